Background: an optimization exercise with open tools, aiming at a short achievable clock period and few clock cycles. Do not read the settings as production practice. The RTL was checked by simulation tests, not by an equivalence proof against the original design. Runs are listed by start time; runs that overlapped did not see each other's results, and the first one shown may already differ from the original design. Some runs may be left out. An edit can pass the tests and still lose a function that they never use.

==> flow/config.mk <==
export PLATFORM = sky130hd
export DESIGN_NAME = mar810
export DESIGN_NICKNAME = mar810
export VERILOG_FILES = /design/flow/design.v
export SDC_FILE = /design/flow/constraint.sdc
export NUM_CORES = 4
export LEC_CHECK = 0
export ABC_CLOCK_PERIOD_IN_PS = 3000
export CAP_MARGIN = 20
export CORE_MARGIN = 2
export CORE_UTILIZATION = 40
export SETUP_SLACK_MARGIN = 5
export SLEW_MARGIN = 20
export TNS_END_PERCENT = 20
==> flow/constraint.sdc <==
create_clock -name core_clock -period 10.5 [get_ports {clk}]
set_input_delay 2.1000 -clock core_clock [delete_from_list [all_inputs] [get_ports {clk}]]
set_output_delay 2.1000 -clock core_clock [all_outputs]
set_load 0.01 [all_outputs]
==> flow/design.v <==
module mar810_pre
(
	input  logic [15:0]       i,
	output logic [61-1:0]  pd
);
	logic is_bal, is_mulgrp, is_40, special, lo0;
	logic bal_t, is_mul, is_bin, is_imm, is_bcc, is_adr, is_alu, is_01;
	logic is_mem, is_ld, is_st, is_inc, is_shi, xwr;
	logic use_a, use_b, wr_d, const_a, const_b;
	logic [3:0] src_a, src_b, dst;
	logic op_add, op_sub, op_and, op_orr, op_xor, op_shl, op_shr;
	logic [1:0] cb_sel;
	logic [12:0] off, off1, off2;
	always_comb begin
		is_bal    = i[7:4] == 4'b0000;
		is_mulgrp = i[7:0] == 8'h80;
		is_40     = i[6:0] == 7'h40;
		lo0       = i[3:0] == 4'b0000;
		special   = is_bal || is_mulgrp || is_40;
		bal_t  = is_bal && {i[15:8], i[3:0]} != 12'd0;
		is_mul = is_mulgrp && i[15:12] != 4'd0 && i[11:8] != 4'd0;
		is_bin = is_40 && i[15:12] == 4'd0 && !i[7];
		is_imm = is_40 && i[15:12] != 4'd0;
		is_bcc = !special && lo0;
		is_adr = !special && !lo0 && i[5:4] == 2'b11;
		is_alu = !special && !lo0 && !i[4];
		is_01  = !special && !lo0 && i[5:4] == 2'b01;
		is_mem = is_01 && i[15:11] == 5'd0;
		is_ld  = is_mem && i[6];
		is_st  = is_mem && !i[6];
		is_inc = is_01 && i[15:11] != 5'd0 && i[10:7] == 4'd0;
		is_shi = is_01 && i[15:11] != 5'd0 && i[10:7] != 4'd0;
		xwr    = is_alu || is_imm || is_adr || is_inc || is_shi;
		use_a   = 1'b0;
		use_b   = 1'b0;
		const_a = 1'b0;
		const_b = 1'b0;
		cb_sel  = 2'd0;
		src_a   = i[15:12];
		src_b   = i[11:8];
		wr_d    = 1'b0;
		dst     = i[3:0];
		if (is_alu) begin
			use_a = 1'b1; use_b = 1'b1; wr_d = 1'b1;
		end
		if (is_mul) begin
			use_a = 1'b1; use_b = 1'b1; wr_d = 1'b1; dst = i[11:8];
		end
		if (is_bin) begin
			use_a = 1'b1; src_a = i[11:8];
		end
		if (is_imm) begin
			wr_d = 1'b1; dst = i[15:12];
			const_a = 1'b1; const_b = 1'b1; cb_sel = 2'd0;
		end
		if (is_bcc) begin
			use_a = 1'b1; use_b = 1'b1;
			src_a = {i[15:13], 1'b0}; src_b = {i[15:13], 1'b1};
		end
		if (is_adr) begin
			wr_d = 1'b1;
			const_a = 1'b1; const_b = 1'b1; cb_sel = 2'd2;
		end
		if (is_ld) begin
			use_a = 1'b1; src_a = i[10:7]; wr_d = 1'b1;
		end
		if (is_st) begin
			use_a = 1'b1; use_b = 1'b1; src_a = i[10:7]; src_b = i[3:0];
		end
		if (is_inc) begin
			use_a = 1'b1; src_a = i[3:0]; wr_d = 1'b1;
			const_b = 1'b1; cb_sel = 2'd1;
		end
		if (is_shi) begin
			use_a = 1'b1; src_a = i[10:7]; wr_d = 1'b1;
			const_b = 1'b1; cb_sel = 2'd1;
		end
		op_sub = (is_alu && i[7:5] == 3'b111) || (is_inc && i[6]);
		op_and = is_alu && i[7:5] == 3'b001;
		op_orr = is_alu && i[7:5] == 3'b010;
		op_xor = is_alu && i[7:5] == 3'b011;
		op_shl = (is_alu && i[7:5] == 3'b100) || (is_shi && !i[6]);
		op_shr = (is_alu && i[7:5] == 3'b101) || (is_shi && i[6]);
		op_add = !op_sub && !op_and && !op_orr && !op_xor && !op_shl && !op_shr;
		if (is_bal)
			off = {i[15], i[15:8], i[3:0]};
		else if (is_adr)
			off = {{3{i[15]}}, i[15:6]};
		else
			off = {{6{i[12]}}, i[12:6]};
		off1 = off + 13'd1;
		off2 = off + 13'd2;
	end
	assign pd = {off2, off1, bal_t, is_mul, is_bin, is_bcc, is_adr, is_mem, is_ld, is_st, xwr,
	             use_a, use_b, wr_d, const_a, const_b, cb_sel, src_a, src_b, dst,
	             op_add, op_sub, op_and, op_orr, op_xor, op_shl, op_shr};
endmodule
module mar810_mul
(
	input  logic        clk,
	input  logic [31:0] a,
	                    b,
	output logic [31:0] p
);
	logic [31:0] pp0;
	assign pp0 = (a & {32{b[0]}}) << 0;
	logic [31:0] pp1;
	assign pp1 = (a & {32{b[1]}}) << 1;
	logic [31:0] pp2;
	assign pp2 = (a & {32{b[2]}}) << 2;
	logic [31:0] pp3;
	assign pp3 = (a & {32{b[3]}}) << 3;
	logic [31:0] pp4;
	assign pp4 = (a & {32{b[4]}}) << 4;
	logic [31:0] pp5;
	assign pp5 = (a & {32{b[5]}}) << 5;
	logic [31:0] pp6;
	assign pp6 = (a & {32{b[6]}}) << 6;
	logic [31:0] pp7;
	assign pp7 = (a & {32{b[7]}}) << 7;
	logic [31:0] pp8;
	assign pp8 = (a & {32{b[8]}}) << 8;
	logic [31:0] pp9;
	assign pp9 = (a & {32{b[9]}}) << 9;
	logic [31:0] pp10;
	assign pp10 = (a & {32{b[10]}}) << 10;
	logic [31:0] pp11;
	assign pp11 = (a & {32{b[11]}}) << 11;
	logic [31:0] pp12;
	assign pp12 = (a & {32{b[12]}}) << 12;
	logic [31:0] pp13;
	assign pp13 = (a & {32{b[13]}}) << 13;
	logic [31:0] pp14;
	assign pp14 = (a & {32{b[14]}}) << 14;
	logic [31:0] pp15;
	assign pp15 = (a & {32{b[15]}}) << 15;
	logic [31:0] pp16;
	assign pp16 = (a & {32{b[16]}}) << 16;
	logic [31:0] pp17;
	assign pp17 = (a & {32{b[17]}}) << 17;
	logic [31:0] pp18;
	assign pp18 = (a & {32{b[18]}}) << 18;
	logic [31:0] pp19;
	assign pp19 = (a & {32{b[19]}}) << 19;
	logic [31:0] pp20;
	assign pp20 = (a & {32{b[20]}}) << 20;
	logic [31:0] pp21;
	assign pp21 = (a & {32{b[21]}}) << 21;
	logic [31:0] pp22;
	assign pp22 = (a & {32{b[22]}}) << 22;
	logic [31:0] pp23;
	assign pp23 = (a & {32{b[23]}}) << 23;
	logic [31:0] pp24;
	assign pp24 = (a & {32{b[24]}}) << 24;
	logic [31:0] pp25;
	assign pp25 = (a & {32{b[25]}}) << 25;
	logic [31:0] pp26;
	assign pp26 = (a & {32{b[26]}}) << 26;
	logic [31:0] pp27;
	assign pp27 = (a & {32{b[27]}}) << 27;
	logic [31:0] pp28;
	assign pp28 = (a & {32{b[28]}}) << 28;
	logic [31:0] pp29;
	assign pp29 = (a & {32{b[29]}}) << 29;
	logic [31:0] pp30;
	assign pp30 = (a & {32{b[30]}}) << 30;
	logic [31:0] pp31;
	assign pp31 = (a & {32{b[31]}}) << 31;
	logic [31:0] l1_s1, l1_c2;
	assign l1_s1 = pp0 ^ pp1 ^ pp2;
	assign l1_c2 = ((pp0 & pp1) | (pp0 & pp2) | (pp1 & pp2)) << 1;
	logic [31:0] l1_s3, l1_c4;
	assign l1_s3 = pp3 ^ pp4 ^ pp5;
	assign l1_c4 = ((pp3 & pp4) | (pp3 & pp5) | (pp4 & pp5)) << 1;
	logic [31:0] l1_s5, l1_c6;
	assign l1_s5 = pp6 ^ pp7 ^ pp8;
	assign l1_c6 = ((pp6 & pp7) | (pp6 & pp8) | (pp7 & pp8)) << 1;
	logic [31:0] l1_s7, l1_c8;
	assign l1_s7 = pp9 ^ pp10 ^ pp11;
	assign l1_c8 = ((pp9 & pp10) | (pp9 & pp11) | (pp10 & pp11)) << 1;
	logic [31:0] l1_s9, l1_c10;
	assign l1_s9 = pp12 ^ pp13 ^ pp14;
	assign l1_c10 = ((pp12 & pp13) | (pp12 & pp14) | (pp13 & pp14)) << 1;
	logic [31:0] l1_s11, l1_c12;
	assign l1_s11 = pp15 ^ pp16 ^ pp17;
	assign l1_c12 = ((pp15 & pp16) | (pp15 & pp17) | (pp16 & pp17)) << 1;
	logic [31:0] l1_s13, l1_c14;
	assign l1_s13 = pp18 ^ pp19 ^ pp20;
	assign l1_c14 = ((pp18 & pp19) | (pp18 & pp20) | (pp19 & pp20)) << 1;
	logic [31:0] l1_s15, l1_c16;
	assign l1_s15 = pp21 ^ pp22 ^ pp23;
	assign l1_c16 = ((pp21 & pp22) | (pp21 & pp23) | (pp22 & pp23)) << 1;
	logic [31:0] l1_s17, l1_c18;
	assign l1_s17 = pp24 ^ pp25 ^ pp26;
	assign l1_c18 = ((pp24 & pp25) | (pp24 & pp26) | (pp25 & pp26)) << 1;
	logic [31:0] l1_s19, l1_c20;
	assign l1_s19 = pp27 ^ pp28 ^ pp29;
	assign l1_c20 = ((pp27 & pp28) | (pp27 & pp29) | (pp28 & pp29)) << 1;
	logic [31:0] l1_s21, l1_c22;
	assign l1_s21 = l1_s1 ^ l1_c2 ^ l1_s3;
	assign l1_c22 = ((l1_s1 & l1_c2) | (l1_s1 & l1_s3) | (l1_c2 & l1_s3)) << 1;
	logic [31:0] l1_s23, l1_c24;
	assign l1_s23 = l1_c4 ^ l1_s5 ^ l1_c6;
	assign l1_c24 = ((l1_c4 & l1_s5) | (l1_c4 & l1_c6) | (l1_s5 & l1_c6)) << 1;
	logic [31:0] l1_s25, l1_c26;
	assign l1_s25 = l1_s7 ^ l1_c8 ^ l1_s9;
	assign l1_c26 = ((l1_s7 & l1_c8) | (l1_s7 & l1_s9) | (l1_c8 & l1_s9)) << 1;
	logic [31:0] l1_s27, l1_c28;
	assign l1_s27 = l1_c10 ^ l1_s11 ^ l1_c12;
	assign l1_c28 = ((l1_c10 & l1_s11) | (l1_c10 & l1_c12) | (l1_s11 & l1_c12)) << 1;
	logic [31:0] l1_s29, l1_c30;
	assign l1_s29 = l1_s13 ^ l1_c14 ^ l1_s15;
	assign l1_c30 = ((l1_s13 & l1_c14) | (l1_s13 & l1_s15) | (l1_c14 & l1_s15)) << 1;
	logic [31:0] l1_s31, l1_c32;
	assign l1_s31 = l1_c16 ^ l1_s17 ^ l1_c18;
	assign l1_c32 = ((l1_c16 & l1_s17) | (l1_c16 & l1_c18) | (l1_s17 & l1_c18)) << 1;
	logic [31:0] l1_s33, l1_c34;
	assign l1_s33 = l1_s19 ^ l1_c20 ^ pp30;
	assign l1_c34 = ((l1_s19 & l1_c20) | (l1_s19 & pp30) | (l1_c20 & pp30)) << 1;
	logic [31:0] l1_s35, l1_c36;
	assign l1_s35 = l1_s21 ^ l1_c22 ^ l1_s23;
	assign l1_c36 = ((l1_s21 & l1_c22) | (l1_s21 & l1_s23) | (l1_c22 & l1_s23)) << 1;
	logic [31:0] l1_s37, l1_c38;
	assign l1_s37 = l1_c24 ^ l1_s25 ^ l1_c26;
	assign l1_c38 = ((l1_c24 & l1_s25) | (l1_c24 & l1_c26) | (l1_s25 & l1_c26)) << 1;
	logic [31:0] l1_s39, l1_c40;
	assign l1_s39 = l1_s27 ^ l1_c28 ^ l1_s29;
	assign l1_c40 = ((l1_s27 & l1_c28) | (l1_s27 & l1_s29) | (l1_c28 & l1_s29)) << 1;
	logic [31:0] l1_s41, l1_c42;
	assign l1_s41 = l1_c30 ^ l1_s31 ^ l1_c32;
	assign l1_c42 = ((l1_c30 & l1_s31) | (l1_c30 & l1_c32) | (l1_s31 & l1_c32)) << 1;
	logic [31:0] l1_s43, l1_c44;
	assign l1_s43 = l1_s33 ^ l1_c34 ^ pp31;
	assign l1_c44 = ((l1_s33 & l1_c34) | (l1_s33 & pp31) | (l1_c34 & pp31)) << 1;
	logic [31:0] l1_s45, l1_c46;
	assign l1_s45 = l1_s35 ^ l1_c36 ^ l1_s37;
	assign l1_c46 = ((l1_s35 & l1_c36) | (l1_s35 & l1_s37) | (l1_c36 & l1_s37)) << 1;
	logic [31:0] l1_s47, l1_c48;
	assign l1_s47 = l1_c38 ^ l1_s39 ^ l1_c40;
	assign l1_c48 = ((l1_c38 & l1_s39) | (l1_c38 & l1_c40) | (l1_s39 & l1_c40)) << 1;
	logic [31:0] l1_s49, l1_c50;
	assign l1_s49 = l1_s41 ^ l1_c42 ^ l1_s43;
	assign l1_c50 = ((l1_s41 & l1_c42) | (l1_s41 & l1_s43) | (l1_c42 & l1_s43)) << 1;
	logic [31:0] l1_s51, l1_c52;
	assign l1_s51 = l1_s45 ^ l1_c46 ^ l1_s47;
	assign l1_c52 = ((l1_s45 & l1_c46) | (l1_s45 & l1_s47) | (l1_c46 & l1_s47)) << 1;
	logic [31:0] l1_s53, l1_c54;
	assign l1_s53 = l1_c48 ^ l1_s49 ^ l1_c50;
	assign l1_c54 = ((l1_c48 & l1_s49) | (l1_c48 & l1_c50) | (l1_s49 & l1_c50)) << 1;
	logic [31:0] r1_0;
	logic [31:0] r1_1;
	logic [31:0] r1_2;
	logic [31:0] r1_3;
	logic [31:0] r1_4;
	always_ff @(posedge clk) begin
		r1_0 <= l1_s51;
		r1_1 <= l1_c52;
		r1_2 <= l1_s53;
		r1_3 <= l1_c54;
		r1_4 <= l1_c44;
	end
	logic [31:0] l2_s55, l2_c56;
	assign l2_s55 = r1_0 ^ r1_1 ^ r1_2;
	assign l2_c56 = ((r1_0 & r1_1) | (r1_0 & r1_2) | (r1_1 & r1_2)) << 1;
	logic [31:0] l2_s57, l2_c58;
	assign l2_s57 = l2_s55 ^ l2_c56 ^ r1_3;
	assign l2_c58 = ((l2_s55 & l2_c56) | (l2_s55 & r1_3) | (l2_c56 & r1_3)) << 1;
	logic [31:0] l2_s59, l2_c60;
	assign l2_s59 = l2_s57 ^ l2_c58 ^ r1_4;
	assign l2_c60 = ((l2_s57 & l2_c58) | (l2_s57 & r1_4) | (l2_c58 & r1_4)) << 1;
	assign p = l2_s59 + l2_c60;
endmodule
module mar810
(
	input  logic        clk,
	                    rst_n,
	input  logic        irq,
	                    halt,
	input  logic        fetch_ready,
	                    data_ready,
	input  logic [31:0] fetch_data_rd,
	                    data_data_rd,
	output logic [31:0] data_data_wr,
	output logic [29:0] fetch_addr,
	                    data_addr,
	output logic        fetch_start,
	                    data_start,
	                    data_write,
	output logic [3:0]  data_data_be,
	output logic        halted
);
	localparam int PD_BALT = 34, PD_MUL = 33, PD_BIN = 32, PD_BCC = 31, PD_ADR = 30,
	               PD_MEM = 29, PD_LD = 28, PD_ST = 27, PD_XWR = 26, PD_USEA = 25,
	               PD_USEB = 24, PD_WRD = 23, PD_CA = 22, PD_CB = 21;
	assign halted = 1'b0;
	assign data_data_be = 4'b1111;
	logic [29:0] fptr;
	logic        f_busy, f_disc, f_odd;
	logic [15:0] hq [6];
	logic [60:0] hp [6];
	logic [2:0]  hcnt;
	logic [30:0] dpc;
	logic        redir;
	logic [30:0] redir_tgt;
	logic        d_go, d_adv;
	logic f_acc, f_resp, push, two;
	logic        sel_x2, sel_x, sel_d, spec, pres_ok;
	logic        psel_f, psel_x2, psel_xt, psel_xa, psel_br;
	logic        br_ok, br_bcc, s1;
	logic [30:0] br_tgt, pres_tgt;
	logic [29:0] pres_next, pres_next2, s1_w1, s1_w2;
	logic        binadr;
	assign sel_x2   = psel_x2;
	assign sel_x    = psel_xt || psel_xa;
	assign sel_d    = psel_br;
	assign spec     = !psel_f;
	assign pres_tgt = psel_xa ? x_a[31:1] : psel_xt ? x_tgt : br_tgt;
	assign pres_next  = pres_tgt[30:1] + 30'd1;
	assign pres_next2 = pres_tgt[30:1] + 30'd2;
	assign fetch_addr  = ({30{psel_f}} & fptr) | ({30{psel_x2}} & s1_w1)
	                   | ({30{psel_xt}} & x_tgt[30:1]) | ({30{psel_xa}} & x_a[31:2])
	                   | ({30{psel_br}} & br_tgt[30:1]);
	logic room;
	assign fetch_start = !psel_f || room;
	assign f_acc  = fetch_start && (!f_busy || fetch_ready);
	assign f_resp = f_busy && fetch_ready;
	assign push   = f_resp && !f_disc;
	assign two    = !f_odd;
	logic s1_taken, s1push;
	assign s1_taken = sel_x2 && (x_bcc ? x_taken : d_redir);
	assign s1push   = s1_taken && f_resp;
	always_ff @(posedge clk or negedge rst_n)
		if (!rst_n) begin
			fptr   <= 30'd0;
			f_busy <= 1'b0;
			f_disc <= 1'b0;
			f_odd  <= 1'b0;
			hcnt   <= 3'd0;
			dpc    <= 31'd0;
		end else if (redir) begin
			if (s1_taken) begin
				if (!f_resp) begin
					fptr   <= s1_w1;
					f_busy <= 1'b1;
				end else if (f_acc) begin
					fptr   <= s1_w2;
					f_busy <= 1'b1;
				end else begin
					fptr   <= s1_w1;
					f_busy <= 1'b0;
				end
				f_disc <= 1'b0;
				f_odd  <= f_resp ? 1'b0 : x_tgt[0];
				hcnt   <= f_resp ? (x_tgt[0] ? 3'd1 : 3'd2) : 3'd0;
			end else begin
				if (pres_ok) begin
					fptr   <= pres_next;
					f_busy <= 1'b1;
					f_disc <= 1'b0;
				end else begin
					fptr   <= redir_tgt[30:1];
					f_busy <= f_acc || (f_busy && !fetch_ready);
					f_disc <= f_acc || (f_busy && !fetch_ready);
				end
				f_odd  <= redir_tgt[0];
				hcnt   <= 3'd0;
			end
			dpc    <= redir_tgt;
		end else begin
			if (f_acc) begin
				if (!spec)
					fptr <= fptr + 30'd1;
				f_busy <= 1'b1;
				f_disc <= spec;
			end else if (f_resp)
				f_busy <= 1'b0;
			if (push)
				f_odd <= 1'b0;
			hcnt <= d_adv ? hcnt_go : hcnt_st;
			if (d_adv)
				dpc <= dpc + 31'd1;
		end
	logic [2:0] hcnt_go, hcnt_st, pushamt;
	assign pushamt = push ? (two ? 3'd2 : 3'd1) : 3'd0;
	assign hcnt_st = hcnt + pushamt;
	assign hcnt_go = hcnt + pushamt - 3'd1;
	logic nx_f_busy, room_go, room_st;
	assign nx_f_busy = f_acc || (f_busy && !fetch_ready);
	assign room_st = ({1'b0, hcnt_st} + {2'b00, nx_f_busy, 1'b0}) <= 4'd4;
	assign room_go = ({1'b0, hcnt_go} + {2'b00, nx_f_busy, 1'b0}) <= 4'd4;
	always_ff @(posedge clk or negedge rst_n)
		if (!rst_n)
			room <= 1'b1;
		else
			room <= redir || (d_adv ? room_go : room_st);
	logic [15:0] n1;
	logic [12:0] n1_off;
	logic        n1_bal, n1_bcc, n1_adrbin;
	assign n1 = hq[1];
	assign n1_bal = hp[1][PD_BALT];
	assign n1_bcc = hp[1][PD_BCC];
	assign n1_adrbin = hp[1][PD_ADR] && hcnt >= 3'd3 && hp[2][PD_BIN] && hq[2][11:8] == n1[3:0];
	assign n1_off = hp[1][60:48];
	logic nx_br_ok, nx_s1, nx_x_bcc, nx_x_bin, nx_binadr;
	always_comb begin
		nx_br_ok = br_ok;
		if (redir)
			nx_br_ok = 1'b0;
		else if (d_adv)
			nx_br_ok = hcnt >= 3'd2 && (n1_bal || n1_bcc || n1_adrbin);
		else if (hcnt == 3'd0)
			nx_br_ok = 1'b0;
		else if (bal_wait)
			nx_br_ok = 1'b1;
		nx_s1     = !redir && sel_d && br_bcc && f_acc && d_adv;
		nx_x_bcc  = d_adv && is_bcc;
		nx_x_bin  = d_adv && is_bin && !bin_early;
		nx_binadr = d_adv && is_adr && hcnt >= 3'd2 && hp[1][PD_BIN]
		            && n1[11:8] == r_lo;
	end
	always_ff @(posedge clk or negedge rst_n)
		if (!rst_n) begin
			br_ok   <= 1'b0;
			br_bcc  <= 1'b0;
			s1      <= 1'b0;
			binadr  <= 1'b0;
			psel_f  <= 1'b1;
			psel_x2 <= 1'b0;
			psel_xt <= 1'b0;
			psel_xa <= 1'b0;
			psel_br <= 1'b0;
		end else begin
			br_ok <= nx_br_ok;
			if (!redir && d_adv)
				br_bcc <= n1_bcc || n1_adrbin;
			else if (bal_wait)
				br_bcc <= 1'b0;
			s1     <= nx_s1;
			binadr <= nx_binadr;
			psel_x2 <= (nx_x_bcc || nx_binadr) && nx_s1;
			psel_xt <= (nx_x_bcc || nx_binadr) && !nx_s1;
			psel_xa <= nx_x_bin;
			psel_br <= nx_br_ok && !nx_x_bcc && !nx_x_bin && !nx_binadr;
			psel_f  <= !nx_x_bcc && !nx_x_bin && !nx_binadr && !nx_br_ok;
		end
	always_ff @(posedge clk) begin
		if (d_go)
			br_tgt <= dpc + {{18{n1_off[12]}}, n1_off};
		else if (bal_wait)
			br_tgt <= d_tgt;
		s1_w1 <= pres_next;
		s1_w2 <= pres_next2;
	end
	logic [15:0] in_lo, in_hi, h_first, s1_first;
	logic [60:0] pd_lo, pd_hi, p_first, ps1_first;
	assign in_lo = fetch_data_rd[15:0];
	assign in_hi = fetch_data_rd[31:16];
	mar810_pre pre_lo (.i(in_lo), .pd(pd_lo));
	mar810_pre pre_hi (.i(in_hi), .pd(pd_hi));
	assign h_first   = f_odd ? in_hi : in_lo;
	assign p_first   = f_odd ? pd_hi : pd_lo;
	assign s1_first  = x_tgt[0] ? in_hi : in_lo;
	assign ps1_first = x_tgt[0] ? pd_hi : pd_lo;
	logic [76:0] qe [6], qe_up [6], qe_go [6], qe_st [6];
	always_comb
		for (int k = 0; k < 6; k++)
			qe[k] = {hp[k], hq[k]};
	always_comb begin
		for (int k = 0; k < 5; k++)
			qe_up[k] = qe[k + 1];
		qe_up[5] = qe[5];
	end
	always_comb
		for (int k = 0; k < 6; k++) begin
			if (push && hcnt == 3'(k + 1))
				qe_go[k] = {p_first, h_first};
			else if (push && two && hcnt == 3'(k))
				qe_go[k] = {pd_hi, in_hi};
			else
				qe_go[k] = qe_up[k];
			if (push && hcnt == 3'(k))
				qe_st[k] = {p_first, h_first};
			else if (push && two && hcnt + 3'd1 == 3'(k))
				qe_st[k] = {pd_hi, in_hi};
			else
				qe_st[k] = qe[k];
		end
	always_ff @(posedge clk)
		for (int k = 0; k < 6; k++)
			if (s1push && k == 0)
				{hp[k], hq[k]} <= {ps1_first, s1_first};
			else if (s1push && k == 1)
				{hp[k], hq[k]} <= {pd_hi, in_hi};
			else
				{hp[k], hq[k]} <= d_go ? qe_go[k] : qe_st[k];
	logic [15:0] i;
	logic        d_valid;
	assign i = hq[0];
	assign d_valid = hcnt != 3'd0;
	logic [60:0] pd0;
	logic bal_taken, is_mul, is_bin, is_bcc, is_adr, is_mem, is_ld, is_st, is_xwr;
	logic use_a, use_b, wr_d, const_a, const_b;
	logic [1:0] cb_sel;
	logic [3:0] src_a, src_b, dst;
	logic op_add, op_sub, op_and, op_orr, op_xor, op_shl, op_shr;
	assign pd0 = hp[0];
	logic [12:0] d_off1, d_off2;
	assign {d_off2, d_off1, bal_taken, is_mul, is_bin, is_bcc, is_adr, is_mem, is_ld, is_st, is_xwr,
	        use_a, use_b, wr_d, const_a, const_b, cb_sel, src_a, src_b, dst,
	        op_add, op_sub, op_and, op_orr, op_xor, op_shl, op_shr} = pd0;
	logic [30:0] d_tgt;
	logic [30:0] adr_off;
	always_comb begin
		adr_off = {{21{i[15]}}, i[15:6]};
		d_tgt = dpc + {{18{d_off1[12]}}, d_off1};
	end
	logic [31:0] rf [16];
	logic        x_wr, x_bcc, x_bin, x_mul, x_adr;
	logic        x_add, x_sub, x_and, x_orr, x_xor, x_shl, x_shr;
	logic [3:0]  x_rd;
	logic [1:0]  x_cond;
	logic [31:0] x_a, x_b, xres;
	logic [30:0] x_tgt;
	logic        m2_v;
	logic [3:0]  m2_rd;
	logic [31:0] mres;
	logic        ds, d_busy, ld_pend;
	logic [3:0]  ld_rd;
	logic        ld_ret;
	assign ld_ret = ld_pend && d_busy && data_ready;
	function automatic logic [31:0] rd_early(input logic [3:0] r);
		if (r == 4'd0)
			rd_early = 32'd0;
		else if (ld_pend && ld_rd == r)
			rd_early = data_data_rd;
		else if (m2_v && m2_rd == r)
			rd_early = mres;
		else
			rd_early = rf[r];
	endfunction
	logic [3:0] r_mid, r_lo;
	assign r_mid = i[11:8];
	assign r_lo  = i[3:0];
	logic [31:0] ca, cb;
	always_comb begin
		ca = is_adr ? {dpc, 1'b1} : 32'd0;
		case (cb_sel)
			2'd0: cb = {{27{i[11]}}, i[11:7]};
			2'd1: cb = {27'd0, i[15:11]};
			default: cb = {adr_off, 1'b1};
		endcase
	end
	logic [31:0] ea, eb, va, vb;
	logic        hit_xa, hit_xb;
	assign ea = const_a ? ca : rd_early(src_a);
	assign eb = const_b ? cb : rd_early(src_b);
	assign hit_xa = !const_a && x_wr && x_rd == src_a;
	assign hit_xb = !const_b && x_wr && x_rd == src_b;
	assign va = hit_xa ? xres : ea;
	assign vb = hit_xb ? xres : eb;
	logic m1_v;
	logic [3:0] m1_rd;
	logic ld_wait, hz_ld, hz_mul, mem_ok, stall;
	assign ld_wait = ld_pend && !(d_busy && data_ready);
	assign hz_ld = ld_wait && ((use_a && src_a == ld_rd) || (use_b && src_b == ld_rd)
	                           || (wr_d && dst == ld_rd));
	assign hz_mul = m1_v && ((use_a && src_a == m1_rd) || (use_b && src_b == m1_rd));
	assign mem_ok = !ds && (!d_busy || data_ready);
	logic bal_wait;
	assign bal_wait = d_valid && bal_taken && !br_ok;
	assign stall = hz_ld || hz_mul || (is_mem && !mem_ok) || bal_wait;
	assign d_go  = d_valid && !stall;
	assign d_adv = d_go && !x_redir;
	logic bin_early;
	assign bin_early = x_wr && x_adr && x_rd == r_mid;
	logic x_redir, x_taken;
	logic [32:0] x_sum;
	always_comb begin
		x_sum = {x_a, 1'b1} + {x_b ^ {32{x_sub}}, x_sub};
		xres = ({32{x_add | x_sub}} & x_sum[32:1])
		     | ({32{x_and}} & (x_a & x_b))
		     | ({32{x_orr}} & (x_a | x_b))
		     | ({32{x_xor}} & (x_a ^ x_b))
		     | ({32{x_shl && x_b[31:5] == 27'd0}} & (x_a << x_b[4:0]))
		     | ({32{x_shr && x_b[31:5] == 27'd0}} & (x_a >> x_b[4:0]));
		case (x_cond)
			2'b00: x_taken = 1'b1;
			2'b01: x_taken = {!x_a[31], x_a[30:0]} < {!x_b[31], x_b[30:0]};
			2'b10: x_taken = x_a == x_b;
			default: x_taken = x_a != x_b;
		endcase
	end
	assign x_redir = (x_bcc && x_taken) || x_bin;
	logic d_redir;
	assign d_redir = d_go && (bal_taken || (is_bin && bin_early));
	assign pres_ok = f_acc && (sel_x ? (x_redir || (binadr && d_redir)) : (sel_d && d_redir && !x_redir));
	always_comb begin
		redir = x_redir || d_redir;
		if (x_redir)
			redir_tgt = x_bin ? x_a[31:1] : x_tgt;
		else if (is_bin)
			redir_tgt = x_tgt;
		else
			redir_tgt = br_tgt;
	end
	always_ff @(posedge clk or negedge rst_n)
		if (!rst_n) begin
			x_wr  <= 1'b0;
			x_bcc <= 1'b0;
			x_bin <= 1'b0;
			x_mul <= 1'b0;
		end else begin
			x_wr  <= d_adv && is_xwr;
			x_bcc <= nx_x_bcc;
			x_bin <= nx_x_bin;
			x_mul <= d_adv && is_mul;
		end
	always_ff @(posedge clk) begin
		x_tgt  <= d_tgt;
		x_cond <= i[5:4];
		x_rd   <= dst;
		x_adr  <= is_adr;
		x_a    <= va;
		x_b    <= vb;
		x_add <= op_add;
		x_sub <= op_sub;
		x_and <= op_and;
		x_orr <= op_orr;
		x_xor <= op_xor;
		x_shl <= op_shl;
		x_shr <= op_shr;
	end
	assign m1_v  = x_mul;
	assign m1_rd = x_rd;
	mar810_mul mul
	(
		.clk(clk),
		.a(x_a),
		.b(x_b),
		.p(mres)
	);
	always_ff @(posedge clk or negedge rst_n)
		if (!rst_n)
			m2_v <= 1'b0;
		else
			m2_v <= x_mul;
	always_ff @(posedge clk)
		m2_rd <= x_rd;
	always_ff @(posedge clk) begin
		rf[0] <= 32'd0;
		for (int k = 1; k < 16; k++)
			if (x_wr && x_rd == 4'(k))
				rf[k] <= xres;
			else if (ld_ret && ld_rd == 4'(k))
				rf[k] <= data_data_rd;
			else if (m2_v && m2_rd == 4'(k))
				rf[k] <= mres;
	end
	logic mem_go;
	assign mem_go = d_adv && is_mem;
	always_ff @(posedge clk or negedge rst_n)
		if (!rst_n) begin
			ds      <= 1'b0;
			d_busy  <= 1'b0;
			ld_pend <= 1'b0;
		end else begin
			ds     <= mem_go;
			d_busy <= ds || (d_busy && !data_ready);
			if (mem_go && is_ld)
				ld_pend <= 1'b1;
			else if (ld_ret)
				ld_pend <= 1'b0;
		end
	assign data_start = ds;
	always_ff @(posedge clk) begin
		if (d_go && is_mem) begin
			data_write   <= is_st;
			data_addr    <= is_ld ? va[31:2] : vb[31:2];
			data_data_wr <= va;
		end
		if (mem_go)
			ld_rd <= r_lo;
	end
endmodule
==> flow/run.sh <==
#!/bin/bash
# synth_recipe.tcl (not shown) runs the flow's synth.tcl, then flattens the netlist and writes it again
# the make line also repeats each setting of config.mk as NAME=value (left out here)
make -C /OpenROAD-flow-scripts/flow DESIGN_CONFIG=/design/flow/config.mk WORK_HOME=/design/flow/orfs CLKGATE_MAP_FILE= SYNTH_SCRIPT=/design/flow/synth_recipe.tcl finish
==> results of run 1 <==
-- what timing repair did --
item                       CTS  global route
hold endpoints to repair     0             0
cloned                       6             2
setup endpoints to repair  723           444
buffers inserted            20            10
pin swaps                    9             4
gates resized for setup     47            46
-- area by class of cell --
| type | count | area, sq um | area share |
|---|---|---|---|
| multi-input combinational | 9488 | 63900 | 0.537 |
| sequential | 1369 | 38100 | 0.321 |
| timing repair buffer | 561 | 4820 | 0.0405 |
| clock buffer | 228 | 4700 | 0.0395 |
| tap | 3552 | 4440 | 0.0374 |
| inverter | 565 | 2140 | 0.0180 |
| clock inverter | 77 | 706 | 0.00593 |
| antenna | 34 | 85.1 | 0.000715 |
-- cell families after synthesis --
logic type | after synthesis
simple gates | 4045
compound gates | 4014
buf+inv | 1774
flops | 1369
fa+ha+maj | 737
xor+xnor | 361
mux | 318
other cells | 2
-- per-stage QoR --
step	setup slack, ns	cell area, sq um	std cells	hold WS (ns)	utilization
after global placement	3.07	113000	15500	0.325	0.421
after CTS	4.77	118000	15800	0.333	0.442
after floorplan	3.53	108000	12600	0.323	-
after global routing	4.81	119000	15900	0.351	0.444
final	4.67	119000	15900	0.332	0.444
after detailed placement	2.98	113000	15500	0.332	0.421
-- cells in the mapped netlist, types with 332 or more instances --
master | instances | area [sq um]
nand2_1 | 1654 | 6210
nor2_1 | 1370 | 5140
a21oi_1 | 1036 | 5180
edfxtp_1 | 1027 | 30800
o21ai_0 | 1007 | 5040
clkbuf_1 | 953 | 3580
inv_1 | 544 | 2040
fa_1 | 417 | 8350
a22oi_1 | 364 | 2730
a211oi_1 | 352 | 2640
nand3_1 | 337 | 1690
o211ai_1 | 332 | 2490
-- per-layer routing --
layer	GRT usage	vias to the layer above	routed length [um]
met5	0.00316	-	226
met4	0.271	26	47000
met3	0.118	2449	78100
met2	0.526	9402	213000
met1	0.464	51600	185000
li1	-	44700	-
-- sequential cells by signal (all words and copies together) (netlist names), 30 cells and up --
name	count
rf	480
hp	353
hq	96
data_data_wr	32
mul.r1_0	32
x_a	32
x_b	32
br_tgt	31
dpc	31
x_tgt	31
data_addr	30
fptr	30
s1_w1	30
s1_w2	30
-- worst paths after layout --
check | end | slack [ns] | depth (start not counted)
worst max-delay path | hp[1][59] | 4.67 | 15
worst min-delay path | x_and | 0.33 | 0
worst max register to register | hp[1][59] | 4.67 | 15
worst min register to register | x_and | 0.33 | 0
max in group asynchronous | x_bin | 7.87 | 2
min in group asynchronous | fptr[19] | 1.18 | 1
==> run notes, run 1 <==
* Vias at 108k
* Count of cell types in the netlist at 116
* Layout cells sized above 1 at 0.0885
* Post-Syn Instances at 12.6k
* Starting Density at 0.402
* WL/cell at 32.9 um
* Synth Area in Compound Gates at 0.239
* Buf+Inv Stages, Crit Path at 5
* Crit path launch type: flip-flop
* FFs w/ async S/R, synth at 0.0606
* CORE AREA at 268000 sq um
* Tmin final at 5.83 ns
* Synth Area in Simple Gates at 0.163
* Largest family of logic cells by synthesized area: compound AO/OA/AOI/OAI gates
* Final period util at 0.555
* Detailed-placement wirelength estimate at 325000 um
* Largest net degree at the start of global routing at 131
* Via/cell ratio at 6.82
* DR iter-0 viols at 19.9k
* Crit path kind: reg2reg
* CTS sink cnt at about 1.4k
* Arr. time, crit path at 6.33 ns
* Detail Route Antenna Nets at 0
* Clock transition at path regs at 0.06 ns
* Num rows at 190
* Port-buffer cells at approximately 160
* Post-Route WL at between 500000 and 600000 um
* Reg2reg start: x_a[25]
* DRT Pass-1 Iters at 17
* Die H at 523 um
* #FFs+latches synth at approximately 1.4k
* CTS tree: done
* Total congestion overflow at 0
* Total I/O pin count at between 150 and 200
* Antenna violations before repair at 53
* Post-CTS Hold Fix Bufs at 0
* RSZ-0062 raised after global routing: true
* Hold Violations, Final at 0
* Critical Path Max Stage Delay at 0.59 ns
* Synth Area per Inst at between 8 and 9 sq um
* Clock buffer depth at 4
* Post-synthesis mux area share at 0.0353
* Worst-Margin Slew at 1.41 ns
* Nature of the critical path endpoint: flip-flop
* Adder-cell share of the synthesized area at 0.115
* Seq/Total Area, Yosys at 0.354
* CP max-delay cell: o31ai_4
* Setup-failing EPs final at 0
* Later-pin clock latency in the skew report at 0.92 ns
* CP cell instances: buf_4, clkinv_2, ha_1, nor4_2, nand4_1, o31ai_4, inv_1, a211oi_4, buf_4, o31ai_4, nand2b_4, buf_6, nand2_1, o22ai_1, a221oi_1
* Vias in the first global route at 101k
* CP max FO at 28
* Hold Crit Class: reg2reg
* Total die area at 273000 sq um
* Post-synthesis xor/xnor area fraction at 0.0294
* CTS Root Cell: clkbuf_16
* Final net count at 13.0k
* Top_reg_cell synth: edfxtp_1
* Max_slew headroom at 0.0575
* Post-synth EDFFs at a little over 1k
* Max Cap Viol at 0
* Clock Skews at 0.0962 ns
* Outcome: finished clean
* # DRC at 0
* Total GRT Usage at 0.368
* Area Overhead vs Synth at 10.5%
* CTS H-tree lvls at 4
* Final count of pins violating max slew at 0
* Critical Path Source: x_a[25]
* TNS Setup at 0 ns
* Global-route wire length before repair at 733000 um
* Die W at 523 um
* Most frequent cells in the layout: 1644 x nand2_1, 1329 x nor2_1, 1029 x a21oi_1
* Synthesized cell area at between 100000 and 150000 sq um
* CTS Buf Count at 172
* Filler Cell Count at 25.8k
* Critical Path RT at 10.99 ns
* Commonest non-fill, non-tap cell in the layout: nand2_1
* Hold Startpoint: hp[0][4]
* Crit path max-delay family: compound AO/OA/AOI/OAI gates
* Max Clock Freq at 171 MHz
* Synthesis Warnings at 10
* Final RePlAce weighted congestion at 1.04
Testbench counts, summed over its fixed seeds: cycles 29,975.
Power of run 1 is not shown: the default activity estimate is doubtful for this run.
==> inputs of run 2 (changes only) <==
--- a/flow/design.v
+++ b/flow/design.v
@@ -247,27 +247,25 @@
 	logic [31:0] l1_s53, l1_c54;
 	assign l1_s53 = l1_c48 ^ l1_s49 ^ l1_c50;
 	assign l1_c54 = ((l1_c48 & l1_s49) | (l1_c48 & l1_c50) | (l1_s49 & l1_c50)) << 1;
+	logic [31:0] l1_s55, l1_c56;
+	assign l1_s55 = l1_s51 ^ l1_c52 ^ l1_s53;
+	assign l1_c56 = ((l1_s51 & l1_c52) | (l1_s51 & l1_s53) | (l1_c52 & l1_s53)) << 1;
 	logic [31:0] r1_0;
 	logic [31:0] r1_1;
 	logic [31:0] r1_2;
 	logic [31:0] r1_3;
-	logic [31:0] r1_4;
 	always_ff @(posedge clk) begin
-		r1_0 <= l1_s51;
-		r1_1 <= l1_c52;
-		r1_2 <= l1_s53;
-		r1_3 <= l1_c54;
-		r1_4 <= l1_c44;
+		r1_0 <= l1_s55;
+		r1_1 <= l1_c56;
+		r1_2 <= l1_c54;
+		r1_3 <= l1_c44;
 	end
-	logic [31:0] l2_s55, l2_c56;
-	assign l2_s55 = r1_0 ^ r1_1 ^ r1_2;
-	assign l2_c56 = ((r1_0 & r1_1) | (r1_0 & r1_2) | (r1_1 & r1_2)) << 1;
 	logic [31:0] l2_s57, l2_c58;
-	assign l2_s57 = l2_s55 ^ l2_c56 ^ r1_3;
-	assign l2_c58 = ((l2_s55 & l2_c56) | (l2_s55 & r1_3) | (l2_c56 & r1_3)) << 1;
+	assign l2_s57 = r1_0 ^ r1_1 ^ r1_2;
+	assign l2_c58 = ((r1_0 & r1_1) | (r1_0 & r1_2) | (r1_1 & r1_2)) << 1;
 	logic [31:0] l2_s59, l2_c60;
-	assign l2_s59 = l2_s57 ^ l2_c58 ^ r1_4;
-	assign l2_c60 = ((l2_s57 & l2_c58) | (l2_s57 & r1_4) | (l2_c58 & r1_4)) << 1;
+	assign l2_s59 = l2_s57 ^ l2_c58 ^ r1_3;
+	assign l2_c60 = ((l2_s57 & l2_c58) | (l2_s57 & r1_3) | (l2_c58 & r1_3)) << 1;
 	assign p = l2_s59 + l2_c60;
 endmodule
 module mar810
@@ -300,13 +298,17 @@
 	logic [60:0] hp [6];
 	logic [2:0]  hcnt;
 	logic [30:0] dpc;
+	logic [30:0] hpc [6];
+	logic [29:0] f_w;
 	logic        redir;
 	logic [30:0] redir_tgt;
 	logic        d_go, d_adv;
 	logic f_acc, f_resp, push, two;
 	logic        sel_x2, sel_x, sel_d, spec, pres_ok;
-	logic        psel_f, psel_x2, psel_xt, psel_xa, psel_br;
+	logic        psel_f, psel_x2, psel_xt, psel_xa, psel_br, psel_b1;
 	logic        br_ok, br_bcc, s1;
+	logic        br1_ok, skip1;
+	logic [30:0] br1_tgt;
 	logic [30:0] br_tgt, pres_tgt;
 	logic [29:0] pres_next, pres_next2, s1_w1, s1_w2;
 	logic        binadr;
@@ -314,18 +316,17 @@
 	assign sel_x    = psel_xt || psel_xa;
 	assign sel_d    = psel_br;
 	assign spec     = !psel_f;
-	assign pres_tgt = psel_xa ? x_a[31:1] : psel_xt ? x_tgt : br_tgt;
+	assign pres_tgt = psel_xa ? x_a[31:1] : psel_xt ? x_tgt : psel_br ? br_tgt : br1_tgt;
 	assign pres_next  = pres_tgt[30:1] + 30'd1;
 	assign pres_next2 = pres_tgt[30:1] + 30'd2;
 	assign fetch_addr  = ({30{psel_f}} & fptr) | ({30{psel_x2}} & s1_w1)
 	                   | ({30{psel_xt}} & x_tgt[30:1]) | ({30{psel_xa}} & x_a[31:2])
-	                   | ({30{psel_br}} & br_tgt[30:1]);
+	                   | ({30{psel_br}} & br_tgt[30:1]) | ({30{psel_b1}} & br1_tgt[30:1]);
 	logic room;
 	assign fetch_start = !psel_f || room;
 	assign f_acc  = fetch_start && (!f_busy || fetch_ready);
 	assign f_resp = f_busy && fetch_ready;
 	assign push   = f_resp && !f_disc;
-	assign two    = !f_odd;
 	logic s1_taken, s1push;
 	assign s1_taken = sel_x2 && (x_bcc ? x_taken : d_redir);
 	assign s1push   = s1_taken && f_resp;
@@ -336,7 +337,6 @@
 			f_disc <= 1'b0;
 			f_odd  <= 1'b0;
 			hcnt   <= 3'd0;
-			dpc    <= 31'd0;
 		end else if (redir) begin
 			if (s1_taken) begin
 				if (!f_resp) begin
@@ -365,7 +365,6 @@
 				f_odd  <= redir_tgt[0];
 				hcnt   <= 3'd0;
 			end
-			dpc    <= redir_tgt;
 		end else begin
 			if (f_acc) begin
 				if (!spec)
@@ -377,17 +376,42 @@
 			if (push)
 				f_odd <= 1'b0;
 			hcnt <= d_adv ? hcnt_go : hcnt_st;
-			if (d_adv)
-				dpc <= dpc + 31'd1;
 		end
+	always_ff @(posedge clk)
+		if (f_acc)
+			f_w <= fetch_addr;
 	logic [2:0] hcnt_go, hcnt_st, pushamt;
-	assign pushamt = push ? (two ? 3'd2 : 3'd1) : 3'd0;
-	assign hcnt_st = hcnt + pushamt;
-	assign hcnt_go = hcnt + pushamt - 3'd1;
+	logic [2:0] hc_p0, hc_p1, hc_p2, hc_m1, hc_p1m, hc_p2m;
+	assign pushamt = push ? ({2'b00, lo_ok} + {2'b00, hi_ok}) : 3'd0;
+	assign hc_p0  = hcnt;
+	assign hc_p1  = hcnt + 3'd1;
+	assign hc_p2  = hcnt + 3'd2;
+	assign hc_m1  = hcnt - 3'd1;
+	assign hc_p1m = hcnt;
+	assign hc_p2m = hcnt + 3'd1;
+	assign hcnt_st = pushamt == 3'd2 ? hc_p2 : pushamt == 3'd1 ? hc_p1 : hc_p0;
+	assign hcnt_go = pushamt == 3'd2 ? hc_p2m : pushamt == 3'd1 ? hc_p1m : hc_m1;
 	logic nx_f_busy, room_go, room_st;
+	logic [1:0] pmax;
+	logic r_st0, r_st1, r_st2, r_go0, r_go1, r_go2, r_st0b, r_st1b, r_st2b, r_go0b, r_go1b, r_go2b;
 	assign nx_f_busy = f_acc || (f_busy && !fetch_ready);
-	assign room_st = ({1'b0, hcnt_st} + {2'b00, nx_f_busy, 1'b0}) <= 4'd4;
-	assign room_go = ({1'b0, hcnt_go} + {2'b00, nx_f_busy, 1'b0}) <= 4'd4;
+	assign pmax = push ? (f_odd ? 2'd1 : 2'd2) : 2'd0;
+	assign r_st0  = {1'b0, hcnt} <= 4'd4;
+	assign r_st1  = {1'b0, hcnt} <= 4'd3;
+	assign r_st2  = {1'b0, hcnt} <= 4'd2;
+	assign r_st0b = {1'b0, hcnt} <= 4'd2;
+	assign r_st1b = {1'b0, hcnt} <= 4'd1;
+	assign r_st2b = {1'b0, hcnt} <= 4'd0;
+	assign r_go0  = {1'b0, hcnt} <= 4'd5;
+	assign r_go1  = {1'b0, hcnt} <= 4'd4;
+	assign r_go2  = {1'b0, hcnt} <= 4'd3;
+	assign r_go0b = {1'b0, hcnt} <= 4'd3;
+	assign r_go1b = {1'b0, hcnt} <= 4'd2;
+	assign r_go2b = {1'b0, hcnt} <= 4'd1;
+	assign room_st = nx_f_busy ? (pmax == 2'd2 ? r_st2b : pmax == 2'd1 ? r_st1b : r_st0b)
+	                           : (pmax == 2'd2 ? r_st2  : pmax == 2'd1 ? r_st1  : r_st0);
+	assign room_go = nx_f_busy ? (pmax == 2'd2 ? r_go2b : pmax == 2'd1 ? r_go1b : r_go0b)
+	                           : (pmax == 2'd2 ? r_go2  : pmax == 2'd1 ? r_go1  : r_go0);
 	always_ff @(posedge clk or negedge rst_n)
 		if (!rst_n)
 			room <= 1'b1;
@@ -400,8 +424,8 @@
 	assign n1_bal = hp[1][PD_BALT];
 	assign n1_bcc = hp[1][PD_BCC];
 	assign n1_adrbin = hp[1][PD_ADR] && hcnt >= 3'd3 && hp[2][PD_BIN] && hq[2][11:8] == n1[3:0];
-	assign n1_off = hp[1][60:48];
-	logic nx_br_ok, nx_s1, nx_x_bcc, nx_x_bin, nx_binadr;
+	assign n1_off = hp[1][47:35];
+	logic nx_br_ok, nx_s1, nx_x_bcc, nx_x_bin, nx_binadr, nx_br1_ok;
 	always_comb begin
 		nx_br_ok = br_ok;
 		if (redir)
@@ -413,6 +437,12 @@
 		else if (bal_wait)
 			nx_br_ok = 1'b1;
 		nx_s1     = !redir && sel_d && br_bcc && f_acc && d_adv;
+		if (redir)
+			nx_br1_ok = 1'b0;
+		else if (d_adv)
+			nx_br1_ok = hcnt >= 3'd3 && hp[2][PD_BALT];
+		else
+			nx_br1_ok = br1_ok && hcnt >= 3'd2;
 		nx_x_bcc  = d_adv && is_bcc;
 		nx_x_bin  = d_adv && is_bin && !bin_early;
 		nx_binadr = d_adv && is_adr && hcnt >= 3'd2 && hp[1][PD_BIN]
@@ -429,7 +459,11 @@
 			psel_xt <= 1'b0;
 			psel_xa <= 1'b0;
 			psel_br <= 1'b0;
+			psel_b1 <= 1'b0;
+			br1_ok  <= 1'b0;
 		end else begin
+			br1_ok  <= nx_br1_ok;
+			psel_b1 <= nx_br1_ok && !nx_br_ok && !nx_x_bcc && !nx_x_bin && !nx_binadr;
 			br_ok <= nx_br_ok;
 			if (!redir && d_adv)
 				br_bcc <= n1_bcc || n1_adrbin;
@@ -441,30 +475,40 @@
 			psel_xt <= (nx_x_bcc || nx_binadr) && !nx_s1;
 			psel_xa <= nx_x_bin;
 			psel_br <= nx_br_ok && !nx_x_bcc && !nx_x_bin && !nx_binadr;
-			psel_f  <= !nx_x_bcc && !nx_x_bin && !nx_binadr && !nx_br_ok;
+			psel_f  <= !nx_x_bcc && !nx_x_bin && !nx_binadr && !nx_br_ok && !nx_br1_ok;
 		end
 	always_ff @(posedge clk) begin
 		if (d_go)
-			br_tgt <= dpc + {{18{n1_off[12]}}, n1_off};
+			br_tgt <= hpc[1] + {{18{n1_off[12]}}, n1_off};
 		else if (bal_wait)
 			br_tgt <= d_tgt;
+		if (d_go)
+			br1_tgt <= hpc[2] + {{18{hp[2][47]}}, hp[2][47:35]};
 		s1_w1 <= pres_next;
 		s1_w2 <= pres_next2;
 	end
-	logic [15:0] in_lo, in_hi, h_first, s1_first;
-	logic [60:0] pd_lo, pd_hi, p_first, ps1_first;
+	logic [15:0] in_lo, in_hi, s1_first;
+	logic [60:0] pd_lo, pd_hi, ps1_first;
+	logic        lo_ok, hi_ok;
+	logic [107:0] e_lo, e_hi, e_first, e_s1a, e_s1b;
 	assign in_lo = fetch_data_rd[15:0];
 	assign in_hi = fetch_data_rd[31:16];
 	mar810_pre pre_lo (.i(in_lo), .pd(pd_lo));
 	mar810_pre pre_hi (.i(in_hi), .pd(pd_hi));
-	assign h_first   = f_odd ? in_hi : in_lo;
-	assign p_first   = f_odd ? pd_hi : pd_lo;
-	assign s1_first  = x_tgt[0] ? in_hi : in_lo;
-	assign ps1_first = x_tgt[0] ? pd_hi : pd_lo;
-	logic [76:0] qe [6], qe_up [6], qe_go [6], qe_st [6];
+	assign lo_ok = !f_odd && in_lo != 16'd0;
+	assign hi_ok = in_hi != 16'd0;
+	assign two   = lo_ok && hi_ok;
+	assign e_lo    = {{f_w, 1'b0}, pd_lo, in_lo};
+	assign e_hi    = {{f_w, 1'b1}, pd_hi, in_hi};
+	assign e_first = lo_ok ? e_lo : e_hi;
+	assign e_s1a   = x_tgt[0] ? {x_tgt, pd_hi, in_hi} : {x_tgt, pd_lo, in_lo};
+	assign e_s1b   = {{x_tgt[30:1], 1'b1}, pd_hi, in_hi};
+	logic [107:0] qe [6], qe_up [6], qe_go [6], qe_st [6];
+	logic         pf;
+	assign pf = push;
 	always_comb
 		for (int k = 0; k < 6; k++)
-			qe[k] = {hp[k], hq[k]};
+			qe[k] = {hpc[k], hp[k], hq[k]};
 	always_comb begin
 		for (int k = 0; k < 5; k++)
 			qe_up[k] = qe[k + 1];
@@ -472,27 +516,28 @@
 	end
 	always_comb
 		for (int k = 0; k < 6; k++) begin
-			if (push && hcnt == 3'(k + 1))
-				qe_go[k] = {p_first, h_first};
-			else if (push && two && hcnt == 3'(k))
-				qe_go[k] = {pd_hi, in_hi};
+			if (pf && hcnt == 3'(k + 1))
+				qe_go[k] = e_first;
+			else if (push && hcnt == 3'(k))
+				qe_go[k] = e_hi;
 			else
 				qe_go[k] = qe_up[k];
-			if (push && hcnt == 3'(k))
-				qe_st[k] = {p_first, h_first};
-			else if (push && two && hcnt + 3'd1 == 3'(k))
-				qe_st[k] = {pd_hi, in_hi};
+			if (pf && hcnt == 3'(k))
+				qe_st[k] = e_first;
+			else if (push && hcnt + 3'd1 == 3'(k))
+				qe_st[k] = e_hi;
 			else
 				qe_st[k] = qe[k];
 		end
 	always_ff @(posedge clk)
 		for (int k = 0; k < 6; k++)
 			if (s1push && k == 0)
-				{hp[k], hq[k]} <= {ps1_first, s1_first};
+				{hpc[k], hp[k], hq[k]} <= e_s1a;
 			else if (s1push && k == 1)
-				{hp[k], hq[k]} <= {pd_hi, in_hi};
+				{hpc[k], hp[k], hq[k]} <= e_s1b;
 			else
-				{hp[k], hq[k]} <= d_go ? qe_go[k] : qe_st[k];
+				{hpc[k], hp[k], hq[k]} <= d_go ? qe_go[k] : qe_st[k];
+	assign dpc = hpc[0];
 	logic [15:0] i;
 	logic        d_valid;
 	assign i = hq[0];
@@ -592,12 +637,16 @@
 	end
 	assign x_redir = (x_bcc && x_taken) || x_bin;
 	logic d_redir;
-	assign d_redir = d_go && (bal_taken || (is_bin && bin_early));
-	assign pres_ok = f_acc && (sel_x ? (x_redir || (binadr && d_redir)) : (sel_d && d_redir && !x_redir));
+	assign d_redir = d_valid && ((bal_taken && br_ok) || (is_bin && bin_early));
+	assign skip1 = psel_b1 && f_acc && d_adv && !d_redir;
+	assign pres_ok = f_acc && (sel_x ? (x_redir || (binadr && d_redir))
+	                                 : sel_d ? (d_redir && !x_redir) : skip1);
 	always_comb begin
-		redir = x_redir || d_redir;
+		redir = x_redir || d_redir || skip1;
 		if (x_redir)
 			redir_tgt = x_bin ? x_a[31:1] : x_tgt;
+		else if (!d_redir)
+			redir_tgt = br1_tgt;
 		else if (is_bin)
 			redir_tgt = x_tgt;
 		else
==> flow/flow/run.sh (new file) <==
#!/bin/bash
set -euo pipefail
export SETUP_SLACK_MARGIN=6.5
export BUFFER_PORTS_ARGS="-buffer_cell sky130_fd_sc_hd__buf_4"
bash standard.sh > standard_flow.log 2>&1
==> flow/standard.sh (new file) <==
#!/bin/bash
# synth_recipe.tcl (not shown) runs the flow's synth.tcl, then flattens the netlist and writes it again
# the make line also repeats each setting of config.mk as NAME=value (left out here)
make -C /OpenROAD-flow-scripts/flow DESIGN_CONFIG=/design/flow/config.mk WORK_HOME=/design/flow/orfs CLKGATE_MAP_FILE= SYNTH_SCRIPT=/design/flow/synth_recipe.tcl "${@:-finish}"
--- a/flow/config.mk
+++ b/flow/config.mk
@@ -9,6 +9,5 @@
 export CAP_MARGIN = 20
 export CORE_MARGIN = 2
 export CORE_UTILIZATION = 40
-export SETUP_SLACK_MARGIN = 5
 export SLEW_MARGIN = 20
 export TNS_END_PERCENT = 20
removed: flow/run.sh
==> run 2 against run 1 <==
  * Maximum frequency is 26% higher
  * Register-to-register slack better by 1.3 ns
  * Synthesized area is 4.4% higher
  * Non-clock buffer count is 685 higher
  * Die area is 4.4% higher
  * Via count is 5.7% higher
  * Global-route usage is 0.66 points higher
  * Synthesized cell count is 0.75% higher
  * Critical path type is now reg2out
  * Critical path depth is 11 lower
  * Sequential cell count is 135 higher
==> run notes, run 2 <==
* Outcome: finished clean
* Reg2reg end: mul.r1_0[31]
* Post-Syn Instances at 12.7k
* Hold Violations, Final at 0
* Most frequent cells in the layout: 1539 x nand2_1, 1308 x nor2_1, 1208 x edfxtp_1
* Detailed-placement wirelength estimate at 334000 um
* Clock buffer depth at 4
* Synth top cells by count: 1583 x nand2_1, 1431 x nor2_1, 1208 x edfxtp_1, 1022 x a21oi_1, 1009 x clkbuf_1
* CP max FO at 10
* Final RePlAce weighted congestion at 1.01
* Max Cap Viol at 0
* Antenna violations before repair at 42
* Max Clock Freq at roughly 220 MHz
* DR iter-0 viols at 20.9k
* Final count of pins violating max slew at 0
* Max_slew headroom at 0.102
* WL/cell at approximately 34 um
* Critical Path Source: x_bin
* Setup-failing EPs final at 0
* Num rows at slightly below 200
* Starting Density at 0.402
* Detail Route Antenna Nets at 0
* Total GRT Usage at 0.375
* Synth Area per Inst at 8.84 sq um
* Die W at 534 um
* Synthesis Warnings at 11
* Final period util at 0.441
* Worst reg-to-reg setup slack at a little under 6 ns
* Register name with the most flops: rf
* CORE AREA at 279000 sq um
* CTS H-tree lvls at 4
* Yosys top cell area share at 0.323
* Critical Path RT at 8.40 ns
* Later-pin clock latency in the skew report at 0.90 ns
* Hold Crit Class: reg2reg
* Reg2reg start: x_a[10]
* CTS tree: done
* DRT Pass-1 Iters at 12
* CTS sink cnt at between 1.5k and 2k
* Layout cells sized above 1 at 0.199
* Global-route wire length before repair at 775000 um
* RSZ-0062 raised after global routing: true
* Hold Startpoint: hp[0][5]
* Area Overhead vs Synth at 22.6%
* Max FFs per register at 480
* Arr. time, crit path at around 2.5 ns
* Synthesized cell area at 112000 sq um
* Crit path kind: reg2out
* Worst Setup EP: fetch_addr[8]
* Clock Skews at 0.0692 ns
* # DRC at 0
* Tmin final at roughly 4.6 ns
* Port-buffer cells at 162
* Die H at 534 um
* TNS Setup at 0 ns
* Post-synth EDFFs at 1208
* FF-to-FF path depth at 17
* Total I/O pin count at 170
* Total die area at around 290000 sq um
* CTS Root Cell: clkbuf_16
* Final net count at 13.8k
* Vias in the first global route at 105k
* Worst-Margin Slew at 1.34 ns
* Count of cell types in the netlist at 104
* Clock transition at path regs at 0.06 ns
* Filler Cell Count at ~25k
* Crit path launch type: flip-flop
* Commonest non-fill, non-tap cell in the layout: nand2_1
* Vias at approximately 110k
* FFs w/ async S/R, synth at 0.0359
* Yosys top cell by area: edfxtp_1
* Top_reg_cell synth: edfxtp_1
* Post-Route WL at 570000 um
* Seq/Total Area, Yosys at 0.378
* Total congestion overflow at 0
* Largest net degree at the start of global routing at 96
* Top-count cell post-synth: nand2_1
* CTS Buf Count at 183
* #FFs+latches synth at between 1.5k and 2k
* Via/cell ratio at 6.78
* Nature of the critical path endpoint: output pin
* Synth top area cells: edfxtp_1 32%, fa_1 7.4%, nand2_1 5.3%, nor2_1 4.8%, a21oi_1 4.6%
[run 2: cell families after synthesis]
kind of cell | synth area share
buffers and inverters | 0.0588
muxes | 0.0455
and+or+nand+nor | 0.150
other | 0.0000668
DFF | 0.378
xor gates and xnor gates | 0.0277
adders and majority gates | 0.114
AOI/OAI and AO/OA | 0.226
[run 2: how the worst min path moves through the flow]
stage,to,slack [ns],depth (start not counted)
2_1_floorplan,x_add,0.32,0
3_3_place_gp,x_sub,0.33,0
3_5_place_dp,x_sub,0.34,0
4_1_cts,x_orr,0.35,0
5_1_grt,x_sub,0.36,0
6_report,x_sub,0.35,0
[run 2: layout make-up]
class,count,area (sq um),share of cell area
multi-input cells,9500,68600,0.498
flip-flops and latches,1504,42600,0.309
repair buffers,1246,13700,0.0996
clock buffers,235,4930,0.0358
well taps,3724,4660,0.0338
inverters,545,2340,0.0170
clock inverters,91,855,0.00620
diodes,22,55.1,0.000400
repair inverters,4,35.0,0.000254
[run 2: metal layers]
| metal | wire (um) | GRT usage | part of all wire |
|---|---|---|---|
| met1 | 200000 | 0.473 | 0.35 |
| met5 | 452 | 0.000167 | 0.00079 |
| met3 | 88400 | 0.134 | 0.16 |
| met2 | 229000 | 0.530 | 0.40 |
| met4 | 51900 | 0.265 | 0.091 |
[run 2: critical path: stages, from the launching register on]
cell	delay (ns)
dfrtp_4	0.58
buf_16	0.20
a222oi_1	0.43
nand2_2	0.23
buf_4	0.20
[run 2: timing repair]
action | in CTS | in global routing
buffers inserted | 313 | 354
pin swaps | 122 | 246
gates cloned | 68 | 34
setup endpoints to repair | 1982 | 1580
gates resized for setup | 764 | 786
hold buffers | 0 | 0
[run 2: through the flow]
| stage | instances | hold WS (ns) | worst slack [ns] | utilization | instance area, sq um |
|---|---|---|---|---|---|
| 2_1_floorplan | 12700 | 0.323 | 3.00 | - | 113000 |
| 3_3_place_gp | 15800 | 0.331 | 3.30 | 0.420 | 117000 |
| 3_5_place_dp | 15800 | 0.343 | 3.28 | 0.420 | 117000 |
| 4_1_cts | 16500 | 0.354 | 5.90 | 0.468 | 131000 |
| 5_1_grt | 16900 | 0.358 | 5.83 | 0.493 | 138000 |
| 6_report | 16900 | 0.350 | 5.87 | 0.493 | 138000 |
Testbench counts for the RTL of run 2, summed over its fixed seeds: cycles 29,206.
Power of run 2 is not shown: the default activity estimate is doubtful for this run.
==> inputs of run 3 (changes only) <==
--- a/flow/design.v
+++ b/flow/design.v
@@ -241,32 +241,43 @@
 	logic [31:0] l1_s49, l1_c50;
 	assign l1_s49 = l1_s41 ^ l1_c42 ^ l1_s43;
 	assign l1_c50 = ((l1_s41 & l1_c42) | (l1_s41 & l1_s43) | (l1_c42 & l1_s43)) << 1;
-	logic [31:0] l1_s51, l1_c52;
-	assign l1_s51 = l1_s45 ^ l1_c46 ^ l1_s47;
-	assign l1_c52 = ((l1_s45 & l1_c46) | (l1_s45 & l1_s47) | (l1_c46 & l1_s47)) << 1;
-	logic [31:0] l1_s53, l1_c54;
-	assign l1_s53 = l1_c48 ^ l1_s49 ^ l1_c50;
-	assign l1_c54 = ((l1_c48 & l1_s49) | (l1_c48 & l1_c50) | (l1_s49 & l1_c50)) << 1;
-	logic [31:0] l1_s55, l1_c56;
-	assign l1_s55 = l1_s51 ^ l1_c52 ^ l1_s53;
-	assign l1_c56 = ((l1_s51 & l1_c52) | (l1_s51 & l1_s53) | (l1_c52 & l1_s53)) << 1;
 	logic [31:0] r1_0;
 	logic [31:0] r1_1;
 	logic [31:0] r1_2;
 	logic [31:0] r1_3;
+	logic [31:0] r1_4;
+	logic [31:0] r1_5;
+	logic [31:0] r1_6;
 	always_ff @(posedge clk) begin
-		r1_0 <= l1_s55;
-		r1_1 <= l1_c56;
-		r1_2 <= l1_c54;
-		r1_3 <= l1_c44;
+		r1_0 <= l1_s45;
+		r1_1 <= l1_c46;
+		r1_2 <= l1_s47;
+		r1_3 <= l1_c48;
+		r1_4 <= l1_s49;
+		r1_5 <= l1_c50;
+		r1_6 <= l1_c44;
 	end
+	logic [31:0] l2_s51, l2_c52;
+	assign l2_s51 = r1_0 ^ r1_1 ^ r1_2;
+	assign l2_c52 = ((r1_0 & r1_1) | (r1_0 & r1_2) | (r1_1 & r1_2)) << 1;
+	logic [31:0] l2_s53, l2_c54;
+	assign l2_s53 = r1_3 ^ r1_4 ^ r1_5;
+	assign l2_c54 = ((r1_3 & r1_4) | (r1_3 & r1_5) | (r1_4 & r1_5)) << 1;
+	logic [31:0] l2_s55, l2_c56;
+	assign l2_s55 = l2_s51 ^ l2_c52 ^ l2_s53;
+	assign l2_c56 = ((l2_s51 & l2_c52) | (l2_s51 & l2_s53) | (l2_c52 & l2_s53)) << 1;
 	logic [31:0] l2_s57, l2_c58;
-	assign l2_s57 = r1_0 ^ r1_1 ^ r1_2;
-	assign l2_c58 = ((r1_0 & r1_1) | (r1_0 & r1_2) | (r1_1 & r1_2)) << 1;
+	assign l2_s57 = l2_s55 ^ l2_c56 ^ l2_c54;
+	assign l2_c58 = ((l2_s55 & l2_c56) | (l2_s55 & l2_c54) | (l2_c56 & l2_c54)) << 1;
 	logic [31:0] l2_s59, l2_c60;
-	assign l2_s59 = l2_s57 ^ l2_c58 ^ r1_3;
-	assign l2_c60 = ((l2_s57 & l2_c58) | (l2_s57 & r1_3) | (l2_c58 & r1_3)) << 1;
-	assign p = l2_s59 + l2_c60;
+	assign l2_s59 = l2_s57 ^ l2_c58 ^ r1_6;
+	assign l2_c60 = ((l2_s57 & l2_c58) | (l2_s57 & r1_6) | (l2_c58 & r1_6)) << 1;
+	logic [31:0] r2_0, r2_1;
+	always_ff @(posedge clk) begin
+		r2_0 <= l2_s59;
+		r2_1 <= l2_c60;
+	end
+	assign p = r2_0 + r2_1;
 endmodule
 module mar810
 (
@@ -305,7 +316,9 @@
 	logic        d_go, d_adv;
 	logic f_acc, f_resp, push, two;
 	logic        sel_x2, sel_x, sel_d, spec, pres_ok;
-	logic        psel_f, psel_x2, psel_xt, psel_xa, psel_br, psel_b1;
+	logic        psel_s, psel_x2, psel_xt, psel_br, psel_b1;
+	logic        np_x2, np_xt, np_br, np_b1, np_s;
+	logic [29:0] alt;
 	logic        br_ok, br_bcc, s1;
 	logic        br1_ok, skip1;
 	logic [30:0] br1_tgt;
@@ -313,17 +326,15 @@
 	logic [29:0] pres_next, pres_next2, s1_w1, s1_w2;
 	logic        binadr;
 	assign sel_x2   = psel_x2;
-	assign sel_x    = psel_xt || psel_xa;
+	assign sel_x    = psel_xt;
 	assign sel_d    = psel_br;
-	assign spec     = !psel_f;
-	assign pres_tgt = psel_xa ? x_a[31:1] : psel_xt ? x_tgt : psel_br ? br_tgt : br1_tgt;
+	assign spec     = psel_s;
+	assign pres_tgt = psel_xt ? x_tgt : psel_br ? br_tgt : br1_tgt;
 	assign pres_next  = pres_tgt[30:1] + 30'd1;
 	assign pres_next2 = pres_tgt[30:1] + 30'd2;
-	assign fetch_addr  = ({30{psel_f}} & fptr) | ({30{psel_x2}} & s1_w1)
-	                   | ({30{psel_xt}} & x_tgt[30:1]) | ({30{psel_xa}} & x_a[31:2])
-	                   | ({30{psel_br}} & br_tgt[30:1]) | ({30{psel_b1}} & br1_tgt[30:1]);
-	logic room;
-	assign fetch_start = !psel_f || room;
+	assign fetch_addr  = psel_s ? alt : fptr;
+	logic nroom;
+	assign fetch_start = psel_s || !nroom;
 	assign f_acc  = fetch_start && (!f_busy || fetch_ready);
 	assign f_resp = f_busy && fetch_ready;
 	assign push   = f_resp && !f_disc;
@@ -414,9 +425,9 @@
 	                           : (pmax == 2'd2 ? r_go2  : pmax == 2'd1 ? r_go1  : r_go0);
 	always_ff @(posedge clk or negedge rst_n)
 		if (!rst_n)
-			room <= 1'b1;
+			nroom <= 1'b0;
 		else
-			room <= redir || (d_adv ? room_go : room_st);
+			nroom <= !(redir || (d_adv ? room_go : room_st));
 	logic [15:0] n1;
 	logic [12:0] n1_off;
 	logic        n1_bal, n1_bcc, n1_adrbin;
@@ -447,23 +458,30 @@
 		nx_x_bin  = d_adv && is_bin && !bin_early;
 		nx_binadr = d_adv && is_adr && hcnt >= 3'd2 && hp[1][PD_BIN]
 		            && n1[11:8] == r_lo;
+		np_x2 = (nx_x_bcc || nx_binadr) && nx_s1;
+		np_xt = (nx_x_bcc || nx_binadr) && !nx_s1;
+		np_br = nx_br_ok && !nx_x_bcc && !nx_x_bin && !nx_binadr;
+		np_b1 = nx_br1_ok && !nx_br_ok && !nx_x_bcc && !nx_x_bin && !nx_binadr;
+		np_s  = np_x2 || np_xt || np_br || np_b1;
 	end
+	logic [30:0] nb_tgt, nb1_tgt;
+	assign nb_tgt  = d_go ? hpc[1] + {{18{n1_off[12]}}, n1_off} : bal_wait ? d_tgt : br_tgt;
+	assign nb1_tgt = d_go ? hpc[2] + {{18{hp[2][47]}}, hp[2][47:35]} : br1_tgt;
 	always_ff @(posedge clk or negedge rst_n)
 		if (!rst_n) begin
 			br_ok   <= 1'b0;
 			br_bcc  <= 1'b0;
 			s1      <= 1'b0;
 			binadr  <= 1'b0;
-			psel_f  <= 1'b1;
+			psel_s  <= 1'b0;
 			psel_x2 <= 1'b0;
 			psel_xt <= 1'b0;
-			psel_xa <= 1'b0;
 			psel_br <= 1'b0;
 			psel_b1 <= 1'b0;
 			br1_ok  <= 1'b0;
 		end else begin
 			br1_ok  <= nx_br1_ok;
-			psel_b1 <= nx_br1_ok && !nx_br_ok && !nx_x_bcc && !nx_x_bin && !nx_binadr;
+			psel_b1 <= np_b1;
 			br_ok <= nx_br_ok;
 			if (!redir && d_adv)
 				br_bcc <= n1_bcc || n1_adrbin;
@@ -471,19 +489,16 @@
 				br_bcc <= 1'b0;
 			s1     <= nx_s1;
 			binadr <= nx_binadr;
-			psel_x2 <= (nx_x_bcc || nx_binadr) && nx_s1;
-			psel_xt <= (nx_x_bcc || nx_binadr) && !nx_s1;
-			psel_xa <= nx_x_bin;
-			psel_br <= nx_br_ok && !nx_x_bcc && !nx_x_bin && !nx_binadr;
-			psel_f  <= !nx_x_bcc && !nx_x_bin && !nx_binadr && !nx_br_ok && !nx_br1_ok;
+			psel_x2 <= np_x2;
+			psel_xt <= np_xt;
+			psel_br <= np_br;
+			psel_s  <= np_s;
 		end
 	always_ff @(posedge clk) begin
-		if (d_go)
-			br_tgt <= hpc[1] + {{18{n1_off[12]}}, n1_off};
-		else if (bal_wait)
-			br_tgt <= d_tgt;
-		if (d_go)
-			br1_tgt <= hpc[2] + {{18{hp[2][47]}}, hp[2][47:35]};
+		br_tgt  <= nb_tgt;
+		br1_tgt <= nb1_tgt;
+		alt <= ({30{np_x2}} & pres_next) | ({30{np_xt}} & d_tgt[30:1])
+		     | ({30{np_br}} & nb_tgt[30:1]) | ({30{np_b1}} & nb1_tgt[30:1]);
 		s1_w1 <= pres_next;
 		s1_w2 <= pres_next2;
 	end
@@ -504,8 +519,6 @@
 	assign e_s1a   = x_tgt[0] ? {x_tgt, pd_hi, in_hi} : {x_tgt, pd_lo, in_lo};
 	assign e_s1b   = {{x_tgt[30:1], 1'b1}, pd_hi, in_hi};
 	logic [107:0] qe [6], qe_up [6], qe_go [6], qe_st [6];
-	logic         pf;
-	assign pf = push;
 	always_comb
 		for (int k = 0; k < 6; k++)
 			qe[k] = {hpc[k], hp[k], hq[k]};
@@ -516,24 +529,24 @@
 	end
 	always_comb
 		for (int k = 0; k < 6; k++) begin
-			if (pf && hcnt == 3'(k + 1))
+			if (hcnt == 3'(k + 1))
 				qe_go[k] = e_first;
-			else if (push && hcnt == 3'(k))
+			else if (hcnt == 3'(k))
 				qe_go[k] = e_hi;
 			else
 				qe_go[k] = qe_up[k];
-			if (pf && hcnt == 3'(k))
+			if (hcnt == 3'(k))
 				qe_st[k] = e_first;
-			else if (push && hcnt + 3'd1 == 3'(k))
+			else if (hcnt + 3'd1 == 3'(k))
 				qe_st[k] = e_hi;
 			else
 				qe_st[k] = qe[k];
 		end
 	always_ff @(posedge clk)
 		for (int k = 0; k < 6; k++)
-			if (s1push && k == 0)
+			if (s1_taken && k == 0)
 				{hpc[k], hp[k], hq[k]} <= e_s1a;
-			else if (s1push && k == 1)
+			else if (s1_taken && k == 1)
 				{hpc[k], hp[k], hq[k]} <= e_s1b;
 			else
 				{hpc[k], hp[k], hq[k]} <= d_go ? qe_go[k] : qe_st[k];
@@ -566,8 +579,8 @@
 	logic [1:0]  x_cond;
 	logic [31:0] x_a, x_b, xres;
 	logic [30:0] x_tgt;
-	logic        m2_v;
-	logic [3:0]  m2_rd;
+	logic        m2_v, m3_v;
+	logic [3:0]  m2_rd, m3_rd;
 	logic [31:0] mres;
 	logic        ds, d_busy, ld_pend;
 	logic [3:0]  ld_rd;
@@ -578,7 +591,7 @@
 			rd_early = 32'd0;
 		else if (ld_pend && ld_rd == r)
 			rd_early = data_data_rd;
-		else if (m2_v && m2_rd == r)
+		else if (m3_v && m3_rd == r)
 			rd_early = mres;
 		else
 			rd_early = rf[r];
@@ -609,7 +622,9 @@
 	assign ld_wait = ld_pend && !(d_busy && data_ready);
 	assign hz_ld = ld_wait && ((use_a && src_a == ld_rd) || (use_b && src_b == ld_rd)
 	                           || (wr_d && dst == ld_rd));
-	assign hz_mul = m1_v && ((use_a && src_a == m1_rd) || (use_b && src_b == m1_rd));
+	assign hz_mul = (m1_v && ((use_a && src_a == m1_rd) || (use_b && src_b == m1_rd)
+	                          || (wr_d && dst == m1_rd)))
+	             || (m2_v && ((use_a && src_a == m2_rd) || (use_b && src_b == m2_rd)));
 	assign mem_ok = !ds && (!d_busy || data_ready);
 	logic bal_wait;
 	assign bal_wait = d_valid && bal_taken && !br_ok;
@@ -689,12 +704,17 @@
 		.p(mres)
 	);
 	always_ff @(posedge clk or negedge rst_n)
-		if (!rst_n)
+		if (!rst_n) begin
 			m2_v <= 1'b0;
-		else
+			m3_v <= 1'b0;
+		end else begin
 			m2_v <= x_mul;
-	always_ff @(posedge clk)
+			m3_v <= m2_v;
+		end
+	always_ff @(posedge clk) begin
 		m2_rd <= x_rd;
+		m3_rd <= m2_rd;
+	end
 	always_ff @(posedge clk) begin
 		rf[0] <= 32'd0;
 		for (int k = 1; k < 16; k++)
@@ -702,7 +722,7 @@
 				rf[k] <= xres;
 			else if (ld_ret && ld_rd == 4'(k))
 				rf[k] <= data_data_rd;
-			else if (m2_v && m2_rd == 4'(k))
+			else if (m3_v && m3_rd == 4'(k))
 				rf[k] <= mres;
 	end
 	logic mem_go;
==> run 3 against run 2 <==
  * Clock skew is 0.019 ns higher
  * First-iteration DRC count is 6.4% lower
  * Design area is 0.57% lower
  * Still clean
  * Critical endpoint is now alt[11]
  * Via count is 2.1% lower
  * Critical path depth is 15 higher
  * Sequential cell count is 139 higher
==> run notes, run 3 <==
* Max Clock Freq at 226 MHz
* Finished Layout Cells at 17.0k
* Synth top area cells: edfxtp_1 30%, dfxtp_1 7.7%, fa_1 7.3%, nand2_1 5.1%, nor2_1 4.9%
* Clock transition at path regs at ~0.070 ns
* Post-Route WL at 544000 um
* Antenna violations before repair at 41
* Worst-Margin Slew at 1.27 ns
* Yosys top cell area share at 0.301
* Count of cell types in the netlist at 105
* Final period util at 0.422
* Top_reg_cell synth: edfxtp_1
* Nature of the critical path endpoint: flip-flop
* CTS sink cnt at 1643
* Layout cells sized above 1 at 0.175
* Largest net degree at the start of global routing at 116
* Total die area at 291000 sq um
* TNS Setup at 0 ns
* Most frequent cells in the layout: 1504 x nand2_1, 1370 x nor2_1, 1148 x edfxtp_1
* DR iter-0 viols at between 15k and 20k
* Hold Violations, Final at 0
* Max_slew headroom at 0.152
* Detailed-placement wirelength estimate at about 330000 um
* Starting Density at 0.402
* Inst Count DP at around 16k
* Max FFs per register at 480
* Clock buffer depth at 4
* Final net count at 13.9k
* Final WS setup at 6.07 ns
* Synthesis Warnings at 11
* CTS Buf Count at 195
* Arr. time, crit path at 5.18 ns
* Num rows at 196
* Post-CTS Hold Fix Bufs at 0
* Post-Syn Instances at 13.0k
* Yosys top cell by area: edfxtp_1
* Detail Route Antenna Nets at 0
* CTS Root Cell: clkbuf_16
* Most Used Layer, Global Route: met2
* Setup-failing EPs final at 0
* Outcome: finished clean
* Final RePlAce weighted congestion at 1.03
* Met2 usage at 0.502
* Critical Path RT at 11.24 ns
* CTS H-tree lvls at 4
* CP max FO at 12
* Total I/O pin count at 170
* Top-count cell post-synth: nand2_1
* Area after detailed placement at 120000 sq um
* Filler Cell Count at 26.7k
* Hold Crit Class: reg2reg
* Area Overhead vs Synth at 19.5%
* Via/cell ratio at 6.60
* WL/cell at ~32 um
* Synth top cells by count: 1559 x nand2_1, 1487 x nor2_1, 1148 x edfxtp_1, 1086 x a21oi_1, 977 x clkbuf_1
* Area occupied by multi-input gates at 67900 sq um
* Total GRT Usage at 0.353
* Vias at 112k
* Final count of pins violating max slew at 0
* Die W at 539 um
* Clock Skews at 0.0883 ns
* DRT Pass-1 Iters at 13
* Die H at 539 um
* Crit path launch type: flip-flop
* Vias in the first global route at 102k
* Synth Area per Inst at 8.84 sq um
* RSZ-0062 raised after global routing: true
* M1 GR Usage at 0.458
* CORE AREA at 285000 sq um
* Post-synth EDFFs at 1148
* #FFs+latches synth at between 1.5k and 2k
* Global-route wire length before repair at 751000 um
* Sequential Area at 44800 sq um
* Later-pin clock latency in the skew report at slightly above 0.9 ns
* # DRC at 0
* Design Area, Final at approximately 140000 sq um
* Register name with the most flops: rf
* Port-buffer cells at approximately 160
* Crit path kind: reg2reg
* Setup WS pre-CTS at 3.67 ns
* Commonest non-fill, non-tap cell in the layout: nand2_1
* Tmin final at 4.43 ns
* Total congestion overflow at 0
* Max Cap Viol at 0
* Seq/Total Area, Yosys at 0.389
* GRT met3 Usage at 0.120
* Synthesized cell area at 115000 sq um
* FFs w/ async S/R, synth at 0.0335
* CTS tree: done
## run 3: critical path, stage by stage, from the launching register on
cell        delay (ns)
dfxtp_1           0.35
buf_8             0.24
clkinvlp_4        0.15
ha_1              0.35
nor4_2            0.21
nand4_1           0.15
buf_6             0.16
o31ai_4           0.39
xor2_1            0.11
nand2_1           0.13
o31ai_4           0.11
buf_12            0.17
or3_4             0.38
a211oi_2          0.23
nor2_1            0.09
nand3b_1          0.27
clkinvlp_4        0.17
buf_6             0.16
buf_12            0.15
a221o_1           0.29
## run 3: cells by family (layout without fill, tap and decap cells)
| group | count (synthesis) | count (layout) | synth area share |
|---|---|---|---|
| xor+xnor | 364 | 364 | 0.0279 |
| flops | 1643 | 1643 | 0.389 |
| simple gates | 3934 | 3942 | 0.145 |
| buf+inv | 1786 | 1981 | 0.0594 |
| mux | 465 | 466 | 0.0449 |
| fa+ha+maj | 772 | 772 | 0.112 |
| compound gates | 4008 | 4011 | 0.222 |
| other cells | 2 | 25 | 0.0000655 |
## run 3: cell type report
| type | instances | share of cell area |
|---|---|---|
| clock inverters | 96 | 0.00642 |
| clock buffers | 256 | 0.0395 |
| diodes | 20 | 0.000365 |
| repair inverters | 10 | 0.00101 |
| multi-input cells | 9560 | 0.496 |
| well taps | 3762 | 0.0344 |
| inverters | 609 | 0.0192 |
| repair buffers | 1010 | 0.0765 |
| flip-flops and latches | 1643 | 0.327 |
## run 3: worst paths after layout
kind,endpoint,cells past startpoint,slack [ns],start
setup / recovery,alt[11],19,6.07,x_a[19]
hold / removal,mul.r2_0[2],0,0.33,mul.r1_0[2]
setup reg to reg,alt[11],19,6.07,x_a[19]
hold reg to reg,mul.r2_0[2],0,0.33,mul.r1_0[2]
max in group asynchronous,hcnt[2],1,8.37,rst_n
min in group asynchronous,fptr[7],1,1.34,rst_n
## run 3: per-layer routing
layer / part of all wire / wire [um]
met1: 0.36 / 198000
met2: 0.40 / 220000
met3: 0.15 / 82900
met4: 0.079 / 42900
met5: 0.00078 / 426
## run 3: through the flow
step                hold WS [ns]  utilization
floorplan                  0.310            -
global placement           0.312        0.420
detailed placement         0.315        0.420
CTS                        0.332        0.465
global route               0.336        0.480
finish                     0.332        0.480
## run 3: repair_timing
item	CTS	global route
cloned	48	23
resized for setup	781	519
pin swaps	154	156
buffers inserted	261	217
setup endpoints to repair	1653	1374
Testbench counts for the RTL of run 3, summed over its fixed seeds: cycles 29,642.
Power of run 3 is not shown: the default activity estimate is doubtful for this run.
==> inputs of run 4 (changes only) <==
--- a/flow/config.mk
+++ b/flow/config.mk
@@ -8,6 +8,6 @@
 export ABC_CLOCK_PERIOD_IN_PS = 3000
 export CAP_MARGIN = 20
 export CORE_MARGIN = 2
-export CORE_UTILIZATION = 40
+export CORE_UTILIZATION = 50
 export SLEW_MARGIN = 20
 export TNS_END_PERCENT = 20
==> run 4 against run 3 <==
  * Still clean on timing, DRC and antenna
  * First-iteration DRC count up 5.6%
  * Utilization is 13 points higher
  * Register-to-register slack better by 0.13 ns
  * Maximum frequency increased by 1.5%
  * Setup slack gained 0.066 ns
  * Final cell count shrank 3.7%
  * Critical path type is now in2reg
==> run notes, run 4 <==
* Outcome: finished clean
* Clock transition at path regs at 0.07 ns
* Register name with the most flops: rf
* CTS tree: done
* Clock buffer depth at 3
* Critical Path Max Stage Delay at approximately 0.58 ns
* Synth top cells by count: 1559 x nand2_1, 1487 x nor2_1, 1148 x edfxtp_1, 1086 x a21oi_1, 977 x clkbuf_1
* Num rows at 175
* Crit path max-delay family: compound AO/OA/AOI/OAI gates
* Total GRT Usage at 0.471
* Setup-failing EPs final at 0
* Final RePlAce weighted congestion at 1.02
* Tmin final at 4.37 ns
* Seq/Total Area, Yosys at 0.389
* Die H at 483 um
* Final net count at ~14k
* Reg2reg start: hp[0][12]
* Max FFs per register at 480
* Vias in the first global route at 106k
* Post-Route WL at 578000 um
* Starting Density at 0.504
* Via/cell ratio at 7.05
* CP cell instances: buf_6, nor2_1, a21o_4, ha_2, nand2_2, or4_4, a21oi_4, nor2_2, a21oi_4, mux2_4, a21oi_2, a21oi_2
* Hold Startpoint: mul.r1_0[1]
* Post-CTS Hold Fix Bufs at 0
* Top_reg_cell synth: edfxtp_1
* Total congestion overflow at 0
* Die W at roughly 480 um
* Hold Crit Class: reg2reg
* Arr. time, crit path at 5.11 ns
* Count of cell types in the netlist at ~110
* Synth Area per Inst at roughly 8.8 sq um
* Vias at 115k
* Clock Skews at 0.0906 ns
* Worst-Margin Slew at roughly 1.4 ns
* Inst Count DP at 15.3k
* Most frequent cells in the layout: 1478 x nand2_1, 1343 x nor2_1, 1148 x edfxtp_1
* CTS H-tree lvls at 4
* Nature of the critical path endpoint: flip-flop
* Total die area at 233000 sq um
* Yosys top cell by area: edfxtp_1
* Max Cap Viol at 0
* Critical Path Source: fetch_data_rd[4]
* DRT Pass-1 Iters at 17
* Detailed-placement wirelength estimate at 337000 um
* Crit path kind: in2reg
* Commonest non-fill, non-tap cell in the layout: nand2_1
* Global-route wire length before repair at 786000 um
* Final period util at 0.416
* CTS Root Cell: clkbuf_16
* Post-Syn Instances at between 10k and 15k
* TNS Setup at 0 ns
* CTS Buf Count at between 150 and 200
* Port-buffer cells at 162
* Finished Layout Cells at 16.3k
* Final count of pins violating max slew at 0
* Detail Route Antenna Nets at 0
* Synthesized cell area at 115000 sq um
* DR iter-0 viols at 20.7k
* Buf+Inv Stages, Crit Path at 1
* CP max-delay cell: or4_4
* Hold Violations, Final at 0
* Filler Cell Count at 19.1k
* #FFs+latches synth at 1643
* Top-count cell post-synth: nand2_1
* # DRC at 0
* CORE AREA at between 200000 and 250000 sq um
* Total I/O pin count at 170
* Layout cells sized above 1 at 0.194
* Synth top area cells: edfxtp_1 30%, dfxtp_1 7.7%, fa_1 7.3%, nand2_1 5.1%, nor2_1 4.9%
* Antenna violations before repair at 55
* Post-synth EDFFs at 1148
* CP max FO at 12
* Critical Path RT at between 10 and 15 ns
* Yosys top cell area share at 0.301
* Crit path launch type: primary input
* Max_slew headroom at 0.0666
* Largest net degree at the start of global routing at 164
* Area Overhead vs Synth at 21.2%
* CTS sink cnt at 1643
* FFs w/ async S/R, synth at 0.0335
* WL/cell at 35.4 um
* Synthesis Warnings at 11
* Max Clock Freq at between 200 and 250 MHz
* RSZ-0062 raised after global routing: true
* Later-pin clock latency in the skew report at 0.91 ns
==> run 4: cell counts after synthesis <==
Identical to the previous run, type by type.
==> run 4: cell families after synthesis <==
family | count (synthesis) | share of synthesized area
and+or+nand+nor | 3934 | 0.145
AOI/OAI and AO/OA | 4008 | 0.222
DFF | 1643 | 0.389
adders and majority gates | 772 | 0.112
other | 2 | 0.0000655
buffers and inverters | 1786 | 0.0594
xor gates and xnor gates | 364 | 0.0279
muxes | 465 | 0.0449
==> run 4: layout make-up <==
class	count	area, sq um	share of cell area
inverters	609	2660	0.0191
flip-flops and latches	1643	44800	0.322
clock buffers	242	5200	0.0374
diodes	21	52.6	0.000378
well taps	3009	3760	0.0271
repair inverters	10	139	0.000999
repair buffers	1132	12000	0.0863
clock inverters	107	1370	0.00988
multi-input cells	9567	69100	0.497
==> run 4: repair_timing <==
action / 4_1_cts / 5_1_grt
resized for setup: 809 / 813
buffers inserted: 268 / 319
gates cloned: 58 / 28
pin swaps: 137 / 268
endpoints found under the setup margin: 1982 / 1376
==> run 4: through the flow <==
stage	setup slack, ns	util	hold slack (ns)	instance area, sq um
after floorplan	5.29	-	0.310	115000
after global placement	3.83	0.522	0.316	119000
after detailed placement	3.66	0.522	0.319	119000
after CTS	6.19	0.582	0.336	132000
after global routing	6.12	0.610	0.343	139000
final	6.13	0.611	0.335	139000
==> run 4: final timing paths <==
kind | endpoint | slack (ns) | depth (start not counted)
min in group asynchronous | psel_br | 1.01 | 1
max reg2reg | data_addr[19] | 6.20 | 11
min reg2reg | mul.r2_0[1] | 0.33 | 0
min | mul.r2_0[1] | 0.33 | 0
max | hp[0][45] | 6.13 | 12
max in group asynchronous | hcnt[2] | 8.31 | 2
==> run 4: layer usage <==
layer / share of wire / up-vias / global-route usage
met2: 0.40 / 10100 / 0.655
met5: 0.00088 / - / 0.00531
met3: 0.16 / 2819 / 0.175
met4: 0.095 / 58 / 0.344
met1: 0.35 / 55100 / 0.598
li1: - / 47100 / -
Power of run 4 is not shown: the default activity estimate is doubtful for this run.

## what the ideal ports hide
Ports are ideal in the flow. The routed layouts listed here were re-timed in OpenROAD. Step 1: set_driving_cell puts a clkbuf_16 on clk and a buf_2 on each other input, an assumption about the parent block. Step 2 also shifts input and output timing later by t, the mid clock arrival at the registers, as if the neighbouring blocks saw the same clock. Three values: ideal, step 1, step 2; two values: the first two.
run | t, ns | setup WS [ns] | worst hold slack (ns)
run 1 | 0.958 | 4.668 / 4.668 / 3.862 | 0.332 / 0.332 / 0.332
run 2 | 0.972 | 5.869 / 5.762 / 4.914 | 0.350 / 0.350 / 0.350
run 3 | 0.982 | 6.069 / 6.034 / 5.126 | 0.332 / 0.332 / 0.332
run 4 | 0.965 | 6.135 / 5.948 / 4.983 | 0.335 / 0.335 / 0.335
After both steps every run listed still meets setup and hold. For run 4, which loses most, drivers alone change the setup slack by -0.187 ns; drivers and shift together by -1.152 ns.
